From an optimization exercise on the open Yosys and OpenROAD flow, aimed at small area and a short achievable clock period; shortcuts taken in it are not production practice.
Function was checked by simulation only, so behaviour that the tests miss may differ from the original.
The runs stand in the order in which they began. Some may have run side by side, so a run need not build on the results above it, and the first need not be the original design.
Not every run is shown, and edits may drop behaviour that the tests do not exercise.
No activity file was given, so power comes from the tool's default toggle rates.

==> flow/config.mk <==
export PLATFORM = sky130hd
export DESIGN_NAME = processor
export DESIGN_NICKNAME = processor
export VERILOG_FILES = /design/flow/design.v
export SDC_FILE = /design/flow/constraint.sdc
export NUM_CORES = 4
export LEC_CHECK = 0
export CAP_MARGIN = 20
export CORE_MARGIN = 2
export CORE_UTILIZATION = 40
export PLACE_DENSITY = 0.6
export SLEW_MARGIN = 20
==> flow/constraint.sdc <==
create_clock -name core_clock -period 9.0 [get_ports {clock}]
set_input_delay 1.8000 -clock core_clock [delete_from_list [all_inputs] [get_ports {clock}]]
set_output_delay 1.8000 -clock core_clock [all_outputs]
set_load 0.01 [all_outputs]
==> flow/design.v <==
`timescale 1ns/100ps
module processor (clock, reset, PC, Inst, MemRead, MemWrite, Addr, Din, Dout);
input clock, reset;
input [31:0] Inst, Dout;
output MemRead, MemWrite;
output [31:0] PC, Addr, Din;
reg [31:0] pc_val;
reg [31:0] fd_Inst;
reg [31:0] dx_rd1;       
reg [31:0] dx_rd2;       
reg [15:0] dx_imm;
reg [4:0]  dx_rt;
reg [4:0]  dx_wr;        
reg        dx_fvx;       
reg        dx_fvw;       
reg        dx_load, dx_store, dx_rw, dx_isJAL, dx_stall;
reg        dx_f1x, dx_f1w, dx_f2x, dx_f2w;
reg        dx_R, dx_shift;
reg        dx_sub, dx_s_add, dx_s_and, dx_s_or, dx_s_xor, dx_s_slt, dx_s_sll, dx_s_srl;
reg [31:0] xm_ALU;
reg [31:0] xm_STORE;
reg [4:0]  xm_rt;
reg [4:0]  xm_wr;
reg        xm_fvx, xm_fvw, xm_load, xm_rw, xm_isJAL, xm_rd, xm_wrm;
reg [31:0] mw_val;
reg [4:0]  mw_wr;
reg        mw_fvw, mw_rw, mw_isJAL;
reg [31:0] gpr [1:31];
wire [5:0] fd_op = fd_Inst[31:26];
wire [5:0] fd_fn = fd_Inst[5:0];
wire [4:0] fd_rs = fd_Inst[25:21];
wire [4:0] fd_rt = fd_Inst[20:16];
wire [4:0] fd_rd = fd_Inst[15:11];
wire d_R     = (fd_op == 6'd0);
wire d_shift = d_R && ((fd_fn == 6'b000000) || (fd_fn == 6'b000010));
wire d_JR    = d_R && (fd_fn == 6'b001000);
wire d_JAL   = (fd_op == 6'b000011);
wire d_J     = (fd_op == 6'b000010) || d_JAL;
wire d_beq   = (fd_op == 6'b000100);
wire d_bne   = (fd_op == 6'b000101);
wire d_br    = d_beq || d_bne;
wire d_load  = (fd_op[5:3] == 3'b100);
wire d_store = (fd_op[5:3] == 3'b101);
wire [4:0] ra1 = d_shift ? fd_rt : fd_rs;
wire [31:0] rf1 = (ra1   == 5'd0) ? 32'd0 : gpr[ra1];
wire [31:0] rf2 = (fd_rt == 5'd0) ? 32'd0 : gpr[fd_rt];
wire d2en = (d_R && !d_shift) || d_br;
wire f1x = xm_fvx && (xm_wr == ra1);
wire f1w = mw_fvw && (mw_wr == ra1);
wire f2x = d2en && xm_fvx && (xm_wr == fd_rt);
wire f2w = d2en && mw_fvw && (mw_wr == fd_rt);
wire [31:0] d1 = f1x ? xm_ALU : f1w ? mw_val : rf1;
wire [31:0] d2 = f2x ? xm_ALU : f2w ? mw_val : rf2;
wire eq    = (d1 == d2);
wire bcond = (d_beq && eq) || (d_bne && !eq);
wire d_stall = (dx_load &&
                ((d_R && ((dx_rt == ra1) || (!d_JR && (dx_rt == fd_rt)))) ||
                 (!d_R && !d_J && (dx_rt == fd_rs)) ||
                 (d_br && (dx_rt == fd_rt)))) ||
               (xm_load &&
                (((d_br || d_JR) && (xm_rt == fd_rs)) ||
                 (d_br && (xm_rt == fd_rt))));
wire kill = d_J || bcond || d_JR;
wire [31:0] pc4   = pc_val + 32'd4;
wire [31:0] brtgt = pc_val + {{14{fd_Inst[15]}}, fd_Inst[15:0], 2'b00};
wire [4:0] d_wr  = d_JAL ? 5'd31 : (d_R ? fd_rd : fd_rt);
wire d_wrnz      = (d_wr != 5'd0);
wire d_fvx       = !fd_op[5] && d_wrnz;
wire d_fvw       = !(fd_op[5] && fd_op[3]) && d_wrnz;
wire d_rw        = !d_store && !d_br && (fd_op != 6'b000010) && !d_JR && d_wrnz;
wire d_add  = d_R ? ((fd_fn != 6'b100100) && (fd_fn != 6'b100101) && (fd_fn != 6'b000000) &&
                     (fd_fn != 6'b101010) && (fd_fn != 6'b000010) && (fd_fn != 6'b100010) &&
                     (fd_fn != 6'b100110))
                  : ((fd_op != 6'b001100) && (fd_op != 6'b001101) && (fd_op != 6'b001010) &&
                     (fd_op != 6'b001110));
wire d_and  = d_R ? (fd_fn == 6'b100100) : (fd_op == 6'b001100);
wire d_or   = d_R ? (fd_fn == 6'b100101) : (fd_op == 6'b001101);
wire d_xor  = d_R ? (fd_fn == 6'b100110) : (fd_op == 6'b001110);
wire d_slt  = d_R ? (fd_fn == 6'b101010) : (fd_op == 6'b001010);
wire d_subo = d_R && (fd_fn == 6'b100010);
wire d_sll  = d_R && (fd_fn == 6'b000000);
wire d_srl  = d_R && (fd_fn == 6'b000010);
always @(posedge clock or posedge reset) begin
  if (reset) begin
    pc_val  <= 32'd0;
    fd_Inst <= 32'd0;
  end else begin
    if (!d_stall) begin
      if (d_J)        pc_val <= {pc_val[31:28], fd_Inst[25:0], 2'b00};
      else if (bcond) pc_val <= brtgt;
      else if (d_JR)  pc_val <= d1;
      else            pc_val <= pc4;
    end
    fd_Inst <= kill ? 32'd0 : (d_stall ? fd_Inst : Inst);
  end
end
always @(posedge clock or posedge reset) begin
  if (reset) begin
    dx_rt <= 5'd0; dx_wr <= 5'd0;
    dx_fvx <= 1'b0; dx_fvw <= 1'b0;
    dx_load <= 1'b0; dx_store <= 1'b0; dx_rw <= 1'b0; dx_isJAL <= 1'b0; dx_stall <= 1'b0;
    dx_f1x <= 1'b0; dx_f1w <= 1'b0; dx_f2x <= 1'b0; dx_f2w <= 1'b0;
    dx_R <= 1'b0; dx_shift <= 1'b0;
    dx_sub <= 1'b0; dx_s_add <= 1'b0; dx_s_and <= 1'b0; dx_s_or <= 1'b0;
    dx_s_xor <= 1'b0; dx_s_slt <= 1'b0; dx_s_sll <= 1'b0; dx_s_srl <= 1'b0;
  end else begin
    dx_rt    <= fd_rt;
    dx_wr    <= d_wr;
    dx_fvx   <= d_fvx;
    dx_fvw   <= d_fvw;
    dx_load  <= d_load;
    dx_store <= d_store;
    dx_rw    <= d_rw;
    dx_isJAL <= d_JAL;
    dx_stall <= d_stall;
    dx_f1x   <= dx_fvx && (dx_wr == ra1);
    dx_f1w   <= xm_fvw && (xm_wr == ra1);
    dx_f2x   <= d_R && !d_shift && dx_fvx && (dx_wr == fd_rt);
    dx_f2w   <= d_R && !d_shift && xm_fvw && (xm_wr == fd_rt);
    dx_R     <= d_R;
    dx_shift <= d_shift;
    dx_sub   <= d_subo || d_slt;
    dx_s_add <= d_add || d_subo;
    dx_s_and <= d_and;
    dx_s_or  <= d_or;
    dx_s_xor <= d_xor;
    dx_s_slt <= d_slt;
    dx_s_sll <= d_sll;
    dx_s_srl <= d_srl;
  end
end
always @(posedge clock) begin
  dx_rd1 <= dx_isJAL ? dx_rd2 : d1;
  dx_rd2 <= d_JAL ? pc4 : d2;
  dx_imm <= fd_Inst[15:0];
end
wire [31:0] A = dx_f1x ? xm_ALU : (dx_f1w ? mw_val : dx_rd1);
wire [31:0] Bn = dx_R ? dx_rd2 : {{16{dx_imm[15]}}, dx_imm};
wire [31:0] B = dx_f2x ? xm_ALU : (dx_f2w ? mw_val : Bn);
wire [4:0]  shamt = dx_imm[10:6];
wire [31:0] sum = A + (dx_sub ? ~B : B) + {31'd0, dx_sub};
wire lt = (A[31] != B[31]) ? A[31] : sum[31];
wire [31:0] A_rev;
genvar gi;
generate
  for (gi = 0; gi < 32; gi = gi + 1) begin : g_rev
    assign A_rev[gi] = A[31-gi];
  end
endgenerate
wire [31:0] sh_in  = dx_s_srl ? A_rev : A;
wire [31:0] sh_out = sh_in << shamt;
wire [31:0] sh_rev;
generate
  for (gi = 0; gi < 32; gi = gi + 1) begin : g_rev2
    assign sh_rev[gi] = sh_out[31-gi];
  end
endgenerate
wire [31:0] result = ({32{dx_s_add}} & sum) |
                     ({32{dx_s_and}} & (A & B)) |
                     ({32{dx_s_or}}  & (A | B)) |
                     ({32{dx_s_xor}} & (A ^ B)) |
                     ({32{dx_s_slt}} & {31'd0, lt}) |
                     ({32{dx_s_sll}} & sh_out) |
                     ({32{dx_s_srl}} & sh_rev);
always @(posedge clock or posedge reset) begin
  if (reset) begin
    xm_rt <= 5'd0; xm_wr <= 5'd0;
    xm_fvx <= 1'b0; xm_fvw <= 1'b0; xm_load <= 1'b0; xm_rw <= 1'b0; xm_isJAL <= 1'b0;
    xm_rd <= 1'b0; xm_wrm <= 1'b0;
  end else begin
    xm_rt    <= dx_rt;
    xm_wr    <= dx_wr;
    xm_fvx   <= dx_fvx;
    xm_fvw   <= dx_fvw;
    xm_load  <= dx_load;
    xm_rw    <= dx_rw && !dx_stall;
    xm_isJAL <= dx_isJAL;
    xm_rd    <= dx_load && !dx_stall;
    xm_wrm   <= dx_store && !dx_stall;
  end
end
always @(posedge clock) begin
  xm_ALU   <= result;
  xm_STORE <= dx_rd2;
end
assign PC       = pc_val;
assign Addr     = xm_ALU;
assign Din      = xm_STORE;
assign MemRead  = xm_rd;
assign MemWrite = xm_wrm;
always @(posedge clock or posedge reset) begin
  if (reset) begin
    mw_wr <= 5'd0; mw_fvw <= 1'b0; mw_rw <= 1'b0; mw_isJAL <= 1'b0;
  end else begin
    mw_wr    <= xm_wr;
    mw_fvw   <= xm_fvw;
    mw_rw    <= xm_rw;
    mw_isJAL <= xm_isJAL;
  end
end
always @(posedge clock) begin
  mw_val <= xm_load ? Dout : xm_ALU;
end
wire [31:0] wb_data = mw_isJAL ? xm_ALU : mw_val;
always @(posedge clock) begin
  if (mw_rw) gpr[mw_wr] <= wb_data;
end
endmodule
==> flow/run.sh <==
#!/bin/bash
# synth_recipe.tcl (not shown) runs the flow's synth.tcl, then flattens the netlist and writes it again
# the make line also repeats each setting of config.mk as NAME=value (left out here)
make -C /OpenROAD-flow-scripts/flow DESIGN_CONFIG=/design/flow/config.mk WORK_HOME=/design/flow/orfs CLKGATE_MAP_FILE= SYNTH_SCRIPT=/design/flow/synth_recipe.tcl finish
==> results of run 1 <==
==> layout make-up <==
cell class / instances / area share
diodes: 7 / 0.000221
clock inverters: 77 / 0.00910
multi-input cells: 4019 / 0.394
repair buffers: 408 / 0.0456
flip-flops and latches: 1287 / 0.459
clock buffers: 185 / 0.0492
well taps: 2310 / 0.0365
inverters: 129 / 0.00615
==> logic make-up (layout without fill, tap and decap cells) <==
group | count (synthesis) | count (layout) | synth area share
multiplexers | 833 | 833 | 0.163
adder cells (fa/ha/maj) | 126 | 126 | 0.0230
AND/OR/NAND/NOR | 1485 | 1485 | 0.0965
other | 0 | 7 | 0
flip-flops | 1287 | 1287 | 0.523
AO/OA/AOI/OAI | 1394 | 1394 | 0.138
buffers and inverters | 563 | 799 | 0.0335
XOR/XNOR | 181 | 181 | 0.0229
==> power breakdown <==
group,total [uW],switching [uW],internal [uW]
combinational,5240,3470,1770
clock,5890,2560,3330
sequential,8340,839,7500
==> per-stage QoR <==
| step | std cells | total power, uW | utilization | instance area (sq um) |
|---|---|---|---|---|
| 2_1_floorplan | 5869 | 10800 | - | 69300 |
| 3_3_place_gp | 8148 | 13400 | 0.433 | 74400 |
| 3_5_place_dp | 8152 | 13400 | 0.433 | 74500 |
| 4_1_cts | 8414 | 19300 | 0.460 | 79100 |
| 5_1_grt | 8415 | 19900 | 0.460 | 79100 |
| 6_report | 8422 | 19500 | 0.460 | 79200 |
==> layout by cell type (no fill, tap or decap), drive strengths merged, types with 29 or more instances in the layout <==
cell and instances:
edfxtp 992, nand2 643, mux2i 461, nor2 358
a21oi 334, buf 244, o21ai 241, mux4 222
clkbuf 186, dfxtp 176, clkdlybuf4s50 163, mux2 150
inv 137, nand3 125, ha 124, xnor2 123
dfrtp 119, a211oi 105, and3 92, a31oi 91
o221ai 70, a32oi 70, a22oi 65, nor3 62
xor2 58, clkinv 55, a221oi 47, o22ai 45
a221o 45, nor2b 38, o211ai 34, nand4 29
a2111oi 29
==> per-layer routing <==
| metal | vias to the layer above | wire length (um) | global-route usage |
|---|---|---|---|
| met1 | 28100 | 109000 | 0.419 |
| met3 | 954 | 35100 | 0.0793 |
| met4 | 10 | 22800 | 0.214 |
| met5 | - | 68 | 0 |
| li1 | 23000 | - | - |
| met2 | 4011 | 134000 | 0.516 |
==> worst max path at each step <==
stage                     start         end  slack, ps  depth (start not counted)
global route         fd_Inst[0]  pc_val[27]        890                         17
floorplan           fd_Inst[17]   pc_val[2]       3630                         21
global placement     fd_Inst[0]  pc_val[27]       1390                         17
finish               fd_Inst[0]  pc_val[27]        940                         17
detailed placement   fd_Inst[5]  pc_val[27]       1330                         17
CTS                  fd_Inst[5]  pc_val[27]       1300                         17
==> flip-flops by register name, indices dropped and copies added, names as in the netlist, 16 cells and up <==
| register | count |
|---|---|
| gpr | 992 |
| dx_rd1 | 32 |
| dx_rd2 | 32 |
| fd_Inst | 32 |
| mw_val | 32 |
| pc_val | 32 |
| xm_ALU | 32 |
| xm_STORE | 32 |
| dx_imm | 16 |
==> critical path, cell delays in order (launching register included) <==
cell,delay [ps]
dfrtp_1,540
nor4_4,700
a211oi_1,280
o211ai_1,860
nand2_1,420
buf_4,400
nor3_1,960
a21oi_1,100
o21ai_0,530
nor2_1,110
or4_1,550
nor4_1,290
o2111ai_1,370
or4_4,670
and3_1,400
buf_4,270
mux2_1,320
o21ai_1,140
==> results.yml, run 1 <==
outcome:
  run_status: "no timing/DRC/antenna violations"
timing:
  final_critical_path_time_including_i_o_delays_and_setup_ps: 8060
  finalMaxSlewViolations: 0
  final_setup_violation_count: 0
  layout_worst_path_cycle_share: 0.895
  final-hold-violation-count: 0
  post-route-worst-setup-slack_ps: 941
  relSlewSlack: 0.123
  max_freq_ghz: 0.124
  tightest_slew_ps: 1310
  hold_slack_ps: 352
  fin_setup_tns_ps: 0
  setup_repair_after_global_routing_missed_its_margin: "false"
  finalClockSkew_ps: 35.1
worst_setup_path:
  timing.critical_path.arrival_ps: 8770
  crit-reg2reg-capture: "pc_val[27]"
  critical_path.endpoint_type: "register"
  crit_required_ps: 9710
  rr_startpoint: "fd_Inst[0]"
  register_to_register_setup_slack_ps: 940
  rr_worst_depth: 17
  cp_max_fo: 12
  crit_path_start_kind: "register"
  path_class: "reg -> reg"
cells_and_area:
  final_net_count: 6181
  seq_area_sq_um: 36300
  synthToLayoutAreaGrowth_pct: 14.2
  multi_input_comb_area_sq_um: 31200
  final_layout_size_suffix_gt1_frac: 0.155
  fill_count: 15600
yosys:
  synth_top_area_cell: "edfxtp_1"
  postSynthNetCount: 6061
  syn-instance-count: 5869
  synth.top_cells.by_area: "edfxtp_1 43%, mux4_2 7.2%, mux2i_1 6.7%"
  synth.distinct_cells: 94
  synth-seq-cells: 1287
  synth_async_sr_flop_share: 0.0925
  avgSynthCellArea_sq_um: 11.8
  number_of_flops_mapped_to_enable_cells_by_yosys: 992
  synthFlopType: "edfxtp_1"
  post_synth_top_cells: "992 x edfxtp_1, 642 x nand2_1, 461 x mux2i_1"
  ys_seq_area_frac: 0.523
  synth.yosys.warnings: 1
  synth_top_area_frac: 0.430
  syn_area_sq_um: 69300
  count_leader_synth: "edfxtp_1"
cts:
  clock_insertion_delay_worst_skew_ps: 820
  max-clock-path-buffers: 3
  hold_fix_buffers_cts: 0
  cts_tree: "built"
  clock_transition_at_the_registers_of_the_reported_paths_ps: 60
  clock_tree.root_cell: "clkbuf_16"
  clkSinkCount: 1287
  post_cts_resized: 0
  post_cts.repair.setup_buffers: 0
  cts_htree_levels: 4
  tritoncts.num_buffers: 144
routing:
  route.antenna.remaining_nets: 0
  via_per_inst: 6.66
  num_vias: 56100
  remaining_design_rule_violation_count: 0
  detail_route.wl_per_cell_um: 35.8
  drt-initial-drc-count: 8491
  wirelength_mm: 301
  first_pass_iters: 9
floorplan:
  die_span_x_um: 420
  ioPinCount: 164
  floorplan.initialDensity: 0.403
  design.core.area_sq_um: 172000
  die_h_um: 420
  fp.dieArea_sq_um: 177000
  std_cell_rows: 152
hold_path:
  hold_path_depth: 0
  worstHoldEndpoint: "mw_isJAL"
  hold_path.startpoint: "xm_isJAL"
  hold_removal_path_class: "reg -> reg"
grt:
  gr-total-overflow: 0
  grt_util_all_layers: 0.334
  first_global_vias: 53400
  grt_max_degree: 90
  grt_pass1_wl_mm: 415
  antenna_found_initial: 12
job:
  maxCapViolCount: 0
power_and_ir_drop:
  power.density_nw_per_um2: 246
  p_leak_uw: 0.0280
  ir_drop_mv: 0.154
placement:
  port_buffers: 163
  detailedPlacementHpwl_mm: 200
  pre_cts_setup_slack_ps: 1330
  place_congestion: 1.01
==> run 2, diff against run 1 <==
--- a/flow/design.v
+++ b/flow/design.v
@@ -7,4 +7,6 @@
 reg [31:0] pc_val;
 reg [31:0] fd_Inst;
+reg        fd_v;         
+reg [4:0]  fd_ra1;       
 reg [31:0] dx_rd1;       
 reg [31:0] dx_rd2;       
@@ -32,15 +34,15 @@
 wire [4:0] fd_rt = fd_Inst[20:16];
 wire [4:0] fd_rd = fd_Inst[15:11];
-wire d_R     = (fd_op == 6'd0);
-wire d_shift = d_R && ((fd_fn == 6'b000000) || (fd_fn == 6'b000010));
-wire d_JR    = d_R && (fd_fn == 6'b001000);
-wire d_JAL   = (fd_op == 6'b000011);
-wire d_J     = (fd_op == 6'b000010) || d_JAL;
-wire d_beq   = (fd_op == 6'b000100);
-wire d_bne   = (fd_op == 6'b000101);
+wire d_R     = !fd_v || (fd_op == 6'd0);
+wire d_shift = !fd_v || (d_R && ((fd_fn == 6'b000000) || (fd_fn == 6'b000010)));
+wire d_JR    = fd_v && (fd_op == 6'd0) && (fd_fn == 6'b001000);
+wire d_JAL   = fd_v && (fd_op == 6'b000011);
+wire d_J     = fd_v && ((fd_op == 6'b000010) || (fd_op == 6'b000011));
+wire d_beq   = fd_v && (fd_op == 6'b000100);
+wire d_bne   = fd_v && (fd_op == 6'b000101);
 wire d_br    = d_beq || d_bne;
-wire d_load  = (fd_op[5:3] == 3'b100);
-wire d_store = (fd_op[5:3] == 3'b101);
-wire [4:0] ra1 = d_shift ? fd_rt : fd_rs;
+wire d_load  = fd_v && (fd_op[5:3] == 3'b100);
+wire d_store = fd_v && (fd_op[5:3] == 3'b101);
+wire [4:0] ra1 = fd_ra1;
 wire [31:0] rf1 = (ra1   == 5'd0) ? 32'd0 : gpr[ra1];
 wire [31:0] rf2 = (fd_rt == 5'd0) ? 32'd0 : gpr[fd_rt];
@@ -54,5 +56,5 @@
 wire eq    = (d1 == d2);
 wire bcond = (d_beq && eq) || (d_bne && !eq);
-wire d_stall = (dx_load &&
+wire d_stall = fd_v && ((dx_load &&
                 ((d_R && ((dx_rt == ra1) || (!d_JR && (dx_rt == fd_rt)))) ||
                  (!d_R && !d_J && (dx_rt == fd_rs)) ||
@@ -60,38 +62,43 @@
                (xm_load &&
                 (((d_br || d_JR) && (xm_rt == fd_rs)) ||
-                 (d_br && (xm_rt == fd_rt))));
+                 (d_br && (xm_rt == fd_rt)))));
 wire kill = d_J || bcond || d_JR;
 wire [31:0] pc4   = pc_val + 32'd4;
 wire [31:0] brtgt = pc_val + {{14{fd_Inst[15]}}, fd_Inst[15:0], 2'b00};
 wire [4:0] d_wr  = d_JAL ? 5'd31 : (d_R ? fd_rd : fd_rt);
-wire d_wrnz      = (d_wr != 5'd0);
+wire d_wrnz      = fd_v && (d_wr != 5'd0);
 wire d_fvx       = !fd_op[5] && d_wrnz;
 wire d_fvw       = !(fd_op[5] && fd_op[3]) && d_wrnz;
 wire d_rw        = !d_store && !d_br && (fd_op != 6'b000010) && !d_JR && d_wrnz;
-wire d_add  = d_R ? ((fd_fn != 6'b100100) && (fd_fn != 6'b100101) && (fd_fn != 6'b000000) &&
+wire d_add  = !fd_v ? 1'b0 : d_R ? ((fd_fn != 6'b100100) && (fd_fn != 6'b100101) && (fd_fn != 6'b000000) &&
                      (fd_fn != 6'b101010) && (fd_fn != 6'b000010) && (fd_fn != 6'b100010) &&
                      (fd_fn != 6'b100110))
                   : ((fd_op != 6'b001100) && (fd_op != 6'b001101) && (fd_op != 6'b001010) &&
                      (fd_op != 6'b001110));
-wire d_and  = d_R ? (fd_fn == 6'b100100) : (fd_op == 6'b001100);
-wire d_or   = d_R ? (fd_fn == 6'b100101) : (fd_op == 6'b001101);
-wire d_xor  = d_R ? (fd_fn == 6'b100110) : (fd_op == 6'b001110);
-wire d_slt  = d_R ? (fd_fn == 6'b101010) : (fd_op == 6'b001010);
-wire d_subo = d_R && (fd_fn == 6'b100010);
-wire d_sll  = d_R && (fd_fn == 6'b000000);
-wire d_srl  = d_R && (fd_fn == 6'b000010);
-always @(posedge clock or posedge reset) begin
-  if (reset) begin
-    pc_val  <= 32'd0;
-    fd_Inst <= 32'd0;
-  end else begin
-    if (!d_stall) begin
-      if (d_J)        pc_val <= {pc_val[31:28], fd_Inst[25:0], 2'b00};
-      else if (bcond) pc_val <= brtgt;
-      else if (d_JR)  pc_val <= d1;
-      else            pc_val <= pc4;
-    end
-    fd_Inst <= kill ? 32'd0 : (d_stall ? fd_Inst : Inst);
-  end
+wire d_and  = fd_v && (d_R ? (fd_fn == 6'b100100) : (fd_op == 6'b001100));
+wire d_or   = fd_v && (d_R ? (fd_fn == 6'b100101) : (fd_op == 6'b001101));
+wire d_xor  = fd_v && (d_R ? (fd_fn == 6'b100110) : (fd_op == 6'b001110));
+wire d_slt  = fd_v && (d_R ? (fd_fn == 6'b101010) : (fd_op == 6'b001010));
+wire d_subo = fd_v && d_R && (fd_fn == 6'b100010);
+wire d_sll  = !fd_v || (d_R && (fd_fn == 6'b000000));
+wire d_srl  = fd_v && d_R && (fd_fn == 6'b000010);
+wire i_shift = (Inst[31:26] == 6'd0) && ((Inst[5:0] == 6'b000000) || (Inst[5:0] == 6'b000010));
+wire [4:0] i_ra1 = i_shift ? Inst[20:16] : Inst[25:21];
+wire [31:0] pc_nb = d_stall ? pc_val :
+                    d_J     ? {pc_val[31:28], fd_Inst[25:0], 2'b00} :
+                    d_JR    ? d1 : pc4;
+always @(posedge clock or posedge reset) begin
+  if (reset) begin
+    pc_val <= 32'd0;
+    fd_v   <= 1'b0;
+    fd_ra1 <= 5'd0;
+  end else begin
+    pc_val <= (bcond && !d_stall) ? brtgt : pc_nb;
+    fd_v   <= !kill;
+    if (!d_stall) fd_ra1 <= i_ra1;
+  end
+end
+always @(posedge clock) begin
+  if (!d_stall) fd_Inst <= Inst;
 end
 always @(posedge clock or posedge reset) begin
@@ -114,6 +121,6 @@
     dx_isJAL <= d_JAL;
     dx_stall <= d_stall;
-    dx_f1x   <= dx_fvx && (dx_wr == ra1);
-    dx_f1w   <= xm_fvw && (xm_wr == ra1);
+    dx_f1x   <= fd_v && dx_fvx && (dx_wr == ra1);
+    dx_f1w   <= fd_v && xm_fvw && (xm_wr == ra1);
     dx_f2x   <= d_R && !d_shift && dx_fvx && (dx_wr == fd_rt);
     dx_f2w   <= d_R && !d_shift && xm_fvw && (xm_wr == fd_rt);
@@ -133,5 +140,5 @@
   dx_rd1 <= dx_isJAL ? dx_rd2 : d1;
   dx_rd2 <= d_JAL ? pc4 : d2;
-  dx_imm <= fd_Inst[15:0];
+  dx_imm <= fd_v ? fd_Inst[15:0] : 16'd0;
 end
 wire [31:0] A = dx_f1x ? xm_ALU : (dx_f1w ? mw_val : dx_rd1);
@@ -139,5 +146,6 @@
 wire [31:0] B = dx_f2x ? xm_ALU : (dx_f2w ? mw_val : Bn);
 wire [4:0]  shamt = dx_imm[10:6];
-wire [31:0] sum = A + (dx_sub ? ~B : B) + {31'd0, dx_sub};
+wire [32:0] sum33 = {A, 1'b1} + {B ^ {32{dx_sub}}, dx_sub};
+wire [31:0] sum = sum33[32:1];
 wire lt = (A[31] != B[31]) ? A[31] : sum[31];
 wire [31:0] A_rev;
--- a/flow/config.mk
+++ b/flow/config.mk
@@ -10,3 +10,4 @@
 export CORE_UTILIZATION = 40
 export PLACE_DENSITY = 0.6
+export SETUP_SLACK_MARGIN = 5
 export SLEW_MARGIN = 20
==> run 2 against run 1 <==
Effect of this change:
- final area grew 1.3%
- largest cell class unchanged
- routed wire length shrank 9.9%
- sequential share of layout area is essentially flat
- worst setup slack gained 2700 ps
- still clean on timing, DRC and antenna
==> results.yml, run 2 <==
routing:
  wirelength_mm: 271
  remaining_design_rule_violation_count: 0
  detail_route.wl_per_cell_um: 36.4
  route.antenna.remaining_nets: 0
  first_pass_iters: 7
  drt-initial-drc-count: 6906
  via_per_inst: 6.56
  num_vias: 48900
floorplan:
  fp.dieArea_sq_um: 172000
  die_h_um: 414
  die_span_x_um: 414
  design.core.area_sq_um: 167000
  ioPinCount: 164
  floorplan.initialDensity: 0.403
  std_cell_rows: 150
yosys:
  avgSynthCellArea_sq_um: 13.9
  ys_seq_area_frac: 0.545
  synth.yosys.warnings: 1
  synth.top_cells.by_area: "edfxtp_1 46%, mux4_2 13%, dfxtp_1 5.4%"
  synth_top_area_frac: 0.457
  post_synth_top_cells: "1024 x edfxtp_1, 397 x mux4_2, 345 x mux2i_1"
  synthFlopType: "edfxtp_1"
  syn_area_sq_um: 67300
  count_leader_synth: "edfxtp_1"
  synth.distinct_cells: 83
  synth_top_area_cell: "edfxtp_1"
  syn-instance-count: 4831
  synth-seq-cells: 1298
  number_of_flops_mapped_to_enable_cells_by_yosys: 1024
  postSynthNetCount: 5023
  synth_async_sr_flop_share: 0.0716
power_and_ir_drop:
  p_leak_uw: 0.0279
  power.density_nw_per_um2: 242
  total_power_uw: 19400
  ir_drop_mv: 0.153
cells_and_area:
  layout.cells.most_common: "edfxtp_1"
  final_net_count: 5316
  multi_input_comb_area_sq_um: 30100
  final_util: 0.479
  fill_count: 14400
  final_layout_size_suffix_gt1_frac: 0.263
  seq_area_sq_um: 36800
  largest_reg_flops: 992
  synthToLayoutAreaGrowth_pct: 19.1
  max_flop_register: "gpr"
  final_cell_mix: "1024 x edfxtp_1, 397 x mux4_2, 339 x mux2i_1, 244 x nor2_1, 227 x buf_4"
timing:
  setup_repair_after_global_routing_missed_its_margin: "true"
  max_freq_ghz: 0.188
  final_critical_path_time_including_i_o_delays_and_setup_ps: 5330
  relSlewSlack: 0.201
  final_setup_violation_count: 0
  finalMaxSlewViolations: 0
  post-route-worst-setup-slack_ps: 3670
  layout_worst_path_cycle_share: 0.592
  final-hold-violation-count: 0
  tightest_slew_ps: 1190
  fin_setup_tns_ps: 0
  finalClockSkew_ps: 55.8
grt:
  first_global_vias: 47400
  antenna_found_initial: 17
  grt_pass1_wl_mm: 374
  grt_max_degree: 79
  gr-total-overflow: 0
  grt_util_all_layers: 0.309
hold_path:
  hold_removal_path_class: "reg -> reg"
  worstHoldEndpoint: "xm_fvw"
  hold_path_depth: 0
  hold_path.startpoint: "dx_fvw"
worst_setup_path:
  crit-reg2reg-capture: "pc_val[26]"
  register_to_register_setup_slack_ps: 3670
  crit_required_ps: 9650
  critical_path.endpoint_type: "register"
  rr_worst_depth: 19
  timing.critical_path.arrival_ps: 5980
  crit_path_start_kind: "register"
  cp_max_fo: 31
  path_class: "reg -> reg"
outcome:
  run_status: "no timing/DRC/antenna violations"
placement:
  pre_cts_setup_slack_ps: 2670
  detailedPlacementHpwl_mm: 175
  port_buffers: 163
  place_congestion: 1.02
cts:
  cts_htree_levels: 4
  clock_insertion_delay_worst_skew_ps: 820
  clock_tree.root_cell: "clkbuf_16"
  cts_tree: "built"
  clkSinkCount: 1298
  tritoncts.num_buffers: 145
  hold_fix_buffers_cts: 0
  max-clock-path-buffers: 3
  clock_transition_at_the_registers_of_the_reported_paths_ps: 50
job:
  maxCapViolCount: 0
## run 2: cell count changes in the layout (fill, tap and decap cells not counted), sizes merged, moves of 73 or more
| cell | previous run | this run |
|---|---|---|
| nand2 | 643 | 204 |
| mux4 | 222 | 397 |
| mux2i | 461 | 345 |
| o21ai | 241 | 152 |
| a21oi | 334 | 252 |
| a31oi | 91 | 18 |
| buf | 244 | 317 |
## run 2: layer usage
layer | GRT usage | vias up | wire [um]
met5 | 0 | - | 138
met4 | 0.196 | 20 | 20700
met3 | 0.0751 | 792 | 29700
met2 | 0.482 | 3244 | 123000
met1 | 0.387 | 25000 | 97400
li1 | - | 19800 | -
## run 2: through the flow
stage	instance area, sq um	hold WS (ps)	cells
floorplan	67800	331	4831
global placement	71900	331	7006
detailed placement	71900	335	7007
CTS	79500	342	7416
global route	80200	357	7450
finish	80200	353	7451
## run 2: kinds of logic after synthesis
| group | Yosys count | synth area share |
|---|---|---|
| AND/OR/NAND/NOR | 851 | 0.0601 |
| buffers and inverters | 450 | 0.0305 |
| flip-flops | 1298 | 0.545 |
| XOR/XNOR | 200 | 0.0260 |
| AO/OA/AOI/OAI | 989 | 0.101 |
| multiplexers | 917 | 0.213 |
| adder cells (fa/ha/maj) | 126 | 0.0235 |
## run 2: worst max-delay path by stage
stage | slack (ps) | cells after the start | startpoint | to
floorplan | 4790 | 17 | fd_ra1[0] | pc_val[21]
global placement | 2430 | 16 | fd_ra1[3] | pc_val[19]
detailed placement | 2670 | 16 | fd_ra1[0] | pc_val[28]
CTS | 3800 | 19 | fd_ra1[0] | pc_val[19]
global route | 3660 | 20 | fd_ra1[0] | pc_val[16]
finish | 3670 | 19 | register | pc_val[26]
## run 2: what timing repair did
item	4_1_cts	5_1_grt
setup buffers	125	32
setup endpoints to repair	129	50
hold endpoints to repair	0	0
gates resized for setup	258	72
pin swaps	39	40
cloned	15	2
## run 2: layout make-up
cell class	count	share of cell area
tap	2204	0.0344
clock buffer	184	0.0489
inverter	101	0.00515
multi-input combinational	3083	0.375
antenna	1	0.0000312
timing repair inverter	1	0.0000624
sequential	1298	0.459
clock inverter	85	0.0109
timing repair buffer	494	0.0669
## run 2: where the power goes
part	total, uW	internal, uW	switching [uW]
clock	6010	3430	2580
sequential	8490	7560	928
combinational	4860	1870	2990
## run 2: critical path, cell delays in order, from the launching register on
cell and delay (ps):
dfxtp_4 460, buf_12 230, nor2b_1 530, nand2_1 370, o22ai_1 310, a21oi_1 120, a32oi_1 460, xor2_2 360
nand4_1 240, or3_1 370, or4_4 530, nor2_4 120, o22ai_4 90, buf_12 140, buf_12 130, buf_16 130
buf_4 130, buf_4 140, nor3_1 190, a211oi_1 70
==> run 3, diff against run 2 <==
--- a/flow/config.mk
+++ b/flow/config.mk
@@ -8,6 +8,6 @@
 export CAP_MARGIN = 20
 export CORE_MARGIN = 2
-export CORE_UTILIZATION = 40
-export PLACE_DENSITY = 0.6
+export CORE_UTILIZATION = 60
+export PLACE_DENSITY = 0.75
 export SETUP_SLACK_MARGIN = 5
 export SLEW_MARGIN = 20
==> run 3 against run 2 <==
Effect of this change:
- via count is 5.6% higher
- clock power down 6.2%
- worst setup slack improved by 160 ps
- flip-flop and latch count did not move
- global-route usage grew 15 points
- critical path type unchanged
- largest power group unchanged
- highest routed layer unchanged
==> results.yml, run 3 <==
outcome:
  run_status: "no timing/DRC/antenna violations"
power_and_ir_drop:
  sequentialPowerShare: 0.443
  power.density_nw_per_um2: 239
  power_report.internal_total_uw: 12600
  power.net_switching_uw: 6470
  p_leak_uw: 0.0282
  netSwitchingFraction: 0.339
  ir_drop_mv: 0.171
  clk_network_pwr_share: 0.295
  p_comb_frac: 0.262
grt:
  grt_pass1_wl_mm: 370
  antenna_found_initial: 20
  first_global_vias: 49700
  gr-total-overflow: 0
  grt_max_degree: 65
  grt.met1_usage: 0.545
  grt_util_met2: 0.665
  global_route.usage.met3: 0.177
  busiest_layer: "met2"
  grt_util_all_layers: 0.456
placement:
  place_congestion: 1.06
  place_inst: 6269
  port_buffers: 163
  detailedPlacementHpwl_mm: 154
  pre_cts_setup_slack_ps: 2520
  placed_area_sq_um: 70800
floorplan:
  ioPinCount: 164
  design.core.area_sq_um: 111000
  std_cell_rows: 122
  die_h_um: 339
  die_span_x_um: 339
  fp.dieArea_sq_um: 115000
  floorplan.initialDensity: 0.607
worst_setup_path:
  cp.depth: 19
  critical-path-top-cell-by-count: "buf_4"
  crit_path_start_kind: "register"
  cp.buffers_inverters: 6
  path_cells: "buf_8 -> nand2b_2 -> nor2_1 -> buf_4 -> a22oi_1 -> nand4_1 -> a22oi_2 -> xnor2_2 -> nor4_2 -> nand4_1 -> or4_4 -> nor2_4 -> o22ai_4 -> buf_12 -> buf_4 -> buf_12 -> buf_4 -> a2111oi_4 -> a221oi_2"
  rr_worst_depth: 19
  path_class: "reg -> reg"
  cpMaxStageDelayCell: "a22oi_2"
  critical_path.endpoint_type: "register"
  cp_top_family: "simple AND/OR/NAND/NOR gates"
  timing.critical_path.arrival_ps: 5790
  slowest_delay_ps: 570
  cp_max_fo: 29
  crit_required_ps: 9620
routing:
  num_vias: 51600
  route.antenna.remaining_nets: 0
  wirelength_mm: 266
  detail_route.wl_per_cell_um: 39.3
  remaining_design_rule_violation_count: 0
  via_per_inst: 7.62
  first_pass_iters: 8
  drt-initial-drc-count: 9308
cts:
  clock_transition_at_the_registers_of_the_reported_paths_ps: 60
  tritoncts.num_buffers: 137
  hold_fix_buffers_cts: 0
  cts_htree_levels: 4
  clock_insertion_delay_worst_skew_ps: 790
  clock_tree.root_cell: "clkbuf_16"
  max-clock-path-buffers: 3
  clkSinkCount: 1298
  cts_tree: "built"
yosys:
  synth_async_sr_flop_share: 0.0716
  synth_compound_area_frac: 0.101
  ys_seq_area_frac: 0.545
  synth.top_cells.by_area: "edfxtp_1 46%, mux4_2 13%, dfxtp_1 5.4%"
  count_leader_synth: "edfxtp_1"
  synthFlopType: "edfxtp_1"
  synth_simple_gate_area_frac: 0.0601
  synth-xor-area-share: 0.0260
  synth_top_family_by_area: "multiplexers"
  synth_top_area_cell: "edfxtp_1"
  post_synth_top_cells: "1024 x edfxtp_1, 397 x mux4_2, 345 x mux2i_1"
  postSynthNetCount: 5023
  avgSynthCellArea_sq_um: 13.9
  synth.yosys.warnings: 1
  adder_cell_fraction_of_synth_area: 0.0235
  syn_area_sq_um: 67300
  yosys-mux-area-fraction: 0.213
  synth_top_area_frac: 0.457
  synth.distinct_cells: 83
  syn-instance-count: 4831
  number_of_flops_mapped_to_enable_cells_by_yosys: 1024
  synth-seq-cells: 1298
cells_and_area:
  seq_area_sq_um: 36800
  largest_reg_flops: 992
  final_layout_size_suffix_gt1_frac: 0.270
  final_util: 0.720
  max_flop_register: "gpr"
  final_net_count: 5351
  fill_count: 7112
  final_cells: 6771
  fin_area_sq_um: 79900
  multi_input_comb_area_sq_um: 30200
  layout.cells.most_common: "edfxtp_1"
  synthToLayoutAreaGrowth_pct: 18.6
  final_cell_mix: "1024 x edfxtp_1, 397 x mux4_2, 340 x mux2i_1, 244 x nor2_1, 244 x buf_4"
timing:
  final_critical_path_time_including_i_o_delays_and_setup_ps: 5170
  finalClockSkew_ps: 30.2
  relSlewSlack: 0.117
  post-route-worst-setup-slack_ps: 3830
  final-hold-violation-count: 0
  finalMaxSlewViolations: 0
  fin_setup_tns_ps: 0
  tightest_slew_ps: 1330
  setup_repair_after_global_routing_missed_its_margin: "true"
  layout_worst_path_cycle_share: 0.574
  final_setup_violation_count: 0
  max_freq_ghz: 0.193
hold_path:
  hold_path_depth: 0
  hold_removal_path_class: "reg -> reg"
job:
  maxCapViolCount: 0
## run 3: worst register-to-register path, delay by kind of cell (launching register included)
family          cells  cell delay (ps)
simple gates        7             2070
compound gates      5             1240
buf+inv             6             1150
flops               1              450
xor+xnor            1              130
## run 3: metal layers
| metal | up-vias | routed length [um] |
|---|---|---|
| li1 | 19900 | - |
| met3 | 1392 | 42300 |
| met4 | 20 | 25600 |
| met2 | 4954 | 115000 |
| met1 | 25300 | 83100 |
| met5 | - | 182 |
## run 3: cells by family (layout without fill, tap and decap cells)
family,Yosys count,count (layout)
compound gates,989,991
xor+xnor,200,200
other cells,0,13
mux,917,917
buf+inv,450,886
simple gates,851,852
flops,1298,1298
fa+ha+maj,126,126
## run 3: path summary, 6_finish.rpt
| kind | startpoint | to | slack [ps] |
|---|---|---|---|
| worst min-delay path | xm_isJAL | mw_isJAL | 350 |
| max in group asynchronous | reset | fd_ra1[1] | 6090 |
| min in group asynchronous | reset | xm_wrm | 1530 |
| worst min register to register | xm_isJAL | mw_isJAL | 350 |
| worst max register to register | register | pc_val[21] | 3830 |
| worst max-delay path | register | pc_val[21] | 3830 |
## run 3: power by group through the flow
stage	logic [uW]	registers, uW	clock network [uW]
final	5010	8460	5640
after CTS	4660	8350	5610
after detailed placement	4290	8470	0
after global routing	5180	8430	5840
after global placement	4210	8460	0
after floorplan	2610	8060	0
## run 3: final cells by class
type                       instances  share of cell area
sequential                      1298               0.460
multi-input combinational       3086               0.378
timing repair buffer             535              0.0777
clock buffer                     179              0.0467
tap                             1488              0.0233
clock inverter                    71             0.00837
inverter                         101             0.00484
antenna                           13            0.000407
## run 3: stage by stage
stage	power, uW	hold WS [ps]
finish	19100	347
global route	19500	373
CTS	18600	348
detailed placement	12800	335
global placement	12700	333
floorplan	10700	331
## run 3: timing repair
action	4_1_cts	5_1_grt
buffers inserted	147	53
setup endpoints to repair	117	91
resized for setup	298	88
pin swaps	55	45
cloned	33	5
==> run 4, diff against run 3 <==
==> flow/design.v (replaced) <==
`timescale 1ns/100ps
module processor (clock, reset, PC, Inst, MemRead, MemWrite, Addr, Din, Dout);
input clock, reset;
input [31:0] Inst, Dout;
output MemRead, MemWrite;
output [31:0] PC, Addr, Din;
localparam OP_R    = 6'b000000;
localparam OP_J    = 6'b000010;
localparam OP_JAL  = 6'b000011;
localparam OP_BEQ  = 6'b000100;
localparam OP_BNE  = 6'b000101;
localparam OP_SLTI = 6'b001010;
localparam OP_ANDI = 6'b001100;
localparam OP_ORI  = 6'b001101;
localparam OP_XORI = 6'b001110;
localparam FN_SLL  = 6'b000000;
localparam FN_SRL  = 6'b000010;
localparam FN_JR   = 6'b001000;
localparam FN_ADD  = 6'b100000;
localparam FN_SUB  = 6'b100010;
localparam FN_AND  = 6'b100100;
localparam FN_OR   = 6'b100101;
localparam FN_XOR  = 6'b100110;
localparam FN_SLT  = 6'b101010;
reg [31:0] pc_val;
reg [31:0] fd_Inst;
reg        fd_v;         
reg [4:0]  fd_ra1;       
reg [31:0] fd_rd1;       
reg [31:0] fd_rd2;       
reg        fd_f1x, fd_f1w, fd_f2x, fd_f2w;   
reg [31:0] dx_A;         
reg [31:0] dx_B;         
reg [31:0] dx_rd2;       
reg [4:0]  dx_sh;        
reg [4:0]  dx_rt;
reg [4:0]  dx_wr;        
reg        dx_fvx;       
reg        dx_fvw;       
reg        dx_load, dx_store, dx_rw, dx_isJAL, dx_stall;
reg        dx_sub, dx_s_add, dx_s_and, dx_s_or, dx_s_xor, dx_s_slt, dx_s_sll, dx_s_srl;
reg [31:0] xm_ALU;
reg [31:0] xm_STORE;
reg [4:0]  xm_rt;
reg [4:0]  xm_wr;
reg        xm_fvx, xm_fvw, xm_load, xm_rw, xm_isJAL, xm_rd, xm_wrm;
reg [31:0] mw_val;
reg [4:0]  mw_wr;
reg        mw_fvw, mw_rw, mw_isJAL;
reg [31:0] gpr [1:31];
wire [5:0] i_op    = Inst[31:26];
wire [5:0] i_fn    = Inst[5:0];
wire       i_R     = (i_op == OP_R);
wire       i_shift = i_R && ((i_fn == FN_SLL) || (i_fn == FN_SRL));
wire       i_d2en  = (i_R && !i_shift) || (i_op == OP_BEQ) || (i_op == OP_BNE);
wire [4:0] i_ra1   = i_shift ? Inst[20:16] : Inst[25:21];
wire [4:0] i_ra2   = Inst[20:16];
reg [31:0] ir1, ir2;
integer ri;
always @(*) begin
  ir1 = 32'd0;
  ir2 = 32'd0;
  for (ri = 1; ri < 32; ri = ri + 1) begin
    ir1 = ir1 | ({32{Inst[25:21] == ri}} & gpr[ri]);
    ir2 = ir2 | ({32{i_ra2 == ri}} & gpr[ri]);
  end
end
wire [5:0] fd_op = fd_Inst[31:26];
wire [5:0] fd_fn = fd_Inst[5:0];
wire [4:0] fd_rs = fd_Inst[25:21];
wire [4:0] fd_rt = fd_Inst[20:16];
wire [4:0] fd_rd = fd_Inst[15:11];
wire d_R     = !fd_v || (fd_op == OP_R);
wire d_shift = !fd_v || (d_R && ((fd_fn == FN_SLL) || (fd_fn == FN_SRL)));
wire d_JR    = fd_v && (fd_op == OP_R) && (fd_fn == FN_JR);
wire d_JAL   = fd_v && (fd_op == OP_JAL);
wire d_J     = fd_v && ((fd_op == OP_J) || (fd_op == OP_JAL));
wire d_beq   = fd_v && (fd_op == OP_BEQ);
wire d_bne   = fd_v && (fd_op == OP_BNE);
wire d_br    = d_beq || d_bne;
wire d_load  = fd_v && (fd_op[5:3] == 3'b100);
wire d_store = fd_v && (fd_op[5:3] == 3'b101);
wire d_d2en  = (d_R && !d_shift) || d_br;
wire [31:0] d1 = fd_f1x ? xm_ALU : (fd_f1w ? mw_val : fd_rd1);
wire [31:0] d2 = fd_f2x ? xm_ALU : (fd_f2w ? mw_val : fd_rd2);
wire eq    = (d1 == d2);
wire bcond = (d_beq && eq) || (d_bne && !eq);
wire d_stall = fd_v && (
               (dx_load &&
                ((d_R && ((dx_rt == fd_ra1) || (!d_JR && (dx_rt == fd_rt)))) ||
                 (!d_R && !d_J && (dx_rt == fd_rs)) ||
                 (d_br && (dx_rt == fd_rt)))) ||
               (xm_load &&
                (((d_br || d_JR) && (xm_rt == fd_rs)) ||
                 (d_br && (xm_rt == fd_rt)))));
wire kill = d_J || bcond || d_JR;
wire [31:0] pc4   = pc_val + 32'd4;
wire [31:0] brtgt = pc_val + {{14{fd_Inst[15]}}, fd_Inst[15:0], 2'b00};
wire [4:0] d_wr  = d_JAL ? 5'd31 : (d_R ? fd_rd : fd_rt);
wire d_wrnz      = fd_v && (d_wr != 5'd0);
wire d_fvx       = !fd_op[5] && d_wrnz;
wire d_fvw       = !(fd_op[5] && fd_op[3]) && d_wrnz;
wire d_rw        = !d_store && !d_br && (fd_op != OP_J) && !d_JR && d_wrnz;
wire d_add  = fd_v && (d_R ? ((fd_fn != FN_AND) && (fd_fn != FN_OR) && (fd_fn != FN_SLL) &&
                              (fd_fn != FN_SLT) && (fd_fn != FN_SRL) && (fd_fn != FN_SUB) &&
                              (fd_fn != FN_XOR))
                           : ((fd_op != OP_ANDI) && (fd_op != OP_ORI) && (fd_op != OP_SLTI) &&
                              (fd_op != OP_XORI)));
wire d_and  = fd_v && (d_R ? (fd_fn == FN_AND) : (fd_op == OP_ANDI));
wire d_or   = fd_v && (d_R ? (fd_fn == FN_OR)  : (fd_op == OP_ORI));
wire d_xor  = fd_v && (d_R ? (fd_fn == FN_XOR) : (fd_op == OP_XORI));
wire d_slt  = fd_v && (d_R ? (fd_fn == FN_SLT) : (fd_op == OP_SLTI));
wire d_subo = fd_v && d_R && (fd_fn == FN_SUB);
wire d_sub  = d_subo || d_slt;
wire d_sll  = !fd_v || (d_R && (fd_fn == FN_SLL));
wire d_srl  = fd_v && d_R && (fd_fn == FN_SRL);
wire x1x = fd_v && dx_fvx && (dx_wr == fd_ra1);
wire x1w = fd_v && xm_fvw && (xm_wr == fd_ra1);
wire x2x = d_R && !d_shift && dx_fvx && (dx_wr == fd_rt);
wire x2w = d_R && !d_shift && xm_fvw && (xm_wr == fd_rt);
wire [31:0] wb_data = mw_isJAL ? xm_ALU : mw_val;
wire wbi1 = mw_rw && (mw_wr == Inst[25:21]);
wire wbi2 = mw_rw && (mw_wr == i_ra2);
wire [31:0] ib1 = wbi1 ? wb_data : ir1;
wire [31:0] ib2 = wbi2 ? wb_data : ir2;
wire wbf1 = mw_rw && (mw_wr == fd_ra1);
wire wbf2 = mw_rw && (mw_wr == fd_rt);
always @(posedge clock) begin
  if (mw_rw) gpr[mw_wr] <= wb_data;
end
wire [31:0] pc_nb = d_stall ? pc_val :
                    d_J     ? {pc_val[31:28], fd_Inst[25:0], 2'b00} :
                    d_JR    ? d1 : pc4;
always @(posedge clock or posedge reset) begin
  if (reset) begin
    pc_val <= 32'd0;
    fd_v   <= 1'b0;
    fd_ra1 <= 5'd0;
    fd_f1x <= 1'b0; fd_f1w <= 1'b0; fd_f2x <= 1'b0; fd_f2w <= 1'b0;
  end else begin
    pc_val <= (bcond && !d_stall) ? brtgt : pc_nb;
    fd_v   <= !kill;
    if (d_stall) begin
      fd_f1x <= dx_fvx && (dx_wr == fd_ra1);
      fd_f1w <= xm_fvw && (xm_wr == fd_ra1);
      fd_f2x <= d_d2en && dx_fvx && (dx_wr == fd_rt);
      fd_f2w <= d_d2en && xm_fvw && (xm_wr == fd_rt);
    end else begin
      fd_ra1 <= i_ra1;
      fd_f1x <= dx_fvx && (dx_wr == i_ra1);
      fd_f1w <= xm_fvw && (xm_wr == i_ra1);
      fd_f2x <= i_d2en && dx_fvx && (dx_wr == i_ra2);
      fd_f2w <= i_d2en && xm_fvw && (xm_wr == i_ra2);
    end
  end
end
always @(posedge clock) begin
  if (d_stall) begin
    if (wbf1) fd_rd1 <= wb_data;
    if (wbf2) fd_rd2 <= wb_data;
  end else begin
    fd_Inst <= Inst;
    fd_rd1  <= i_shift ? ib2 : ib1;
    fd_rd2  <= ib2;
  end
end
always @(posedge clock or posedge reset) begin
  if (reset) begin
    dx_rt <= 5'd0; dx_wr <= 5'd0;
    dx_fvx <= 1'b0; dx_fvw <= 1'b0;
    dx_load <= 1'b0; dx_store <= 1'b0; dx_rw <= 1'b0; dx_isJAL <= 1'b0; dx_stall <= 1'b0;
    dx_sub <= 1'b0; dx_s_add <= 1'b0; dx_s_and <= 1'b0; dx_s_or <= 1'b0;
    dx_s_xor <= 1'b0; dx_s_slt <= 1'b0; dx_s_sll <= 1'b0; dx_s_srl <= 1'b0;
  end else begin
    dx_rt    <= fd_rt;
    dx_wr    <= d_wr;
    dx_fvx   <= d_fvx;
    dx_fvw   <= d_fvw;
    dx_load  <= d_load;
    dx_store <= d_store;
    dx_rw    <= d_rw;
    dx_isJAL <= d_JAL;
    dx_stall <= d_stall;
    dx_sub   <= d_sub;
    dx_s_add <= d_add || d_subo;
    dx_s_and <= d_and;
    dx_s_or  <= d_or;
    dx_s_xor <= d_xor;
    dx_s_slt <= d_slt;
    dx_s_sll <= d_sll;
    dx_s_srl <= d_srl;
  end
end
wire [31:0] A = dx_A;
wire [31:0] B = dx_B;
wire [31:0] Bx = B;      
wire [31:0] g0 = A & Bx;
wire [31:0] p0 = A ^ Bx;
wire [31:0] gk [0:5];
wire [31:0] pk [0:5];
assign gk[0] = {g0[31:1], g0[0] | (p0[0] & dx_sub)};
assign pk[0] = p0;
genvar lv, bi;
generate
  for (lv = 0; lv < 5; lv = lv + 1) begin : g_lv
    for (bi = 0; bi < 32; bi = bi + 1) begin : g_bi
      if (bi >= (1 << lv)) begin : g_c
        assign gk[lv+1][bi] = gk[lv][bi] | (pk[lv][bi] & gk[lv][bi - (1 << lv)]);
        assign pk[lv+1][bi] = pk[lv][bi] & pk[lv][bi - (1 << lv)];
      end else begin : g_p
        assign gk[lv+1][bi] = gk[lv][bi];
        assign pk[lv+1][bi] = pk[lv][bi];
      end
    end
  end
endgenerate
wire [31:0] sum = p0 ^ {gk[5][30:0], dx_sub};
wire lt = (A[31] == B[31]) ? A[31] : sum[31];    
wire [31:0] A_rev, sh_rev;
wire [31:0] sh_out = (dx_s_srl ? A_rev : A) << dx_sh;
genvar ri2;
generate
  for (ri2 = 0; ri2 < 32; ri2 = ri2 + 1) begin : g_rev
    assign A_rev[ri2]  = A[31-ri2];
    assign sh_rev[ri2] = sh_out[31-ri2];
  end
endgenerate
wire [31:0] result = ({32{dx_s_add}} & sum) |
                     ({32{dx_s_and}} & (A & B)) |
                     ({32{dx_s_or}}  & (A | B)) |
                     ({32{dx_s_xor}} & (A ^ B)) |
                     ({32{dx_s_slt}} & {31'd0, lt}) |
                     ({32{dx_s_sll}} & sh_out) |
                     ({32{dx_s_srl}} & sh_rev);
wire [31:0] mw_next = xm_load ? Dout : xm_ALU;
always @(posedge clock) begin
  dx_A   <= x1x      ? result :
            dx_isJAL ? dx_rd2 :
            x1w      ? mw_next : d1;
  dx_B   <= {32{d_sub}} ^ (x2x ? result :
                          x2w ? mw_next :
                          d_R ? d2 : {{16{fd_Inst[15]}}, fd_Inst[15:0]});
  dx_rd2 <= d_JAL ? pc4 : d2;
  dx_sh  <= fd_v ? fd_Inst[10:6] : 5'd0;
end
always @(posedge clock or posedge reset) begin
  if (reset) begin
    xm_rt <= 5'd0; xm_wr <= 5'd0;
    xm_fvx <= 1'b0; xm_fvw <= 1'b0; xm_load <= 1'b0; xm_rw <= 1'b0; xm_isJAL <= 1'b0;
    xm_rd <= 1'b0; xm_wrm <= 1'b0;
  end else begin
    xm_rt    <= dx_rt;
    xm_wr    <= dx_wr;
    xm_fvx   <= dx_fvx;
    xm_fvw   <= dx_fvw;
    xm_load  <= dx_load;
    xm_rw    <= dx_rw && !dx_stall;
    xm_isJAL <= dx_isJAL;
    xm_rd    <= dx_load && !dx_stall;
    xm_wrm   <= dx_store && !dx_stall;
  end
end
always @(posedge clock) begin
  xm_ALU   <= result;
  xm_STORE <= dx_rd2;
end
assign PC       = pc_val;
assign Addr     = xm_ALU;
assign Din      = xm_STORE;
assign MemRead  = xm_rd;
assign MemWrite = xm_wrm;
always @(posedge clock or posedge reset) begin
  if (reset) begin
    mw_wr <= 5'd0; mw_fvw <= 1'b0; mw_rw <= 1'b0; mw_isJAL <= 1'b0;
  end else begin
    mw_wr    <= xm_wr;
    mw_fvw   <= xm_fvw;
    mw_rw    <= xm_rw;
    mw_isJAL <= xm_isJAL;
  end
end
always @(posedge clock) begin
  mw_val <= mw_next;
end
endmodule
==> flow/flow/run.sh (new file) <==
#!/bin/bash
# Standard layout (standard.sh, unchanged synthesis) with
# - a tighter setup repair target: repair_timing aims for slack >= SETUP_SLACK_MARGIN;
# - plain buf_2 cells as the port buffers (every port still gets its buffer).
# Each tool's full output stays in orfs/logs/; make's own output goes to make.log.
set -euo pipefail
bash standard.sh SETUP_SLACK_MARGIN=5.4 "BUFFER_PORTS_ARGS=-buffer_cell sky130_fd_sc_hd__buf_2" finish > make.log 2>&1
==> flow/standard.sh (new file) <==
#!/bin/bash
# synth_recipe.tcl (not shown) runs the flow's synth.tcl, then flattens the netlist and writes it again
# the make line also repeats each setting of config.mk as NAME=value (left out here)
make -C /OpenROAD-flow-scripts/flow DESIGN_CONFIG=/design/flow/config.mk WORK_HOME=/design/flow/orfs CLKGATE_MAP_FILE= SYNTH_SCRIPT=/design/flow/synth_recipe.tcl "${@:-finish}"
--- a/flow/config.mk
+++ b/flow/config.mk
@@ -7,7 +7,9 @@
 export LEC_CHECK = 0
 export CAP_MARGIN = 20
+export CELL_PAD_IN_SITES_DETAIL_PLACEMENT = 1
 export CORE_MARGIN = 2
-export CORE_UTILIZATION = 60
-export PLACE_DENSITY = 0.75
-export SETUP_SLACK_MARGIN = 5
+export CORE_UTILIZATION = 40
+export CTS_CLUSTER_DIAMETER = 70
+export CTS_CLUSTER_SIZE = 24
+export PLACE_DENSITY = 0.6
 export SLEW_MARGIN = 20
removed: flow/run.sh
==> run 4 against run 3 <==
Effect of this change:
- still clean on timing, DRC and antenna
- flip-flop and latch count up 77
- first-iteration DRC count up 30%
- hold slack better by 11 ps
- cell count up 18%
- die area up 48%
- non-clock buffer count down 38
- synthesized cell count up 15%
- utilization down 25 points
- global-route usage down 6.6 points
- worst setup slack better by 1300 ps
- critical path depth down 5
- clock power down 11%
- largest power group unchanged
==> results.yml, run 4 <==
worst_setup_path:
  path_cells: "buf_16 -> clkbuf_4 -> nand3b_1 -> buf_6 -> nor2_4 -> buf_12 -> buf_4 -> a22o_1 -> a221oi_1 -> nand3_1 -> nor3_4 -> mux2i_1 -> nand2_1 -> o21ai_0"
  cp_max_fo: 7
  cp_top_family: "simple AND/OR/NAND/NOR gates"
  cpMaxStageDelayCell: "a221oi_1"
  register_to_register_setup_slack_ps: 5320
  rr_worst_depth: 11
  crit_path_start_kind: "primary input"
  cp.buffers_inverters: 5
  timing.critical_path.arrival_ps: 4370
  crit_required_ps: 9470
  rr_startpoint: "dx_A[6]"
  crit-reg2reg-capture: "dx_B[31]"
  critical_path.endpoint_type: "register"
  slowest_delay_ps: 340
  path_class: "in -> reg"
yosys:
  postSynthNetCount: 5705
  syn-instance-count: 5542
  avgSynthCellArea_sq_um: 12.0
  synth.distinct_cells: 85
  synth.top_cells.by_area: "edfxtp_1 49%, a22oi_1 5.9%, dfxtp_1 5.9%"
  count_leader_synth: "edfxtp_1"
  ys_seq_area_frac: 0.583
  syn_area_sq_um: 66700
  post_synth_top_cells: "1088 x edfxtp_1, 527 x a22oi_1, 353 x clkbuf_1"
  synth-seq-cells: 1375
  synth.yosys.warnings: 1
  number_of_flops_mapped_to_enable_cells_by_yosys: 1088
  synth_async_sr_flop_share: 0.0655
  synth_top_area_cell: "edfxtp_1"
  synth_top_area_frac: 0.490
  synthFlopType: "edfxtp_1"
power_and_ir_drop:
  ir_drop_mv: 0.172
  power.density_nw_per_um2: 243
  total_power_uw: 19000
  p_leak_uw: 0.0271
cts:
  hold_fix_buffers_cts: 0
  clock_transition_at_the_registers_of_the_reported_paths_ps: 90
  cts_tree: "built"
  clock_insertion_delay_worst_skew_ps: 870
  max-clock-path-buffers: 3
  tritoncts.num_buffers: 98
  clock_tree.root_cell: "clkbuf_16"
  cts_htree_levels: 3
  clkSinkCount: 1375
timing:
  setup_repair_after_global_routing_missed_its_margin: "true"
  final_setup_violation_count: 0
  final-hold-violation-count: 0
  layout_worst_path_cycle_share: 0.434
  max_freq_ghz: 0.256
  finalMaxSlewViolations: 0
  finalClockSkew_ps: 120
  final_critical_path_time_including_i_o_delays_and_setup_ps: 3900
  relSlewSlack: 0.113
  fin_setup_tns_ps: 0
  tightest_slew_ps: 1290
  hold_slack_ps: 358
hold_path:
  hold_removal_path_class: "reg -> reg"
  hold_path_depth: 0
  worstHoldEndpoint: "mw_rw"
  hold_path.startpoint: "xm_rw"
cells_and_area:
  synthToLayoutAreaGrowth_pct: 17.0
  final_layout_size_suffix_gt1_frac: 0.196
  max_flop_register: "gpr"
  fill_count: 17000
  final_cell_mix: "1088 x edfxtp_1, 523 x a22oi_1, 322 x nand2_1, 235 x nor2_1, 219 x buf_4"
  final_util: 0.472
  final_net_count: 5887
  seq_area_sq_um: 38900
  layout.cells.most_common: "edfxtp_1"
  largest_reg_flops: 992
  multi_input_comb_area_sq_um: 27600
routing:
  remaining_design_rule_violation_count: 0
  via_per_inst: 7.62
  num_vias: 61100
  wirelength_mm: 350
  route.antenna.remaining_nets: 0
  detail_route.wl_per_cell_um: 43.7
  drt-initial-drc-count: 12100
  first_pass_iters: 13
grt:
  grt_pass1_wl_mm: 463
  gr-total-overflow: 0
  grt_max_degree: 66
  antenna_found_initial: 27
  first_global_vias: 57800
  grt_util_all_layers: 0.390
floorplan:
  die_h_um: 412
  die_span_x_um: 412
  ioPinCount: 164
  std_cell_rows: 149
  fp.dieArea_sq_um: 170000
  floorplan.initialDensity: 0.403
  design.core.area_sq_um: 165000
placement:
  detailedPlacementHpwl_mm: 198
  place_congestion: 0.993
  port_buffers: 163
outcome:
  run_status: "no timing/DRC/antenna violations"
job:
  maxCapViolCount: 0
-- run 4: cell types whose count changed after synthesis, sizes merged, moves of 99 or more --
cell,change
mux2i,-172
a21oi,-103
clkbuf,+183
buf,-114
nand2,+130
mux4,-349
mux2,-99
a22o,+166
o21ai,+105
nand4,+99
a221oi,+154
a22oi,+414
-- run 4: power breakdown --
group          switching, uW  total, uW  internal [uW]
Sequential               974       9060           8090
Combinational           3340       4910           1570
Clock                   2710       5010           2300
Total                   7030      19000          12000
-- run 4: cell families after synthesis --
kind of cell,share of synthesized area
AOI/OAI and AO/OA,0.193
DFF,0.583
and+or+nand+nor,0.0874
buffers and inverters,0.0345
muxes,0.0563
xor gates and xnor gates,0.0277
adders and majority gates,0.0185
-- run 4: stage by stage --
stage	worst slack (ps)	area, sq um	std cells
4_1_cts	5300	75800	7886
2_1_floorplan	5250	67600	5542
3_5_place_dp	3690	70900	7646
6_report	5100	78000	8016
5_1_grt	5220	78000	7992
3_3_place_gp	3650	70900	7646
-- run 4: how the worst max path moves through the flow --
stage              from    endpoint  slack (ps)  depth (start not counted)
2_1_floorplan  Inst[24]  fd_rd1[13]        5250                         10
3_3_place_gp   Inst[17]  fd_rd1[29]        3650                         12
3_5_place_dp   Inst[17]  fd_rd1[29]        3690                         12
4_1_cts        Inst[20]  fd_rd2[13]        5300                         12
5_1_grt        Inst[18]  fd_rd1[28]        5220                         14
6_report       Inst[18]  fd_rd2[28]        5100                         14
-- run 4: timing repair --
action / in CTS / in global routing
endpoints found under the setup margin: 253 / 150
resized for setup: 209 / 256
pin swaps: 22 / 66
cloned: 4 / 12
setup buffers: 58 / 93
-- run 4: layout make-up --
cell class | instances | share of cell area
flip-flops and latches | 1375 | 0.498
multi-input cells | 3585 | 0.354
repair buffers | 497 | 0.0588
well taps | 2189 | 0.0351
clock buffers | 100 | 0.0315
clock inverters | 78 | 0.0135
inverters | 167 | 0.00829
diodes | 25 | 0.000802
-- run 4: routing by layer --
layer	GRT usage	part of all wire	wire, um	vias up
li1	-	-	-	22400
met1	0.470	0.33	117000	29900
met2	0.554	0.40	141000	6525
met3	0.172	0.17	58100	2257
met4	0.274	0.10	35000	26
met5	0.00367	0.00083	292	-
==> run 5, diff against run 4 <==
==> flow/run.sh (new file) <==
#!/bin/bash
# synth_recipe.tcl (not shown) runs the flow's synth.tcl, then flattens the netlist and writes it again
# the make line also repeats each setting of config.mk as NAME=value (left out here)
make -C /OpenROAD-flow-scripts/flow DESIGN_CONFIG=/design/flow/config.mk WORK_HOME=/design/flow/orfs CLKGATE_MAP_FILE= SYNTH_SCRIPT=/design/flow/synth_recipe.tcl finish
--- a/flow/config.mk
+++ b/flow/config.mk
@@ -7,9 +7,7 @@
 export LEC_CHECK = 0
 export CAP_MARGIN = 20
-export CELL_PAD_IN_SITES_DETAIL_PLACEMENT = 1
 export CORE_MARGIN = 2
 export CORE_UTILIZATION = 40
-export CTS_CLUSTER_DIAMETER = 70
-export CTS_CLUSTER_SIZE = 24
 export PLACE_DENSITY = 0.6
+export SETUP_SLACK_MARGIN = 5
 export SLEW_MARGIN = 20
removed: flow/flow/run.sh
removed: flow/standard.sh
==> run 5 against run 4 <==
Effect of this change:
- die area stayed put
- combinational power is 3% lower
- non-clock buffer count is 117 lower
- clock skew is 81 ps lower
- routed wire length is 7.4% lower
==> results.yml, run 5 <==
outcome:
  run_status: "no timing/DRC/antenna violations"
routing:
  wirelength_mm: 325
  via_per_inst: 7.36
  first_pass_iters: 17
  drt-initial-drc-count: 13500
  remaining_design_rule_violation_count: 0
  detail_route.wl_per_cell_um: 40.7
  num_vias: 58700
  route.antenna.remaining_nets: 0
grt:
  antenna_found_initial: 20
  gr-total-overflow: 0
  grt_pass1_wl_mm: 440
  grt_util_all_layers: 0.372
  first_global_vias: 54600
  grt_max_degree: 73
worst_setup_path:
  critical_path.endpoint_type: "register"
  cp_top_family: "buffers and inverters"
  crit_path_start_kind: "primary input"
  cpMaxStageDelayCell: "buf_2"
  path_class: "in -> reg"
  critical-path-top-cell-by-count: "buf_4"
  cp_max_fo: 17
  cp.buffers_inverters: 4
  path_cells: "buf_2 -> nand3b_1 -> buf_4 -> nor2_4 -> buf_4 -> buf_6 -> a22o_1 -> a221oi_1 -> nand4_1 -> nor3_1 -> mux2i_1 -> o21ai_0 -> a22oi_1"
  crit_required_ps: 9510
  timing.critical_path.arrival_ps: 4570
  slowest_delay_ps: 340
timing:
  final_setup_violation_count: 0
  tightest_slew_ps: 1270
  finalMaxSlewViolations: 0
  max_freq_ghz: 0.247
  layout_worst_path_cycle_share: 0.450
  finalClockSkew_ps: 38.5
  relSlewSlack: 0.130
  final_critical_path_time_including_i_o_delays_and_setup_ps: 4050
  setup_repair_after_global_routing_missed_its_margin: "true"
  hold_slack_ps: 346
  fin_setup_tns_ps: 0
  post-route-worst-setup-slack_ps: 4950
  final-hold-violation-count: 0
power_and_ir_drop:
  total_power_uw: 20100
  ir_drop_mv: 0.181
  p_leak_uw: 0.0265
  power.density_nw_per_um2: 261
floorplan:
  std_cell_rows: 149
  fp.dieArea_sq_um: 170000
  ioPinCount: 164
  floorplan.initialDensity: 0.403
  design.core.area_sq_um: 165000
  die_span_x_um: 412
  die_h_um: 412
job:
  maxCapViolCount: 0
cts:
  clkSinkCount: 1375
  clock_insertion_delay_worst_skew_ps: 830
  cts_tree: "built"
  hold_fix_buffers_cts: 0
  cts_htree_levels: 4
  clock_transition_at_the_registers_of_the_reported_paths_ps: 70
  max-clock-path-buffers: 3
  tritoncts.num_buffers: 145
  clock_tree.root_cell: "clkbuf_16"
yosys:
  synth.top_cells.by_area: "edfxtp_1 49%, a22oi_1 5.9%, dfxtp_1 5.9%"
  postSynthNetCount: 5705
  avgSynthCellArea_sq_um: 12.0
  synth-seq-cells: 1375
  synth_top_area_frac: 0.490
  number_of_flops_mapped_to_enable_cells_by_yosys: 1088
  count_leader_synth: "edfxtp_1"
  synthFlopType: "edfxtp_1"
  synth_top_area_cell: "edfxtp_1"
  synth_async_sr_flop_share: 0.0655
  syn_area_sq_um: 66700
  syn-instance-count: 5542
  synth.yosys.warnings: 1
  ys_seq_area_frac: 0.583
  synth.distinct_cells: 85
  post_synth_top_cells: "1088 x edfxtp_1, 527 x a22oi_1, 353 x clkbuf_1"
cells_and_area:
  final_cell_mix: "1088 x edfxtp_1, 527 x a22oi_1, 329 x nand2_1, 243 x o21ai_0, 236 x nor2_1"
  layout.cells.most_common: "edfxtp_1"
  max_flop_register: "gpr"
  largest_reg_flops: 992
  synthToLayoutAreaGrowth_pct: 15.6
  final_layout_size_suffix_gt1_frac: 0.132
  final_net_count: 5815
  final_util: 0.467
placement:
  detailedPlacementHpwl_mm: 188
  place_congestion: 1.02
  pre_cts_setup_slack_ps: 2970
  port_buffers: 163
hold_path:
  hold_removal_path_class: "reg -> reg"
run 5: metrics by stage:
step	cell area, sq um	std cells
2_1_floorplan	66700	5542
3_3_place_gp	71300	7635
3_5_place_dp	71300	7635
4_1_cts	76800	7952
5_1_grt	77100	7963
6_report	77100	7980
run 5: worst paths after layout:
path | cells after the start | slack [ps] | startpoint | end
min reg2reg | 0 | 350 | xm_rw | mw_rw
min | 0 | 350 | xm_rw | mw_rw
max reg2reg | 11 | 5010 | fd_f2w | pc_val[24]
max | 13 | 4950 | Inst[20] | fd_rd1[25]
max in group asynchronous | 3 | 6220 | reset | dx_s_srl
min in group asynchronous | 2 | 1520 | reset | xm_rt[1]
run 5: cells by family (layout without fill, tap and decap cells):
kind of cell             Yosys count  in the layout  share of synthesized area
AO/OA/AOI/OAI                   1753           1753                      0.193
XOR/XNOR                         211            211                     0.0277
adder cells (fa/ha/maj)           97             97                     0.0185
buffers and inverters            585            813                     0.0345
flip-flops                      1375           1375                      0.583
multiplexers                     297            297                     0.0563
other                              0             20                          0
AND/OR/NAND/NOR                 1224           1225                     0.0874
run 5: worst reg2reg max path, cell delays in order (launching register included):
cell      delay, ps
dfrtp_2         350
clkbuf_8        340
mux2_2          410
mux2i_1         380
xnor2_1         120
nor4_1          450
nand4_1         290
or3_1           500
nand2_2         270
buf_4           310
mux2_2          360
a21oi_1         140
run 5: layout make-up:
cell class                      instances  area, sq um
Antenna cell                           20         50.0
Timing Repair Buffer                  380         3400
Sequential cell                      1375        38900
Fill cell                           14600        88200
Multi-Input combinational cell       3583        26500
Tap cell                             2189         2740
Clock inverter                         82         1050
Inverter                              167          647
Clock buffer                          184         3870
run 5: power breakdown:
part           internal (uW)  total [uW]  switching, uW
clock                   3650        6320           2670
sequential              8100        9060            960
combinational           1610        4760           3150
total                  13400       20100           6780
run 5: routing by layer:
layer	wire, um	track usage	part of all wire	vias up
met5	425	0.0105	0.0013	-
met3	56100	0.182	0.17	1959
met1	108000	0.445	0.33	28100
li1	-	-	-	22300
met2	129000	0.519	0.40	6375
met4	31100	0.260	0.096	26
run 5: timing repair:
item	CTS	global route
endpoints found under the setup margin	216	147
cloned	1	0
gates resized for setup	82	80
buffers inserted	50	8
pin swaps	25	4

what the ideal ports hide:
In the flow no input, the clock included, has a driving cell. The finished layouts below were timed again as built, in two steps. Step 1: set_driving_cell puts a clkbuf_16 on clock and a buf_2 on each other input, an assumption about the parent block. Step 2 times the ports against the registers' clock, not the clock port: input delays grow and output delays shrink by t, the midpoint of the rising clock arrivals with the driver on. Slacks: no drivers / after step 1 / after step 2; pairs: no drivers / after step 1.
run | shift t [ns] | slack for setup (ns) | hold WS [ns]
run 1 | 0.891 | 0.941 / 0.941 / 0.941 | 0.352 / 0.352 / 0.352
run 2 | 0.877 | 3.669 / 3.669 / 3.669 | 0.353 / 0.353 / 0.353
run 3 | 0.851 | 3.832 / 3.832 / 3.832 | 0.347 / 0.347 / 0.347
run 4 | 0.894 | 5.098 / 5.115 / 4.221 | 0.358 / 0.358 / 0.358
run 5 | 0.883 | 4.950 / 4.926 / 4.120 | 0.346 / 0.346 / 0.346
After both steps every run listed still meets setup and hold. The setup slack of run 4, which loses most, moves by +0.017 ns with the drivers and by -0.877 ns with both steps.
